From an optimization exercise on the open Yosys and OpenROAD flow, aimed at small area and few clock cycles; shortcuts taken in it are not production practice. Where RTL was checked, it was by simulation tests only, not by an equivalence proof against the original. The runs stand in the order in which they began. Some may have run side by side, so a run need not build on the results above it, and the first need not be the original design. Not every run is shown, and edits may drop behaviour that the tests do not exercise. Only the layout flow was run in runs 2 and 3; the RTL was not checked for function there. No driver is modelled on the clock port, so clocking that relies on it looks cheaper here than on a real chip. No activity file was given, so power comes from the tool's default toggle rates.

==> design/flow/design.v <==
module SORT(
  clk,
  rst_n,
  in_valid1,
  in_valid2,
  in,
  mode,
  op,
  out_valid,
  out
);
input clk;
input rst_n;
input in_valid1;
input in_valid2;
input mode;
input [1:0] op;
input [4:0] in;
output reg out_valid;
output [4:0] out;
wire clr  = in_valid2;
wire push = in_valid1 & op[0];
wire pop  = in_valid1 & ~op[1] & ~op[0];
wire srt  = in_valid1 & op[1];
reg        qmode;             
reg  [4:0] wp;                
reg  [4:0] rp;                
reg  [4:0] s [0:9];
function [9:0] jdec;
  input [4:0] q;
  begin
    jdec[0] = ~q[4] & ~q[0];
    jdec[1] =  q[0] & ~q[1];
    jdec[2] =  q[1] & ~q[2];
    jdec[3] =  q[2] & ~q[3];
    jdec[4] =  q[3] & ~q[4];
    jdec[5] =  q[4] &  q[0];
    jdec[6] = ~q[0] &  q[1];
    jdec[7] = ~q[1] &  q[2];
    jdec[8] = ~q[2] &  q[3];
    jdec[9] = ~q[3] &  q[4];
  end
endfunction
wire [9:0] dw = jdec(wp);
wire [9:0] dr = jdec(rp);
wire       last = rp[4] & ~rp[3];    
reg  [9:0] cand;
reg  [4:0] mx;
reg  [9:0] first;
reg        seen;
integer i, b;
always @(*) begin
  cand = 10'h3ff;
  for (b = 4; b >= 0; b = b - 1) begin
    mx[b] = 1'b0;
    for (i = 0; i < 10; i = i + 1)
      mx[b] = mx[b] | (cand[i] & s[i][b]);
    for (i = 0; i < 10; i = i + 1)
      cand[i] = cand[i] & (s[i][b] | ~mx[b]);
  end
  seen = 1'b0;
  for (i = 0; i < 10; i = i + 1) begin
    first[i] = cand[i] & ~seen;
    seen = seen | cand[i];
  end
end
assign out = mx & {5{out_valid}};
always @(posedge clk or negedge rst_n) begin
  if (!rst_n)
    out_valid <= 1'b0;
  else
    out_valid <= srt | (out_valid & ~last);
end
always @(posedge clk) begin
  if (clr)
    qmode <= mode;
end
always @(posedge clk) begin
  if (clr)
    wp <= 5'd0;
  else if (push)
    wp <= {wp[3:0], ~wp[4]};
  else if (pop & ~qmode)
    wp <= {~wp[0], wp[4:1]};
end
always @(posedge clk) begin
  if (clr | srt)
    rp <= 5'd0;
  else if (out_valid | (pop & qmode))
    rp <= {rp[3:0], ~rp[4]};
end
genvar g;
generate
  for (g = 0; g < 10; g = g + 1) begin : slot
    wire we = push & dw[g];
    wire z  = clr | (out_valid & first[g]) |
              (pop & (qmode ? dr[g] : dw[(g + 1) % 10]));
    always @(posedge clk) begin
      if (we)
        s[g] <= in;
      else if (z)
        s[g] <= 5'd0;
    end
  end
endgenerate
endmodule
==> design/flow/run.sh <==
#!/bin/bash
# synth_recipe.tcl (not shown) runs the flow's synth.tcl, then flattens the netlist and writes it again
# the make line also repeats each setting of config.mk as NAME=value (left out here)
make -C /OpenROAD-flow-scripts/flow DESIGN_CONFIG=/design/flow/config.mk WORK_HOME=/design/flow/orfs CLKGATE_MAP_FILE= SYNTH_SCRIPT=/design/flow/synth_recipe.tcl finish
==> design/flow/config.mk <==
export PLATFORM = sky130hd
export DESIGN_NAME = SORT
export DESIGN_NICKNAME = SORT
export VERILOG_FILES = /design/flow/design.v
export SDC_FILE = /design/flow/constraint.sdc
export NUM_CORES = 4
export LEC_CHECK = 0
export CAP_MARGIN = 20
export CORE_MARGIN = 2
export CORE_UTILIZATION = 40
export SLEW_MARGIN = 20
==> design/flow/constraint.sdc <==
create_clock -name core_clock -period 6.0 [get_ports {clk}]
set_input_delay 1.2000 -clock core_clock [delete_from_list [all_inputs] [get_ports {clk}]]
set_output_delay 1.2000 -clock core_clock [all_outputs]
set_load 0.01 [all_outputs]
==> reports/qor.txt, run 1 <==
Synth Instances: 369
Crit Path Class: register to output port
CTS root buffer: clkbuf_8
clock skew: 0.00675 ns
post-route ant nets: 0
VDD IR max: 0.000123 V
number of antenna diodes: 0
Sink Count: 62
Max Fclk: 174 MHz
GRT Util Overall: 22.4%
startpoint types: register
leak pwr: 1.58 nW
Placed Cells incl. Taps: 506
outcome: timing/DRC/antenna clean
WL met2: 5.27 mm
Post-DP HPWL: 8.12 mm
Layout Area Growth over Synthesis: 14.0%
largest net degree at the start of global routing: 19
Wirelength per Cell: 20.6 µm
fin crit period: 5.75 ns
nets@finish: 403
crit end category: output port
via density per instance: 6.13
worst-path fanout max: 15
DRT Wirelength: 10.8 mm
Least-Margin Pin Slew: 0.998 ns
Pwr Total: 1.38 mW
Synth Net Count: 381
TritonCTS clock tree: done
Top FF cell, synth: edfxtp_1
number of flops mapped to enable cells by yosys: 51
layout cell share with drive strength beyond 1: 15.7%
Clock Latency Late Sink: 0.35 ns
Worst R2R Start: s[5][4]$_SDFFCE_PN0P_
Detailed Route Iter0 Violations: 242
number of buffers created by CTS: 9
R2R depth: 15
core footprint: 9330 µm²
yosys warns: 2
Hold Path End: rp[2]$_SDFFE_PP0P_
fillers: 883
reg2reg end: s[7][0]$_SDFFCE_PN0P_
DR vias: 3,220
most frequent cells in the layout: edfxtp_1, and2_1, nor2_1, clkdlybuf4s50_1
pwr/cell area: 313 nW/µm²
WL met1: 4.86 mm
Final GP Congestion: 0.942
asr flop ratio synth: 1.61%
Clock Tree Buf Depth: 2
hold path start: rp[2]$_SDFFE_PP0P_
DIE AREA: 10,500 µm²
Cell Area, Synth: 3870 µm²
commonest non-fill, non-tap cell in the layout: edfxtp_1
reg2reg setup slack: 0.87 ns
Slew Viols, Final: 0
uppermost routed layer: met4
average cell area after synthesis: 10.5 µm²
total grt overflow: 0
Netlist cell types: 76
Met3 Routed Length: 491 µm
Finish-stage setup viols: 0
Die X-Extent: 102 µm
number of top-level pins: 18
Seq/Total Area, Yosys: 45.4%
clk slew on worst S/H paths: 0.07 ns
Max Cap Viol: 0
count of non-filler cells in the finished layout: 525
Die Ht: 102 µm
first-pass GRT wire length: 17.4 mm
Hold WC Path Type: register to register
TritonRoute pass-1 iters: 4
Cell Rows: 35
Fin. Hold Viols: 0
Slew headroom: 32.8%
Post-route DRC: 0
Port Buffers: 17
#FFs+latches synth: 62
initial antenna violation count: 0
number of global-route vias before repair: 3,084
Data arrival, critical path: 4.55 ns
period utilisation layout: 95.9%
Critical Path RT: 4.80 ns
Hold Path Depth: 2
htree depth: 3
Initial Util: 41.5%
synthesized netlist by cell type, types with 3 or more instances:
library cell	count	area, µm²
a2111oi_0	5	43.8
a21oi_1	9	45.0
a222oi_1	4	40.0
a22oi_1	8	60.1
a31oi_1	5	31.3
and2_1	47	294
and3_1	11	68.8
and3_2	3	22.5
buf_6	4	45.0
clkbuf_1	7	26.3
dfxtp_1	10	200
edfxtp_1	51	1530
inv_1	3	11.3
nand2_1	15	56.3
nand2b_1	4	25.0
nand3_1	15	75.1
nand4_1	3	18.8
nor2_1	36	135
nor3_1	8	40.0
nor3b_1	7	52.6
nor4_1	3	18.8
o211ai_1	9	67.6
o21a_1	7	52.6
o21ai_0	15	75.1
o221a_2	4	45.0
o22a_2	6	60.1
o22ai_1	4	25.0
o31ai_1	5	37.5
kinds of logic after synthesis:
logic type,count (synthesis),share of synthesized area (%)
buffers and inverters,17,2.78
multiplexers,3,0.809
AO/OA/AOI/OAI,117,24.6
AND/OR/NAND/NOR,170,26.4
flip-flops,62,45.4
per-stage QoR:
stage	TNS (ns)	setup slack, ns	area (µm²)	util (%)	hold WS, ns
finish	0	0.248	4410	47.3	0.489
global route	-0.00661	-0.00661	4410	47.3	0.511
CTS	0	0.171	4370	46.8	0.491
detailed placement	0	0.557	4140	44.4	0.480
global placement	0	0.655	4140	44.4	0.480
floorplan	0	1.48	3870	-	0.455
cell type report:
type	instances	area (µm²)	share of cell area, %
multi-input cells	291	2020	45.8
flip-flops and latches	62	1760	39.8
repair buffers	24	235	5.33
well taps	129	161	3.66
clock buffers	12	155	3.52
clock inverters	4	70.1	1.59
inverters	3	11.3	0.255
sequential cells by signal (all words and copies together) (netlist names):
name       flops
s             50
rp             5
wp             5
out_valid      1
qmode          1
worst max-delay path, stage by stage, from the launching register on:
cell,delay (ns)
edfxtp_1,0.50
or4_4,0.58
nor2_1,0.14
o311ai_2,0.13
o31ai_4,0.35
a221o_2,0.25
a21oi_4,0.05
buf_12,0.15
o31a_1,0.30
nand4bb_4,0.27
nor2_4,0.19
o221a_2,0.30
a22oi_2,0.13
and3_1,0.20
nor2_1,0.10
clkdlybuf4s50_1,0.55
how the worst max path moves through the flow:
stage	start	to	slack, ns
after global routing	s[5][4]$_SDFFCE_PN0P_	out[0]	-0.007
after detailed placement	s[5][3]$_SDFFCE_PN0P_	out[0]	0.56
after global placement	s[5][3]$_SDFFCE_PN0P_	out[0]	0.65
after CTS	s[5][3]$_SDFFCE_PN0P_	out[0]	0.17
final	s[5][3]$_SDFFCE_PN0P_	out[0]	0.25
after floorplan	s[5][3]$_SDFFCE_PN0P_	out[0]	1.48
power breakdown:
group	leakage (nW)	internal [mW]	switching (mW)	total [mW]
registers	0.625	0.517	0.0631	0.580
logic	0.839	0.166	0.213	0.379
clock network	0.116	0.255	0.168	0.423
total	1.58	0.938	0.444	1.38
per-layer routing:
| metal | vias up | track usage (%) |
|---|---|---|
| met5 | - | 0 |
| met1 | 1587 | 30.0 |
| met2 | 103 | 37.0 |
| met3 | 20 | 4.79 |
| li1 | 1510 | - |
| met4 | 0 | 5.95 |
timing repair:
item,4_1_cts,5_1_grt
buffers inserted,0,2
endpoints found under the setup margin,0,1
endpoints found under the hold margin,0,0
hold buffers,0,0
gates resized for setup,0,2
Testbench counts, summed over its fixed seeds: cycles 5,225.
==> inputs of run 2 (changes only) <==
--- a/design/flow/design.v
+++ b/design/flow/design.v
@@ -95,12 +95,9 @@
     wire we = push & dw[g];
     wire z  = clr | (out_valid & first[g]) |
               (pop & (qmode ? dr[g] : dw[(g + 1) % 10]));
-    always @(posedge clk) begin
-      if (we)
-        s[g] <= in;
-      else if (z)
-        s[g] <= 5'd0;
-    end
+    wire keep = ~we & ~z;
+    always @(posedge clk)
+      s[g] <= (in & {5{we}}) | (s[g] & {5{keep}});
   end
 endgenerate
 endmodule
==> run 2 against run 1 <==
Clock power fell by 13%. Sequential power fell by 25%. Register-to-register slack improved by 0.10 ns. Routed wire length rose by 2.4%. Maximum frequency fell by 0.40%. Clock-buffer cell count fell by 2. Non-clock buffer count rose by 3. Setup slack got worse by 0.023 ns. Die area fell by 9.2%. Area after synthesis fell by 9.6%. Highest routed layer unchanged.
==> reports/qor.txt, run 2 <==
sequential power share: 40.8%
DRT Wirelength: 11.1 mm
combinational share of power: 24.3%
number of antenna diodes: 0
clock skew: 0.0112 ns
htree depth: 3
Synth Instances: 398
number of global-route vias before repair: 3,213
final worst setup slack: 0.225 ns
Initial Util: 40.7%
Netlist cell types: 70
Clock Latency Late Sink: 0.35 ns
pre-CTS WS: 0.474 ns
outcome: timing/DRC/antenna clean
post-route ant nets: 0
top-count cell post-synth: dfxtp_1
Hold WC Path Type: register to register
Compound-Gate Fraction of Synth Area: 40.1%
startpoint types: register
Critical Path RT: 4.80 ns
switching share of power: 32.7%
#FFs+latches synth: 62
core footprint: 8590 µm²
Sink Count: 62
clock share of power: 34.9%
period utilisation layout: 96.2%
TritonCTS clock tree: done
DR vias: 3,475
simple-gate portion of the synthesized area: 18.7%
pwr/cell area: 264 nW/µm²
Port Buffers: 17
Synth Net Count: 410
max reg flops: 50
crit path cell chain: or4_1 -> nor4_4 -> a211oi_1 -> and2_4 -> o221a_1 -> a32o_1 -> or4_4 -> a211o_1 -> nor2_2 -> o211ai_1 -> and3_1 -> nor2_1 -> clkdlybuf4s50_1
Cell Rows: 34
Pwr Total: 1.06 mW
leak pwr: 1.50 nW
count of non-filler cells in the finished layout: 532
number of top-level pins: 18
Final GP Congestion: 0.929
Top FF cell, synth: dfxtp_1
Hold Buf Count CTS: 0
Die Ht: 97.5 µm
Slew Viols, Final: 0
post-route design area: 4010 µm²
Wirelength per Cell: 20.8 µm
Data arrival, critical path: 4.57 ns
VDD IR max: 0.0000928 V
Crit path largest cell delay: 0.67 ns
register with the highest flop count: s
number of flops mapped to enable cells by yosys: 1
internal power: 0.713 mW
GRT Util Overall: 23.5%
Slew headroom: 27.1%
Clock Tree Buf Depth: 2
Post-route DRC: 0
Synth Area in XOR/XNOR: 0%
worst-path fanout max: 11
largest cells by area after synthesis: dfxtp_1, a22o_1, a32o_1
yosys warns: 2
Die X-Extent: 97.5 µm
average cell area after synthesis: 8.79 µm²
Post-synth top cells: dfxtp_1, nor2_1, nand2_1
asr flop ratio synth: 1.61%
first-pass GRT wire length: 17.5 mm
nets@finish: 431
layout cell share with drive strength beyond 1: 11.6%
CTS root buffer: clkbuf_8
CP max-delay cell: or4_1
commonest non-fill, non-tap cell in the layout: dfxtp_1
TritonRoute pass-1 iters: 5
Regs by FF count: s x50, rp x5, wp x5
largest family of logic cells by synthesized area: compound AO/OA/AOI/OAI gates
Max Cap Viol: 0
Worst Path Buf+Inv: 1
Finish-stage setup viols: 0
share of the synthesized area in the top cell type: 34.3%
initial antenna violation count: 0
Post-DP HPWL: 8.20 mm
Fin. Hold Viols: 0
via density per instance: 6.53
Detailed Route Iter0 Violations: 351
post-synth top area cell: dfxtp_1
crit end category: output port
most frequent cells in the layout: dfxtp_1, nor2_1, nand2_1, a22o_1, a32o_1
Layout Area Growth over Synthesis: 14.7%
number of buffers created by CTS: 9
Psw: 0.347 mW
DIE AREA: 9510 µm²
post-synthesis mux area share: 1.14%
fin crit period: 5.77 ns
largest net degree at the start of global routing: 18
top cell family by delay on the critical path: simple AND/OR/NAND/NOR gates
Max Fclk: 173 MHz
Post-Synth Adder-Cell Area: 0%
clk slew on worst S/H paths: 0.08 ns
Seq/Total Area, Yosys: 35.9%
Placed Cells incl. Taps: 513
Crit Path Class: register to output port
Cell Area, Placed: 3780 µm²
Least-Margin Pin Slew: 1.09 ns
total grt overflow: 0
Cell Area, Synth: 3500 µm²
==> run 2: final timing paths <==
| check | end | startpoint | cells past startpoint | slack, ns |
|---|---|---|---|---|
| worst max-delay path | out[0] | s[1][4]$_DFF_P_ | 13 | 0.23 |
| worst min-delay path | s[8][0]$_DFF_P_ | s[8][0]$_DFF_P_ | 2 | 0.51 |
| worst max register to register | s[8][4]$_DFF_P_ | s[1][4]$_DFF_P_ | 16 | 0.97 |
| worst min register to register | s[8][0]$_DFF_P_ | s[8][0]$_DFF_P_ | 2 | 0.51 |
| max in group asynchronous | out_valid$_DFF_PN0_ | rst_n | 1 | 4.92 |
| min in group asynchronous | out_valid$_DFF_PN0_ | rst_n | 1 | 0.99 |
==> run 2: cells by family (layout without fill, tap and decap cells) <==
group,count (synthesis),in the layout
flip-flops,62,62
AO/OA/AOI/OAI,168,168
buffers and inverters,35,61
multiplexers,4,4
AND/OR/NAND/NOR,129,129
==> run 2: power by group through the flow <==
stage	clock network, mW	registers, mW	logic (mW)
2_1_floorplan	0	0.437	0.179
3_3_place_gp	0	0.442	0.243
3_5_place_dp	0	0.442	0.244
4_1_cts	0.374	0.433	0.245
5_1_grt	0.393	0.434	0.278
6_report	0.370	0.433	0.258
==> run 2: area by class of cell <==
class | instances | area [µm²]
inverter | 18 | 67.6
clock buffer | 10 | 128
timing repair buffer | 27 | 245
sequential | 62 | 1260
multi-input combinational | 301 | 2120
fill | 853 | 4580
tap | 108 | 135
clock inverter | 6 | 61.3
==> run 2: routing by layer <==
metal / routed length [µm] / global-route usage [%] / up-vias / part of all wire [%]
met5: 0 / 0 / - / 0
met4: 269 / 9.51 / 0 / 2.4
met3: 736 / 3.31 / 23 / 6.7
met2: 5020 / 36.2 / 165 / 45
met1: 5040 / 33.0 / 1677 / 46
li1: - / - / 1610 / -
==> run 2: metrics by stage <==
stage | hold WS (ns) | TNS, ns | utilization, %
after floorplan | 0.465 | 0 | -
after global placement | 0.502 | 0 | 44.0
after detailed placement | 0.512 | 0 | 44.0
after CTS | 0.522 | 0 | 46.2
after global routing | 0.550 | -0.000709 | 46.7
final | 0.514 | 0 | 46.7
==> run 2: worst register-to-register path: cells and delay by family, from the launching register on <==
kind | cells | cell delay, ns
buffers and inverters | 1 | 0.17
AND/OR/NAND/NOR | 8 | 2.70
AO/OA/AOI/OAI | 7 | 1.67
flip-flops | 1 | 0.39
==> run 2: repair_timing <==
| action | 4_1_cts | 5_1_grt |
|---|---|---|
| resized for setup | 0 | 4 |
| endpoints found under the hold margin | 0 | 0 |
| setup endpoints to repair | 0 | 1 |
| setup buffers | 0 | 3 |
==> inputs of run 3 (changes only) <==
--- a/design/flow/config.mk
+++ b/design/flow/config.mk
@@ -7,5 +7,5 @@
 export LEC_CHECK = 0
 export CAP_MARGIN = 20
 export CORE_MARGIN = 2
-export CORE_UTILIZATION = 40
+export CORE_UTILIZATION = 65
 export SLEW_MARGIN = 20
==> run 3 against run 2 <==
Highest routed layer unchanged. Area after synthesis stayed put. Routed wire length up 1.1%. Clock-buffer cell count stayed put.
==> reports/qor.txt, run 3 <==
Initial Util: 68.0%
leak pwr: 1.51 nW
Synth Instances: 398
RSZ-0062 raised after global routing: false
Worst Setup EP: out[0]
Finish-stage setup viols: 0
htree depth: 3
TritonRoute pass-1 iters: 8
GRT Util Overall: 38.5%
largest net degree at the start of global routing: 18
largest cells by area after synthesis: dfxtp_1, a22o_1, a32o_1
Port Buffers: 17
setup TNS: 0 ns
post-route design area: 4000 µm²
fin util: 77.8%
worst-path fanout max: 11
Detailed Route Iter0 Violations: 531
Max Cap Viol: 0
fillers: 388
R2R depth: 16
Crit path largest cell delay: 0.61 ns
share of the synthesized area in the top cell type: 34.3%
Slew headroom: 21.0%
Clock Latency Late Sink: 0.35 ns
most frequent cells in the layout: dfxtp_1, nor2_1, nand2_1, a22o_1, a32o_1
crit path cell chain: or4_4 -> o41ai_4 -> o21ai_2 -> and2_4 -> o221a_1 -> a32o_1 -> or4_4 -> a211o_1 -> o22ai_1 -> a21oi_1 -> and3_1 -> nor2_1 -> clkdlybuf4s50_1
clk slew on worst S/H paths: 0.07 ns
average cell area after synthesis: 8.79 µm²
via density per instance: 7.57
DRT Wirelength: 11.2 mm
number of antenna diodes: 0
Worst R2R Start: s[5][4]$_DFF_P_
Synth Net Count: 410
register with the highest flop count: s
CP max-delay cell: or4_4
Crit Path Class: register to output port
Hold WC Path Type: register to register
Levels on crit path: 13
number of flops mapped to enable cells by yosys: 1
crit end category: output port
pre-CTS WS: 0.539 ns
post-synth top area cell: dfxtp_1
Data arrival, critical path: 4.63 ns
Layout Area Growth over Synthesis: 14.4%
Fin. Hold Viols: 0
total grt overflow: 0
Worst Path Buf+Inv: 1
initial antenna violation count: 0
top cell family by delay on the critical path: simple AND/OR/NAND/NOR gates
Post-DP HPWL: 8.23 mm
Wirelength per Cell: 22.7 µm
nets@finish: 430
Final GP Congestion: 1.03
Die Ht: 77.4 µm
Post-route DRC: 0
Setup crit start: s[5][4]$_DFF_P_
number of buffers created by CTS: 9
core footprint: 5140 µm²
Cell Rows: 26
CP most frequent cell: or4_4
asr flop ratio synth: 1.61%
first-pass GRT wire length: 17.9 mm
CTS root buffer: clkbuf_8
Top FF cell, synth: dfxtp_1
DR vias: 3,723
layout cell share with drive strength beyond 1: 11.8%
Max Fclk: 171 MHz
number of top-level pins: 18
Clock Tree Buf Depth: 2
reg2reg end: s[6][3]$_DFF_P_
top-count cell post-synth: dfxtp_1
#FFs+latches synth: 62
fin crit period: 5.83 ns
startpoint types: register
reg2reg setup slack: 0.94 ns
clock skew: 0.0102 ns
pwr/cell area: 278 nW/µm²
Slew Viols, Final: 0
period utilisation layout: 97.2%
yosys warns: 2
VDD IR max: 0.000174 V
max reg flops: 50
DIE AREA: 5980 µm²
number of global-route vias before repair: 3,512
Seq/Total Area, Yosys: 35.9%
post-route ant nets: 0
Netlist cell types: 70
Least-Margin Pin Slew: 1.17 ns
Die X-Extent: 77.4 µm
Sink Count: 62
final worst setup slack: 0.167 ns
Critical Path RT: 4.80 ns
outcome: timing/DRC/antenna clean
commonest non-fill, non-tap cell in the layout: dfxtp_1
Cell Area, Synth: 3500 µm²
Post-synth top cells: dfxtp_1, nor2_1, nand2_1
Cell Area, Placed: 3730 µm²
Regs by FF count: s x50, rp x5, wp x5
TritonCTS clock tree: done
==> run 3: cells by family (layout without fill, tap and decap cells) <==
| kind of cell | after synthesis | after routing | synth area share [%] |
|---|---|---|---|
| buffers and inverters | 35 | 59 | 4.15 |
| AOI/OAI and AO/OA | 168 | 168 | 40.1 |
| muxes | 4 | 4 | 1.14 |
| and+or+nand+nor | 129 | 129 | 18.7 |
| DFF | 62 | 62 | 35.9 |
==> run 3: layout make-up <==
cell class,instances,area (µm²),area share (%)
Multi-Input combinational cell,301,2130,53.2
Sequential cell,62,1260,31.4
Timing Repair Buffer,26,238,5.94
Clock buffer,10,138,3.44
Tap cell,70,87.6,2.19
Clock inverter,5,83.8,2.10
Inverter,18,67.6,1.69
==> run 3: metrics by stage <==
| step | cells | hold slack, ns | total power [mW] |
|---|---|---|---|
| after floorplan | 398 | 0.465 | 0.616 |
| after detailed placement | 475 | 0.520 | 0.686 |
| final | 492 | 0.547 | 1.11 |
| after global routing | 492 | 0.558 | 1.15 |
| after CTS | 490 | 0.541 | 1.10 |
| after global placement | 475 | 0.504 | 0.679 |
==> run 3: routing by layer <==
layer	GRT usage [%]	vias to the layer above	share of wire, %
met5	0	-	0
met1	47.5	1734	38
met3	6.16	68	9.6
met4	26.4	0	6.3
met2	61.7	305	47
li1	-	1616	-
==> run 3: how the worst min path moves through the flow <==
stage | from | end | slack, ns | cells after the start
after floorplan | s[9][0]$_DFF_P_ | s[9][0]$_DFF_P_ | 0.47 | 1
after global placement | s[8][0]$_DFF_P_ | s[8][0]$_DFF_P_ | 0.50 | 2
after detailed placement | s[8][0]$_DFF_P_ | s[8][0]$_DFF_P_ | 0.52 | 2
after CTS | s[0][1]$_DFF_P_ | s[0][1]$_DFF_P_ | 0.54 | 2
after global routing | s[5][0]$_DFF_P_ | s[5][0]$_DFF_P_ | 0.56 | 1
final | s[0][1]$_DFF_P_ | s[0][1]$_DFF_P_ | 0.55 | 2
==> run 3: report_power, final <==
part	internal [mW]	total [mW]	switching, mW	leakage (nW)
registers	0.421	0.434	0.0129	0.504
logic	0.103	0.261	0.158	0.899
clock network	0.243	0.417	0.174	0.105
==> run 3: worst reg2reg max path, delay by kind of cell, from the launching register on <==
family	cells	cell delay (ns)
buf+inv	1	0.20
simple gates	7	2.45
flops	1	0.35
compound gates	8	2.02
==> run 3: what timing repair did <==
action                     CTS  global route
gates resized for setup      0             6
hold buffers                 0             0
setup buffers                0             2
setup endpoints to repair    0             1
==> inputs of run 4 (changes only) <==
--- a/design/flow/design.v
+++ b/design/flow/design.v
@@ -84,17 +84,20 @@
     wp <= {~wp[0], wp[4:1]};
 end
 always @(posedge clk) begin
-  if (clr | srt)
+  if (clr)
+    rp <= {~mode, 4'd0};
+  else if (srt)
     rp <= 5'd0;
-  else if (out_valid | (pop & qmode))
+  else if (out_valid | (pop & qmode) | (push & ~qmode))
     rp <= {rp[3:0], ~rp[4]};
+  else if (pop)
+    rp <= {~rp[0], rp[4:1]};
 end
 genvar g;
 generate
   for (g = 0; g < 10; g = g + 1) begin : slot
     wire we = push & dw[g];
-    wire z  = clr | (out_valid & first[g]) |
-              (pop & (qmode ? dr[g] : dw[(g + 1) % 10]));
+    wire z  = clr | (out_valid & first[g]) | (pop & dr[g]);
     wire keep = ~we & ~z;
     always @(posedge clk)
       s[g] <= (in & {5{we}}) | (s[g] & {5{keep}});
==> design/flow/flow/run.sh (new file) <==
#!/bin/bash
# Layout flow: the standard flow, with two changes:
#  - synthesis maps the logic with ABC's area-oriented mapper (flow/area.abc)
#    instead of ORFS's script; registers come out exactly as in the standard
#    synthesis, since ABC only maps the logic between them;
#  - ports are buffered with sky130_fd_sc_hd__buf_1 cells.
set -euo pipefail
W=$PWD
{ head -1 synth_recipe.tcl; cat flow/abc_override.tcl; tail -n +2 synth_recipe.tcl; } > my_synth.tcl
sed -e "s#SYNTH_SCRIPT=[^ ]*#SYNTH_SCRIPT=$W/my_synth.tcl#" standard.sh > my_standard.sh
export MY_ABC_SCRIPT=$W/flow/area.abc
export BUFFER_PORTS_ARGS="-buffer_cell sky130_fd_sc_hd__buf_1"
bash my_standard.sh > flow_make.log 2>&1
==> design/flow/flow/abc_override.tcl (new file) <==
# Run ABC with the script named by MY_ABC_SCRIPT in place of ORFS's.
proc abc {args} {
  set i [lsearch -exact $args -script]
  if {$i >= 0 && [info exists ::env(MY_ABC_SCRIPT)]} {
    set args [lreplace $args [expr {$i + 1}] [expr {$i + 1}] $::env(MY_ABC_SCRIPT)]
  }
  yosys abc {*}$args
}
==> design/flow/flow/area.abc (new file) <==
strash
dch
amap
==> design/flow/standard.sh (new file) <==
#!/bin/bash
# synth_recipe.tcl (not shown) runs the flow's synth.tcl, then flattens the netlist and writes it again
# the make line also repeats each setting of config.mk as NAME=value (left out here)
make -C /OpenROAD-flow-scripts/flow DESIGN_CONFIG=/design/flow/config.mk WORK_HOME=/design/flow/orfs CLKGATE_MAP_FILE= SYNTH_SCRIPT=/design/flow/synth_recipe.tcl "${@:-finish}"
--- a/design/flow/config.mk
+++ b/design/flow/config.mk
@@ -7,5 +7,5 @@
 export LEC_CHECK = 0
 export CAP_MARGIN = 20
 export CORE_MARGIN = 2
-export CORE_UTILIZATION = 65
+export CORE_UTILIZATION = 40
 export SLEW_MARGIN = 20
removed: design/flow/run.sh
==> run 4 against run 3 <==
The layout now fails its checks (setup timing). Die area grew 31%. Sequential share of layout area is 3.4 points lower. Register-to-register slack got worse by 1.9 ns. Final cell count increased by 22%. Core utilization decreased by 11 points. Global-route usage fell by 12 points. First-iteration DRC count decreased by 64%. Combinational power grew 100%. Synthesized cell count fell by 7.0%. Cell area grew 14%. Critical endpoint unchanged. Highest routed layer unchanged.
==> reports/qor.txt, run 4 <==
Placed Cells incl. Taps: 545
CP most frequent cell: o221ai_2
clk slew on worst S/H paths: 0.08 ns
VDD IR max: 0.000217 V
count of non-filler cells in the finished layout: 599
leak pwr: 1.72 nW
number of antenna diodes: 0
yosys warns: 2
post-synth top area cell: dfxtp_1
Crit path largest cell delay: 0.48 ns
most frequent cells in the layout: buf_4, clkinv_1, dfxtp_1, o22ai_1, nor2_1
Post-route DRC: 0
pwr/cell area: 300 nW/µm²
fin crit period: 6.97 ns
Final GP Congestion: 0.849
Fail Reasons: setup timing
Crit Path Class: register to output port
number of flops mapped to enable cells by yosys: 2
DR vias: 3,403
Fin. Hold Viols: 0
max reg flops: 50
Wirelength per Cell: 18.1 µm
CTS root buffer: clkbuf_8
period utilisation layout: 116%
Cell Area, Synth: 2850 µm²
largest net degree at the start of global routing: 15
layout cell share with drive strength beyond 1: 39.0%
Pwr Total: 1.36 mW
Clock Latency Late Sink: 0.36 ns
register with the highest flop count: s
Slew headroom: 45.1%
via density per instance: 5.68
first-pass GRT wire length: 15.6 mm
total grt overflow: 0
nets@finish: 510
Sink Count: 62
Die Ht: 88.4 µm
fin util: 66.6%
average cell area after synthesis: 7.70 µm²
top-count cell post-synth: clkinv_1
Detailed Route Iter0 Violations: 192
GRT Util Overall: 26.1%
post-route ant nets: 0
Synth Instances: 370
share of the synthesized area in the top cell type: 41.5%
Clock Tree Buf Depth: 2
fillers: 529
crit end category: output port
asr flop ratio synth: 1.61%
Cell Rows: 30
Port Buffers: 17
worst-path fanout max: 8
Synth Net Count: 382
outcome: failed layout checks
Max Cap Viol: 0
Max Fclk: 143 MHz
DIE AREA: 7810 µm²
Hold WC Path Type: register to register
Layout Area Growth over Synthesis: 59.7%
Seq/Total Area, Yosys: 44.5%
Slew Viols, Final: 0
largest cells by area after synthesis: dfxtp_1, o22ai_1, clkinv_1
Data arrival, critical path: 5.77 ns
Hold Path Depth: 2
Finish-stage setup viols: 52
Top FF cell, synth: dfxtp_1
#FFs+latches synth: 62
Post-DP HPWL: 6.53 mm
number of top-level pins: 18
Post-synth top cells: clkinv_1, o22ai_1, nor2_1
R2R depth: 41
core footprint: 6830 µm²
RSZ-0062 raised after global routing: true
Regs by FF count: s x50, rp x5, wp x5
number of buffers created by CTS: 9
CP max-delay cell: a222oi_1
clock skew: 0.0128 ns
htree depth: 3
commonest non-fill, non-tap cell in the layout: buf_4
startpoint types: register
Critical Path RT: 4.80 ns
setup TNS: -32.95 ns
Die X-Extent: 88.4 µm
initial antenna violation count: 0
Initial Util: 41.7%
TritonCTS clock tree: done
final worst setup slack: -0.972 ns
Netlist cell types: 35
Least-Margin Pin Slew: 0.822 ns
TritonRoute pass-1 iters: 4
DRT Wirelength: 10.9 mm
number of global-route vias before repair: 3,148
-- run 4: cell count changes after synthesis, sizes merged, moves of 18 or more --
cell | previous run | this run
inv | 18 | 0
nand2 | 36 | 12
o22ai | 4 | 64
clkinv | 0 | 78
a32o | 26 | 0
a22o | 31 | 1
-- run 4: worst max-delay path, delay by kind of cell (launching register included) --
family          cells  cell delay, ns
buf+inv             6            0.98
simple gates        9            1.18
compound gates     16            2.89
flops               1            0.35
-- run 4: power by group --
group | switching, mW | internal (mW)
logic | 0.263 | 0.259
clock network | 0.181 | 0.218
registers | 0.0124 | 0.427
total | 0.457 | 0.905
-- run 4: final timing paths --
path                                      start             endpoint  slack [ns]
worst max-delay path            s[1][4]$_DFF_P_               out[0]       -0.97
worst min register to register  s[9][0]$_DFF_P_      s[9][0]$_DFF_P_        0.47
max in group asynchronous                 rst_n  out_valid$_DFF_PN0_        5.31
worst max register to register  s[1][4]$_DFF_P_      s[0][0]$_DFF_P_       -0.94
min in group asynchronous                 rst_n  out_valid$_DFF_PN0_        0.59
worst min-delay path            s[9][0]$_DFF_P_      s[9][0]$_DFF_P_        0.47
-- run 4: through the flow --
step / hold slack [ns] / instance area, µm² / setup WS (ns)
final: 0.472 / 4550 / -0.972
after global placement: 0.466 / 3570 / -0.739
after detailed placement: 0.474 / 3570 / -1.02
after global routing: 0.501 / 4550 / -1.21
after CTS: 0.487 / 4200 / -0.670
after floorplan: 0.446 / 2910 / 0.0168
-- run 4: logic make-up (layout without fill, tap and decap cells) --
group                  after synthesis  count (layout)  synth area share [%]
AO/OA/AOI/OAI                      127             127                  29.7
AND/OR/NAND/NOR                    103             103                  15.6
flip-flops                          62              62                  44.5
buffers and inverters               78             211                  10.3
-- run 4: final cells by class --
type	count	area (µm²)	area share, %
Multi-Input combinational cell	230	1780	39.2
Sequential cell	62	1270	28.0
Timing Repair Buffer	117	862	19.0
Inverter	78	293	6.44
Clock buffer	10	149	3.27
Tap cell	96	120	2.64
Clock inverter	6	67.6	1.49
-- run 4: metal layers --
layer  vias up  track usage, %  wire, µm
li1       1599               -         -
met1      1627            36.0      4650
met4         0            9.23       344
met2       146            39.2      5180
met3        31            7.00       681
met5         -            3.90         0
-- run 4: timing repair --
action / in CTS / in global routing
hold buffers: 0 / 0
setup endpoints to repair: 52 / 52
setup buffers: 25 / 14
resized for setup: 43 / 64
pin swaps: 22 / 40
gates cloned: 1 / 0
Testbench counts for the RTL of run 4, summed over its fixed seeds: cycles 5,225.
==> inputs of run 5 (changes only) <==
==> design/flow/flow/area.abc (replaced) <==
strash
dch
map -a
topo
stime -c
buffer -c
upsize -c
dnsize -c
==> run 5 against run 4 <==
Now clean on timing, DRC and antenna. Combinational power fell by 52%. Sequential share of layout area rose by 8.6 points. Die area grew 6.5%. First-iteration DRC count rose by 12%. Via count is 13% lower. Final cell count decreased by 12%. Sequential power about the same. Clock-buffer cell count rose by 3. Flip-flop and latch count is the same. Clock skew decreased by 0.0027 ns. Worst hold slack better by 0.017 ns. Synthesized cell count grew 7.3%. Highest routed layer unchanged.
==> reports/qor.txt, run 5 <==
TritonRoute pass-1 iters: 5
register with the highest flop count: s
Placed Cells incl. Taps: 510
number of buffers created by CTS: 9
Slew Viols, Final: 0
CTS root buffer: clkbuf_8
commonest non-fill, non-tap cell in the layout: inv_1
nets@finish: 437
GRT Util Overall: 20.6%
Regs by FF count: s x50, rp x5, wp x5
Layout Area Growth over Synthesis: 13.7%
layout cell share with drive strength beyond 1: 10.5%
average cell area after synthesis: 7.66 µm²
Hold WC Path Type: register to register
Initial Util: 41.7%
leak pwr: 1.23 nW
post-route design area: 3460 µm²
crit end category: output port
share of the synthesized area in the top cell type: 38.8%
Hold Buf Count CTS: 0
met1 Track Usage GR: 30.0%
DIE AREA: 8310 µm²
clock skew: 0.0101 ns
count of non-filler cells in the finished layout: 529
TritonCTS clock tree: done
DRT Wirelength: 8.41 mm
fillers: 787
Finish-stage setup viols: 0
Port Buffers: 17
worst-path fanout max: 10
outcome: timing/DRC/antenna clean
Slew headroom: 35.2%
Psw: 0.352 mW
final worst setup slack: 0.343 ns
Synth Net Count: 409
max reg flops: 50
fin crit period: 5.66 ns
Data arrival, critical path: 4.46 ns
GRT met3 Usage: 5.15%
Clock Latency Late Sink: 0.35 ns
pwr/cell area: 309 nW/µm²
Cell Rows: 31
Die Ht: 91.2 µm
core footprint: 7290 µm²
M2 GR Usage: 29.6%
Cell Area, Synth: 3040 µm²
Cell Area, Placed: 3220 µm²
number of global-route vias before repair: 2,636
Post-route DRC: 0
post-route ant nets: 0
startpoint types: register
Least-Margin Pin Slew: 0.964 ns
post-synth top area cell: dfxtp_1
number of antenna diodes: 0
Synth Instances: 397
setup TNS: 0 ns
top-count cell post-synth: inv_1
first-pass GRT wire length: 13.4 mm
DR vias: 2,948
clock share of power: 35.1%
Post-DP HPWL: 6.34 mm
Fin. Hold Viols: 0
pre-CTS WS: 0.812 ns
total grt overflow: 0
asr flop ratio synth: 1.61%
Seq/Total Area, Yosys: 41.6%
Die X-Extent: 91.2 µm
Top FF cell, synth: dfxtp_1
Wirelength per Cell: 15.9 µm
sequential power share: 41.4%
combinational share of power: 23.5%
clk slew on worst S/H paths: 0.07 ns
via density per instance: 5.57
htree depth: 3
VDD IR max: 0.000120 V
Critical Path RT: 4.80 ns
number of flops mapped to enable cells by yosys: 2
Clock Tree Buf Depth: 2
largest net degree at the start of global routing: 15
largest cells by area after synthesis: dfxtp_1, o22ai_1, inv_1
Sink Count: 62
Post-synth top cells: inv_1, dfxtp_1, o22ai_1
minimum hold slack: 0.489 ns
initial antenna violation count: 0
most frequent cells in the layout: inv_1, dfxtp_1, o22ai_1, nor2_1, a21oi_1
Max Fclk: 177 MHz
switching share of power: 32.9%
Max Cap Viol: 0
#FFs+latches synth: 62
Detailed Route Iter0 Violations: 215
RSZ-0062 raised after global routing: false
yosys warns: 2
Netlist cell types: 46
number of top-level pins: 18
fin util: 47.4%
Most Crowded Layer GR: met1
reg2reg setup slack: 0.67 ns
Pwr Total: 1.07 mW
Final GP Congestion: 0.906
period utilisation layout: 94.3%
Crit Path Class: register to output port
internal power: 0.716 mW
[run 5: cell types whose count changed after synthesis, moves of 5 or more]
| cell | delta |
|---|---|
| o22ai_1 | -7 |
| inv_1 | +91 |
| nand2_1 | +6 |
| nor2_1 | -23 |
| clkinv_1 | -71 |
| inv_2 | +5 |
| o21ai_1 | +14 |
| nand3_1 | -5 |
| a21oi_1 | +21 |
[run 5: area by class of cell]
cell class                 count  area, µm²  area share [%]
multi-input combinational    229       1390            40.3
inverter                     104        393            11.4
clock inverter                 3       42.5            1.23
clock buffer                  13        159            4.60
tap                           99        124            3.58
sequential                    62       1270            36.6
timing repair buffer          19       78.8            2.28
[run 5: final timing paths]
path / to / cells past startpoint / start
max reg2reg: s[9][0]$_DFF_P_ / 34 / s[6][4]$_DFF_P_
min reg2reg: s[5][1]$_DFF_P_ / 2 / s[5][1]$_DFF_P_
min: s[5][1]$_DFF_P_ / 2 / s[5][1]$_DFF_P_
max: out[0] / 26 / s[1][4]$_DFF_P_
max in group asynchronous: out_valid$_DFF_PN0_ / 1 / rst_n
min in group asynchronous: out_valid$_DFF_PN0_ / 1 / rst_n
[run 5: cell families (layout without fill, tap and decap cells)]
family | count (synthesis) | count (layout) | synth area share [%]
buffers and inverters | 107 | 139 | 13.3
and+or+nand+nor | 80 | 81 | 12.8
AOI/OAI and AO/OA | 148 | 148 | 32.3
DFF | 62 | 62 | 41.6
[run 5: per-layer routing]
layer	routed length (µm)	share of wire, %
met5	0	0
met3	479	5.7
met2	3670	44
met4	117	1.4
met1	4140	49
[run 5: worst max-delay path: stages, from the launching register on]
cell and delay, ns:
dfxtp_1 0.34, nor4_2 0.31, nand4_2 0.23, nor2_4 0.21, buf_4 0.13, nor2_1 0.03, inv_1 0.09, a221oi_2 0.07
o211ai_2 0.09, nor2_4 0.07, inv_2 0.10, a21oi_1 0.09, nand2_1 0.06, o21ai_0 0.07, a221oi_1 0.29, nand2_2 0.17
inv_4 0.11, o21ai_0 0.14, o2111ai_2 0.25, nor2_4 0.10, o21ai_1 0.20, o22ai_1 0.11, a221oi_1 0.29, nand3_2 0.19
inv_2 0.14, nor2_1 0.07, buf_1 0.15
[run 5: power by group through the flow]
| stage | registers (mW) | logic [mW] | clock network, mW |
|---|---|---|---|
| 2_1_floorplan | 0.447 | 0.185 | 0 |
| 3_3_place_gp | 0.450 | 0.236 | 0 |
| 3_5_place_dp | 0.450 | 0.238 | 0 |
| 4_1_cts | 0.441 | 0.240 | 0.378 |
| 5_1_grt | 0.443 | 0.279 | 0.396 |
| 6_report | 0.442 | 0.251 | 0.375 |
[run 5: repair_timing]
action                                  in CTS  in global routing
gates resized for setup                      0                  4
endpoints found under the setup margin       0                  1
buffers inserted                             0                  2
hold endpoints to repair                     0                  0
==> inputs of run 6 (changes only) <==
==> design/flow/flow/run.sh (replaced) <==
#!/bin/bash
# Layout flow: the standard flow (standard.sh), with these changes:
#  - synthesis maps the logic with ABC's area-recovering mapper (flow/area.abc)
#    instead of ORFS's script; ABC only maps the logic between registers, so the
#    registers come out exactly as in the standard synthesis;
#  - ports are buffered with sky130_fd_sc_hd__buf_1 cells;
#  - a small fixed clock tree (flow/clkroot.tcl, run before CTS): the clock
#    port drives one root buffer, which drives four leaf buffers, each feeding
#    a quarter of the registers; TritonCTS is then given only the clock port's
#    net, which has a single sink, so it adds nothing.
# The make output goes to flow_make.log; each ORFS step logs to orfs/logs/.
set -euo pipefail
W=$PWD
{ head -1 synth_recipe.tcl; cat flow/abc_override.tcl; tail -n +2 synth_recipe.tcl; } > my_synth.tcl
sed -e "s#SYNTH_SCRIPT=[^ ]*#SYNTH_SCRIPT=$W/my_synth.tcl#" standard.sh > my_standard.sh
export MY_ABC_SCRIPT=$W/flow/area.abc
export BUFFER_PORTS_ARGS="-buffer_cell sky130_fd_sc_hd__buf_1"
export PRE_CTS_TCL=$W/flow/clkroot.tcl
export MY_CLK_BUF=sky130_fd_sc_hd__clkbuf_8
export MY_CLK_ROOT=sky130_fd_sc_hd__clkbuf_4
export CTS_ARGS="-clk_nets clk"
bash my_standard.sh > flow_make.log 2>&1
==> design/flow/flow/clkroot.tcl (new file) <==
# Clock distribution: split the registers into four groups by position (halves
# by x, then each half by y, so the groups are of equal size) and drive each
# group from its own clock buffer (MY_CLK_BUF) placed at the group's centroid.
# The clock port drives one root buffer (MY_CLK_ROOT) that drives those four,
# so every register sees the same two buffer stages.
set block [ord::get_db_block]
set clknet [$block findNet clk]
set master [[ord::get_db] findMaster $::env(MY_CLK_BUF)]
set sinks {}
foreach it [$clknet getITerms] {
  set loc [[$it getInst] getLocation]
  lappend sinks [list $it [lindex $loc 0] [lindex $loc 1]]
}
set sinks [lsort -integer -index 1 $sinks]
set h [expr {[llength $sinks] / 2}]
set groups {}
foreach half [list [lrange $sinks 0 [expr {$h - 1}]] [lrange $sinks $h end]] {
  set half [lsort -integer -index 2 $half]
  set q [expr {[llength $half] / 2}]
  lappend groups [lrange $half 0 [expr {$q - 1}]] [lrange $half $q end]
}
set rmaster [[ord::get_db] findMaster $::env(MY_CLK_ROOT)]
set root [odb::dbInst_create $block $rmaster clkroot_r]
set rnet [odb::dbNet_create $block clknet_root_r]
$rnet setSigType CLOCK
[$root findITerm A] connect $clknet
[$root findITerm X] connect $rnet
set k 0
set rx 0; set ry 0
foreach g $groups {
  set inst [odb::dbInst_create $block $master clkroot_$k]
  set net [odb::dbNet_create $block clknet_root_$k]
  $net setSigType CLOCK
  set sx 0; set sy 0
  foreach s $g {
    set it [lindex $s 0]
    $it disconnect
    $it connect $net
    incr sx [lindex $s 1]; incr sy [lindex $s 2]
  }
  [$inst findITerm A] connect $rnet
  [$inst findITerm X] connect $net
  $inst setLocation [expr {$sx / [llength $g]}] [expr {$sy / [llength $g]}]
  $inst setPlacementStatus PLACED
  puts "clkroot_$k: drives [llength $g] clock pins"
  incr k
  set loc [$inst getLocation]
  incr rx [lindex $loc 0]; incr ry [lindex $loc 1]
}
$root setLocation [expr {$rx / $k}] [expr {$ry / $k}]
$root setPlacementStatus PLACED
--- a/design/flow/config.mk
+++ b/design/flow/config.mk
@@ -7,5 +7,5 @@
 export LEC_CHECK = 0
 export CAP_MARGIN = 20
 export CORE_MARGIN = 2
-export CORE_UTILIZATION = 40
+export CORE_UTILIZATION = 60
 export SLEW_MARGIN = 20
==> run 6 against run 5 <==
Clock power is 48% lower. Largest power group unchanged. Routed wire length fell by 8.8%. Final cell count down 8.5%. Global-route usage grew 7.3 points. Critical path depth decreased by 2. Setup slack better by 0.067 ns. Largest cell class unchanged. Sequential power about the same. Via count decreased by 3.6%. Clock skew is 0.0092 ns higher. Flip-flop and latch count unchanged.
==> reports/qor.txt, run 6 <==
outcome: timing/DRC/antenna clean
clock skew: 0.0193 ns
TritonRoute pass-1 iters: 5
Hold WC Path Type: register to register
Wirelength per Cell: 15.8 µm
Met3 Routed Length: 685 µm
switching share of power: 35.4%
first-pass GRT wire length: 12.3 mm
startpoint types: register
number of flops mapped to enable cells by yosys: 2
Least-Margin Pin Slew: 0.942 ns
WL met1: 3.70 mm
Post-CTS Setup Inserts: 0
VDD IR max: 0.000226 V
Finish-stage setup viols: 0
DRT Wirelength: 7.67 mm
largest net degree at the start of global routing: 17
Post-route DRC: 0
fillers: 457
Fin. Hold Viols: 0
Clock Latency Late Sink: 0.38 ns
Final GP Congestion: 1.00
crit end category: output port
Reg area: 1270 µm²
post-synth top area cell: dfxtp_1
via density per instance: 5.87
combinational share of power: 27.5%
number of global-route vias before repair: 2,532
Hold Buf Count CTS: 0
Max Cap Viol: 0
DIE AREA: 5650 µm²
Port Buffers: 17
average cell area after synthesis: 7.66 µm²
number of top-level pins: 18
clk slew on worst S/H paths: 0.10 ns
Cell Area, Synth: 3040 µm²
asr flop ratio synth: 1.61%
largest cells by area after synthesis: dfxtp_1, o22ai_1, inv_1
Synth Instances: 397
GRT Util Overall: 27.9%
period utilisation layout: 93.2%
commonest non-fill, non-tap cell in the layout: inv_1
clock share of power: 22.3%
Data arrival, critical path: 4.39 ns
layout cell share with drive strength beyond 1: 7.67%
nets@finish: 431
#FFs+latches synth: 62
post-route ant nets: 0
Synth Net Count: 409
Max Fclk: 179 MHz
yosys warns: 2
initial antenna violation count: 0
Layout Area Growth over Synthesis: 6.75%
multi-input logic area: 1380 µm²
setup TNS: 0 ns
core footprint: 4820 µm²
pre-CTS WS: 0.847 ns
Psw: 0.311 mW
number of antenna diodes: 0
sequential power share: 50.3%
Crit Path Class: register to output port
WL met2: 3.21 mm
Critical Path RT: 4.80 ns
Slew Viols, Final: 0
Cell Rows: 25
DR vias: 2,842
Detailed Route Iter0 Violations: 247
uppermost routed layer: met4
final worst setup slack: 0.410 ns
share of the synthesized area in the top cell type: 38.8%
leak pwr: 1.15 nW
Initial Util: 63.1%
max reg flops: 50
Top FF cell, synth: dfxtp_1
Post-synth top cells: inv_1, dfxtp_1, o22ai_1
Die X-Extent: 75.2 µm
pwr/cell area: 270 nW/µm²
top-count cell post-synth: inv_1
register with the highest flop count: s
Slew headroom: 36.7%
total grt overflow: 0
worst-path fanout max: 10
fin crit period: 5.59 ns
most frequent cells in the layout: inv_1, dfxtp_1, o22ai_1, nor2_1, a21oi_1
internal power: 0.567 mW
CTS resizes: 0
Die Ht: 75.2 µm
Post-DP HPWL: 6.01 mm
Netlist cell types: 46
Seq/Total Area, Yosys: 41.6%
Regs by FF count: s x50, rp x5, wp x5
[run 6: cell counts after synthesis]
No cell type changed its count.
[run 6: logic make-up (layout without fill, tap and decap cells)]
logic type / after synthesis / count (layout) / synth area share [%]
AOI/OAI and AO/OA: 148 / 148 / 32.3
buffers and inverters: 107 / 126 / 13.3
DFF: 62 / 62 / 41.6
and+or+nand+nor: 80 / 81 / 12.8
[run 6: worst paths after layout]
check                                     start                   to  slack [ns]  depth (start not counted)
worst max-delay path            s[1][4]$_DFF_P_               out[0]        0.41                         24
worst min-delay path            s[0][3]$_DFF_P_      s[0][3]$_DFF_P_        0.49                          2
worst max register to register  s[6][4]$_DFF_P_      s[9][4]$_DFF_P_        0.85                         33
worst min register to register  s[0][3]$_DFF_P_      s[0][3]$_DFF_P_        0.49                          2
max in group asynchronous                 rst_n  out_valid$_DFF_PN0_        5.33                          1
min in group asynchronous                 rst_n  out_valid$_DFF_PN0_        0.56                          1
[run 6: per-stage QoR]
stage	hold WS (ns)	instances	power, mW	utilization, %	instance area [µm²]
after detailed placement	0.469	478	0.684	65.9	3180
after global routing	0.506	484	0.923	67.4	3250
final	0.489	484	0.877	67.4	3250
after CTS	0.471	483	0.825	67.2	3240
after floorplan	0.441	397	0.632	-	3040
after global placement	0.464	478	0.681	65.9	3180
[run 6: layer usage]
layer / up-vias / track usage (%)
li1: 1425 / -
met1: 1314 / 44.3
met2: 97 / 40.5
met3: 6 / 5.09
met4: 0 / 3.12
met5: - / 0
[run 6: critical path: stages, from the launching register on]
cell	delay (ns)
dfxtp_1	0.34
nor4_1	0.32
nand4_2	0.21
nor2_2	0.26
nor2_1	0.06
inv_1	0.07
a22oi_1	0.07
o221ai_1	0.12
nor2_4	0.10
inv_2	0.10
a21oi_1	0.08
o2bb2ai_1	0.14
nor4_2	0.31
nand2_2	0.15
inv_4	0.11
o21ai_0	0.13
o2111ai_2	0.25
nor2_4	0.10
o21ai_1	0.19
o22ai_1	0.11
a221oi_1	0.29
nand3_2	0.19
inv_2	0.14
nor2_1	0.05
buf_1	0.15
[run 6: layout make-up]
type / count / area share, %
multi-input cells: 229 / 42.4
inverters: 104 / 12.1
repair buffers: 17 / 1.97
plain buffers: 5 / 1.93
well taps: 67 / 2.58
flip-flops and latches: 62 / 39.0
[run 6: power by group through the flow]
| stage | logic [mW] | clock network, mW | registers (mW) |
|---|---|---|---|
| final | 0.241 | 0.195 | 0.441 |
| after detailed placement | 0.234 | 0 | 0.450 |
| after global placement | 0.231 | 0 | 0.450 |
| after CTS | 0.235 | 0.140 | 0.450 |
| after global routing | 0.268 | 0.211 | 0.443 |
| after floorplan | 0.185 | 0 | 0.447 |
==> inputs of run 7 (changes only) <==
--- a/design/flow/design.v
+++ b/design/flow/design.v
@@ -47,17 +47,28 @@
 reg  [9:0] cand;
 reg  [4:0] mx;
 reg  [9:0] first;
-reg        seen;
+reg        seen, a11, a01;
 integer i, b;
 always @(*) begin
   cand = 10'h3ff;
-  for (b = 4; b >= 0; b = b - 1) begin
+  for (b = 4; b >= 2; b = b - 2) begin
     mx[b] = 1'b0;
+    a11 = 1'b0;
+    a01 = 1'b0;
+    for (i = 0; i < 10; i = i + 1) begin
+      mx[b] = mx[b] | (cand[i] & s[i][b]);
+      a11   = a11   | (cand[i] & s[i][b] & s[i][b-1]);
+      a01   = a01   | (cand[i] & s[i][b-1]);
+    end
+    mx[b-1] = mx[b] ? a11 : a01;
     for (i = 0; i < 10; i = i + 1)
-      mx[b] = mx[b] | (cand[i] & s[i][b]);
-    for (i = 0; i < 10; i = i + 1)
-      cand[i] = cand[i] & (s[i][b] | ~mx[b]);
+      cand[i] = cand[i] & (s[i][b] | ~mx[b]) & (s[i][b-1] | ~mx[b-1]);
   end
+  mx[0] = 1'b0;
+  for (i = 0; i < 10; i = i + 1)
+    mx[0] = mx[0] | (cand[i] & s[i][0]);
+  for (i = 0; i < 10; i = i + 1)
+    cand[i] = cand[i] & (s[i][0] | ~mx[0]);
   seen = 1'b0;
   for (i = 0; i < 10; i = i + 1) begin
     first[i] = cand[i] & ~seen;
--- a/design/flow/flow/run.sh
+++ b/design/flow/flow/run.sh
@@ -1,6 +1,6 @@
 #!/bin/bash
 # Layout flow: the standard flow (standard.sh), with these changes:
-#  - synthesis maps the logic with ABC's area-recovering mapper (flow/area.abc)
+#  - synthesis maps the logic with ABC's &nf mapper (flow/area.abc)
 #    instead of ORFS's script; ABC only maps the logic between registers, so the
 #    registers come out exactly as in the standard synthesis;
 #  - ports are buffered with sky130_fd_sc_hd__buf_1 cells;
==> design/flow/flow/area.abc (replaced) <==
&get -n
&st
&dch
&nf -R 1000
&put
topo
stime -c
buffer -c
upsize -c
dnsize -c
--- a/design/flow/config.mk
+++ b/design/flow/config.mk
@@ -7,5 +7,5 @@
 export LEC_CHECK = 0
 export CAP_MARGIN = 20
 export CORE_MARGIN = 2
-export CORE_UTILIZATION = 60
+export CORE_UTILIZATION = 75
 export SLEW_MARGIN = 20
==> run 7 against run 6 <==
First-iteration DRC count is 17% higher. Sequential share of layout area grew 0.99 points. Die area decreased by 20%. Area after synthesis is 0.91% lower. Core utilization is 13 points higher. Maximum frequency decreased by 2.3%. Register-to-register slack worse by 0.20 ns. Setup slack got worse by 0.13 ns. Still clean on timing, DRC and antenna. Global-route usage is 5.9 points higher. Clock skew decreased by 0.012 ns. Critical path depth fell by 6. Final cell count decreased by 20%.
==> reports/qor.txt, run 7 <==
setup TNS: 0 ns
DRT Wirelength: 7.60 mm
DR vias: 2,765
Wirelength per Cell: 19.7 µm
Post-synth top cells: dfxtp_1, a22o_1, nand2_1
commonest non-fill, non-tap cell in the layout: dfxtp_1
Post-DP HPWL: 5.65 mm
Post-CTS Setup Inserts: 0
post-route design area: 3170 µm²
Max Cap Viol: 0
Finish-stage setup viols: 0
multi-input logic area: 1650 µm²
nets@finish: 350
max reg flops: 50
yosys warns: 2
top-count cell post-synth: dfxtp_1
initial antenna violation count: 0
period utilisation layout: 95.3%
via density per instance: 7.16
Fin. Hold Viols: 0
count of non-filler cells in the finished layout: 386
Cell Rows: 23
register with the highest flop count: s
Least-Margin Pin Slew: 0.945 ns
Slew Viols, Final: 0
Hold WC Path Type: register to register
Critical Path RT: 4.80 ns
Top FF cell, synth: dfxtp_1
number of top-level pins: 18
pwr/cell area: 272 nW/µm²
Clock Latency Late Sink: 0.37 ns
RSZ-0062 raised after global routing: false
post-synth top area cell: dfxtp_1
TritonRoute pass-1 iters: 5
Reg area: 1270 µm²
Final GP Congestion: 0.885
first-pass GRT wire length: 12.0 mm
number of flops mapped to enable cells by yosys: 2
leak pwr: 1.17 nW
core footprint: 3940 µm²
largest net degree at the start of global routing: 18
worst-path fanout max: 13
VDD IR max: 0.000241 V
Slew headroom: 37.0%
Layout Area Growth over Synthesis: 5.07%
Port Buffers: 17
outcome: timing/DRC/antenna clean
number of global-route vias before repair: 2,495
Die X-Extent: 67.4 µm
average cell area after synthesis: 9.30 µm²
largest cells by area after synthesis: dfxtp_1, a22o_1, nand2_1
fillers: 261
Post-route DRC: 0
Cell Area, Placed: 3100 µm²
fin crit period: 5.72 ns
number of antenna diodes: 0
post-route ant nets: 0
DIE AREA: 4540 µm²
Netlist cell types: 50
Seq/Total Area, Yosys: 42.0%
Max Fclk: 175 MHz
most frequent cells in the layout: dfxtp_1, a22o_1, nand2_1, nor2_1, buf_1
Die Ht: 67.4 µm
Synth Instances: 324
clock skew: 0.00764 ns
#FFs+latches synth: 62
Regs by FF count: s x50, rp x5, wp x5
Placed Cells incl. Taps: 381
clk slew on worst S/H paths: 0.10 ns
startpoint types: register
Data arrival, critical path: 4.52 ns
crit end category: output port
asr flop ratio synth: 1.61%
total grt overflow: 0
Cell Area, Synth: 3010 µm²
Crit Path Class: register to output port
layout cell share with drive strength beyond 1: 11.3%
Initial Util: 76.4%
share of the synthesized area in the top cell type: 39.2%
GRT Util Overall: 33.8%
Detailed Route Iter0 Violations: 289
Synth Net Count: 336
run 7: cell types whose count changed after synthesis, sizes merged, moves of 7 or more:
cell   delta
inv      -91
o22ai    -54
a22o     +51
o21ai    -20
a21oi    -16
nand2    +14
nor2     -11
buf      +10
nor4     +10
o221a     +8
nor3b     +7
o22a      +7
run 7: worst paths after layout:
check | cells after the start | end | slack [ns] | start
max | 18 | out[0] | 0.28 | s[0][3]$_DFF_P_
min | 1 | s[9][0]$_DFF_P_ | 0.50 | s[9][0]$_DFF_P_
max reg2reg | 25 | s[8][3]$_DFF_P_ | 0.65 | s[0][3]$_DFF_P_
min reg2reg | 1 | s[9][0]$_DFF_P_ | 0.50 | s[9][0]$_DFF_P_
max in group asynchronous | 1 | out_valid$_DFF_PN0_ | 5.31 | rst_n
min in group asynchronous | 1 | out_valid$_DFF_PN0_ | 0.58 | rst_n
run 7: through the flow:
stage          hold WS (ns)  worst slack, ns  utilization (%)  power (mW)
6_report              0.500            0.281             80.3       0.860
5_1_grt               0.535         0.000175             80.3       0.899
4_1_cts               0.473            0.545             80.2       0.816
3_5_place_dp          0.469            0.580             78.6       0.674
3_3_place_gp          0.459            0.700             78.6       0.671
2_1_floorplan         0.442             1.26                -       0.630
run 7: cell type report:
type / instances / share of cell area [%]
multi-input combinational: 241 / 52.3
sequential: 62 / 40.0
timing repair buffer: 21 / 2.96
buffer: 5 / 1.98
tap: 50 / 1.98
inverter: 7 / 0.830
run 7: what timing repair did:
item	4_1_cts	5_1_grt
setup endpoints to repair	0	1
resized for setup	0	2
hold buffers	0	0
run 7: kinds of logic after synthesis:
group / Yosys count / synth area share [%]
AO/OA/AOI/OAI: 120 / 33.0
AND/OR/NAND/NOR: 120 / 21.5
flip-flops: 62 / 42.0
buffers and inverters: 21 / 3.16
multiplexers: 1 / 0.332
run 7: worst max-delay path, stage by stage (launching register included):
cell and delay (ns):
dfxtp_1 0.35, a222oi_1 0.35, nand3_1 0.13, a221o_1 0.27
a221o_1 0.27, a221oi_2 0.18, buf_4 0.21, o22ai_1 0.17
nor2_1 0.22, a221oi_1 0.08, and3_2 0.31, a41o_2 0.32
o221a_2 0.28, a22o_1 0.22, a221oi_1 0.25, o21ai_2 0.12
nor2_4 0.19, nor2_1 0.08, buf_1 0.13
run 7: report_power, final:
| part | internal (mW) | switching (mW) |
|---|---|---|
| logic | 0.0933 | 0.137 |
| registers | 0.426 | 0.0170 |
| clock network | 0.0680 | 0.119 |
| total | 0.587 | 0.273 |
run 7: layer usage:
layer | track usage (%) | vias up | share of wire [%]
met3 | 3.50 | 15 | 7.3
li1 | - | 1290 | -
met5 | 0 | - | 0
met1 | 45.0 | 1317 | 41
met2 | 59.0 | 143 | 49
met4 | 7.65 | 0 | 2.8
Testbench counts for the RTL of run 7, summed over its fixed seeds: cycles 5,225.
==> inputs of run 8 (changes only) <==
--- a/design/flow/flow/run.sh
+++ b/design/flow/flow/run.sh
@@ -7,7 +7,9 @@
 #  - a small fixed clock tree (flow/clkroot.tcl, run before CTS): the clock
 #    port drives one root buffer, which drives four leaf buffers, each feeding
 #    a quarter of the registers; TritonCTS is then given only the clock port's
-#    net, which has a single sink, so it adds nothing.
+#    net, which has a single sink, so it adds nothing. After CTS,
+#    flow/clkfix.tcl swaps a leaf buffer for sky130_fd_sc_hd__clkbuf_16 if its
+#    registers' estimated clock slew is over MY_CLK_SLEW ns.
 # The make output goes to flow_make.log; each ORFS step logs to orfs/logs/.
 set -euo pipefail
 W=$PWD
@@ -16,6 +18,8 @@
 export MY_ABC_SCRIPT=$W/flow/area.abc
 export BUFFER_PORTS_ARGS="-buffer_cell sky130_fd_sc_hd__buf_1"
 export PRE_CTS_TCL=$W/flow/clkroot.tcl
+export POST_CTS_TCL=$W/flow/clkfix.tcl
+export MY_CLK_SLEW=0.115
 export MY_CLK_BUF=sky130_fd_sc_hd__clkbuf_8
 export MY_CLK_ROOT=sky130_fd_sc_hd__clkbuf_4
 export CTS_ARGS="-clk_nets clk"
==> design/flow/flow/area.abc (replaced) <==
&get -n
&st
&dch
&nf -R 1000
&put
==> design/flow/flow/clkfix.tcl (new file) <==
# After CTS: a leaf clock buffer (from flow/clkroot.tcl) whose registers see a
# clock slew over MY_CLK_SLEW (ns, estimated from the placement) is swapped
# for sky130_fd_sc_hd__clkbuf_16, and the placement legalized again.
set block [ord::get_db_block]
set_propagated_clock [all_clocks]
estimate_parasitics -placement
set changed 0
for {set j 0} {[$block findInst clkroot_$j] ne "NULL"} {incr j} {
  set worst 0
  foreach it [[$block findNet clknet_root_$j] getITerms] {
    set i [$it getInst]
    if {[$i getName] eq "clkroot_$j"} { continue }
    set sl [get_property [get_pins "[$i getName]/[[$it getMTerm] getName]"] slew_max]
    if {$sl > $worst} { set worst $sl }
  }
  puts "clkroot_$j: worst estimated clock slew $worst"
  if {$worst > $::env(MY_CLK_SLEW)} {
    replace_cell clkroot_$j sky130_fd_sc_hd__clkbuf_16
    puts "clkroot_$j: replaced by sky130_fd_sc_hd__clkbuf_16"
    set changed 1
  }
}
if {$changed} {
  detailed_placement
  check_placement -verbose
  estimate_parasitics -placement
}
--- a/design/flow/flow/clkroot.tcl
+++ b/design/flow/flow/clkroot.tcl
@@ -2,7 +2,8 @@
 # by x, then each half by y, so the groups are of equal size) and drive each
 # group from its own clock buffer (MY_CLK_BUF) placed at the group's centroid.
 # The clock port drives one root buffer (MY_CLK_ROOT) that drives those four,
-# so every register sees the same two buffer stages.
+# so every register sees the same two buffer stages. flow/clkfix.tcl, run
+# after CTS, upsizes any leaf buffer whose clock slew is too high.
 set block [ord::get_db_block]
 set clknet [$block findNet clk]
 set master [[ord::get_db] findMaster $::env(MY_CLK_BUF)]
@@ -49,3 +50,4 @@
 }
 $root setLocation [expr {$rx / $k}] [expr {$ry / $k}]
 $root setPlacementStatus PLACED
+
--- a/design/flow/config.mk
+++ b/design/flow/config.mk
@@ -8,4 +8,5 @@
 export CAP_MARGIN = 20
 export CORE_MARGIN = 2
 export CORE_UTILIZATION = 75
+export SETUP_SLACK_MARGIN = 0.1
 export SLEW_MARGIN = 20
==> run 8 against run 7 <==
Clock skew rose by 0.0049 ns. Final cell count rose by 0.52%. Highest routed layer unchanged. Area after synthesis fell by 5.8%. First-iteration DRC count rose by 55%. Cell area fell by 1.2%. Power rose by 1.6%. Still clean on timing, DRC and antenna.
==> reports/qor.txt, run 8 <==
Data arrival, critical path: 4.59 ns
asr flop ratio synth: 1.61%
crit end category: output port
RSZ-0062 raised after global routing: false
GRT Util Overall: 39.0%
startpoint types: register
sequential power share: 50.7%
Finish-stage setup viols: 0
Slew headroom: 35.0%
Die Ht: 65.5 µm
Post-route DRC: 0
average cell area after synthesis: 9.15 µm²
number of top-level pins: 18
Max Cap Viol: 0
layout cell share with drive strength beyond 1: 6.47%
Psw: 0.290 mW
most frequent cells in the layout: dfxtp_1, a22o_1, nand2_1, nor2_1, buf_1
Least-Margin Pin Slew: 0.967 ns
total grt overflow: 0
Regs by FF count: s x50, rp x5, wp x5
max reg flops: 50
TritonRoute pass-1 iters: 6
Post-DP HPWL: 5.98 mm
DR vias: 3,008
VDD IR max: 0.000219 V
number of global-route vias before repair: 2,716
Synth Net Count: 322
combinational share of power: 26.8%
Crit Path Class: register to output port
via density per instance: 7.75
Top FF cell, synth: dfxtp_1
period utilisation layout: 96.6%
Seq/Total Area, Yosys: 44.6%
outcome: timing/DRC/antenna clean
DRT Wirelength: 8.53 mm
post-route ant nets: 0
DIE AREA: 4290 µm²
Max Fclk: 173 MHz
largest net degree at the start of global routing: 18
pwr/cell area: 280 nW/µm²
Cell Area, Placed: 3010 µm²
Die X-Extent: 65.5 µm
switching share of power: 33.2%
clock skew: 0.0125 ns
post-route design area: 3130 µm²
reg2reg setup slack: 0.33 ns
clk slew on worst S/H paths: 0.10 ns
Wirelength per Cell: 22.0 µm
Synth Instances: 310
Detailed Route Iter0 Violations: 447
number of antenna diodes: 0
Port Buffers: 17
register with the highest flop count: s
Final GP Congestion: 0.965
top-count cell post-synth: dfxtp_1
post-synth top area cell: dfxtp_1
Critical Path RT: 4.80 ns
number of flops mapped to enable cells by yosys: 2
Post-synth top cells: dfxtp_1, a22o_1, nand2_1
fillers: 229
worst-path fanout max: 8
setup TNS: 0 ns
core footprint: 3660 µm²
Hold WC Path Type: register to register
leak pwr: 1.14 nW
Clock Latency Late Sink: 0.41 ns
Pwr Total: 0.874 mW
#FFs+latches synth: 62
commonest non-fill, non-tap cell in the layout: dfxtp_1
Layout Area Growth over Synthesis: 10.2%
internal power: 0.584 mW
share of the synthesized area in the top cell type: 41.6%
yosys warns: 2
Initial Util: 77.5%
Slew Viols, Final: 0
clock share of power: 22.5%
nets@finish: 354
M2 GR Usage: 63.4%
met1 Track Usage GR: 49.3%
Fin. Hold Viols: 0
largest cells by area after synthesis: dfxtp_1, a22o_1, nand2_1
GRT met3 Usage: 5.82%
first-pass GRT wire length: 13.1 mm
Most Crowded Layer GR: met2
pre-CTS WS: 0.122 ns
Netlist cell types: 33
Cell Area, Synth: 2840 µm²
fin crit period: 5.79 ns
initial antenna violation count: 0
Cell Rows: 22
final worst setup slack: 0.207 ns
==> run 8: path summary, 6_finish.rpt <==
check / startpoint / endpoint / cells after the start
worst max-delay path: s[0][3]$_DFF_P_ / out[0] / 21
worst min-delay path: s[9][0]$_DFF_P_ / s[9][0]$_DFF_P_ / 1
worst max register to register: s[0][3]$_DFF_P_ / s[6][0]$_DFF_P_ / 26
worst min register to register: s[9][0]$_DFF_P_ / s[9][0]$_DFF_P_ / 1
max in group asynchronous: rst_n / out_valid$_DFF_PN0_ / 1
min in group asynchronous: rst_n / out_valid$_DFF_PN0_ / 1
==> run 8: final cells by class <==
| class | count | area, µm² | area share [%] |
|---|---|---|---|
| Multi-Input combinational cell | 242 | 1600 | 51.0 |
| Tap cell | 48 | 60.1 | 1.92 |
| Timing Repair Buffer | 24 | 116 | 3.72 |
| Buffer | 5 | 62.6 | 2.00 |
| Sequential cell | 62 | 1270 | 40.5 |
| Inverter | 7 | 26.3 | 0.840 |
==> run 8: logic make-up (layout without fill, tap and decap cells) <==
group	Yosys count	count (layout)	share of synthesized area [%]
flops	62	62	44.6
buf+inv	7	36	0.926
simple gates	120	121	19.9
mux	1	1	0.353
compound gates	120	120	34.2
==> run 8: per-stage QoR <==
step,hold slack (ns),cells,utilization [%]
floorplan,0.442,310,-
global placement,0.466,380,82.1
detailed placement,0.470,380,82.1
global route,0.529,388,85.4
finish,0.515,388,85.4
==> run 8: power groups by stage <==
stage	Clock (mW)	Sequential (mW)	Combinational, mW
floorplan	0	0.447	0.151
global placement	0	0.451	0.203
detailed placement	0	0.452	0.209
global route	0.206	0.445	0.253
finish	0.197	0.443	0.234
==> run 8: metal layers <==
| layer | vias to the layer above | part of all wire, % |
|---|---|---|
| met5 | - | 0 |
| met4 | 0 | 6.3 |
| met3 | 59 | 10 |
| met2 | 262 | 46 |
| met1 | 1376 | 37 |
| li1 | 1311 | - |
==> run 8: worst max-delay path, cell delays in order (launching register included) <==
cell and delay, ns:
dfxtp_1 0.36, a222oi_1 0.37, nand3_1 0.15, a221o_1 0.28, a221o_1 0.27, a221oi_2 0.22
buf_4 0.21, o22ai_1 0.10, clkinv_1 0.08, and2_0 0.20, a221o_1 0.13, a221oi_1 0.04
o21ai_0 0.09, a221oi_1 0.07, a41o_2 0.32, o221a_1 0.27, a22o_1 0.24, a221oi_1 0.22
o21ai_1 0.15, nor2_2 0.23, nor2_1 0.08, buf_1 0.13
==> inputs of run 9 (changes only) <==
--- a/design/flow/design.v
+++ b/design/flow/design.v
@@ -109,9 +109,8 @@
   for (g = 0; g < 10; g = g + 1) begin : slot
     wire we = push & dw[g];
     wire z  = clr | (out_valid & first[g]) | (pop & dr[g]);
-    wire keep = ~we & ~z;
     always @(posedge clk)
-      s[g] <= (in & {5{we}}) | (s[g] & {5{keep}});
+      s[g] <= (in & {5{we}}) | (s[g] & {5{~z}});
   end
 endgenerate
 endmodule
==> run 9 against run 8 <==
Setup slack better by 0.091 ns. First-iteration DRC count is 16% lower. Clock power is 4% lower. Final cell count is 3.9% lower. Sequential power hardly changed. Critical path depth is 3 lower. Core utilization is 1.8 points lower. Clock skew is 0.0023 ns higher. Critical path type unchanged. Global-route usage is 2.7 points lower. Maximum frequency is 1.6% higher. Largest cell class unchanged. Cell area is 2.8% lower. Worst hold slack better by 0.011 ns.
==> reports/qor.txt, run 9 <==
Detailed Route Iter0 Violations: 377
Synth Instances: 298
count of non-filler cells in the finished layout: 373
fillers: 239
initial antenna violation count: 0
Max Cap Viol: 0
post-synth top area cell: dfxtp_1
share of the synthesized area in the top cell type: 42.2%
GRT Util Overall: 36.3%
RSZ-0062 raised after global routing: false
Hold WC Path Type: register to register
DIE AREA: 4240 µm²
minimum hold slack: 0.526 ns
Clock Latency Late Sink: 0.38 ns
DRT Wirelength: 7.72 mm
Fin. Hold Viols: 0
average cell area after synthesis: 9.40 µm²
Die Ht: 65.1 µm
number of global-route vias before repair: 2,526
Port Buffers: 17
first-pass GRT wire length: 12.3 mm
max reg flops: 50
VDD IR max: 0.000211 V
DR vias: 2,843
yosys warns: 2
Slew headroom: 36.1%
Initial Util: 77.1%
Synth Net Count: 310
Regs by FF count: s x50, rp x5, wp x5
Die X-Extent: 65.1 µm
nets@finish: 339
Cell Area, Synth: 2800 µm²
clock skew: 0.0148 ns
register with the highest flop count: s
core footprint: 3630 µm²
clk slew on worst S/H paths: 0.09 ns
Cell Rows: 22
#FFs+latches synth: 62
Final GP Congestion: 0.965
outcome: timing/DRC/antenna clean
largest net degree at the start of global routing: 17
leak pwr: 1.11 nW
most frequent cells in the layout: dfxtp_1, a22o_1, nand2_1, nor2_1, nand3_1
number of antenna diodes: 0
via density per instance: 7.62
Layout Area Growth over Synthesis: 8.58%
startpoint types: register
Netlist cell types: 33
Post-DP HPWL: 5.64 mm
Seq/Total Area, Yosys: 45.2%
asr flop ratio synth: 1.61%
Max Fclk: 175 MHz
Crit Path Class: register to output port
Top FF cell, synth: dfxtp_1
Slew Viols, Final: 0
pwr/cell area: 285 nW/µm²
total grt overflow: 0
post-route design area: 3040 µm²
Post-route DRC: 0
Data arrival, critical path: 4.50 ns
Wirelength per Cell: 20.7 µm
post-route ant nets: 0
setup TNS: 0 ns
Post-synth top cells: dfxtp_1, a22o_1, nand2_1
Least-Margin Pin Slew: 0.953 ns
worst-path fanout max: 13
commonest non-fill, non-tap cell in the layout: dfxtp_1
number of top-level pins: 18
Cell Area, Placed: 2960 µm²
crit end category: output port
Critical Path RT: 4.80 ns
number of flops mapped to enable cells by yosys: 2
layout cell share with drive strength beyond 1: 4.31%
largest cells by area after synthesis: dfxtp_1, a22o_1, nand2_1
TritonRoute pass-1 iters: 6
fin crit period: 5.70 ns
Finish-stage setup viols: 0
top-count cell post-synth: dfxtp_1
Placed Cells incl. Taps: 368
period utilisation layout: 95.0%
[run 9: changes by cell type in the layout (fill, tap and decap cells not counted), sizes merged, moves of 5 or more]
cell   delta
nor2      -7
nand2     -6
nand3     +7
nor4      -6
a22oi     +5
[run 9: layout make-up]
| class | instances | area [µm²] | share of cell area, % |
|---|---|---|---|
| plain buffers | 5 | 62.6 | 2.06 |
| inverters | 4 | 15.0 | 0.494 |
| multi-input cells | 232 | 1540 | 50.5 |
| flip-flops and latches | 62 | 1270 | 41.6 |
| well taps | 48 | 60.1 | 1.98 |
| repair buffers | 22 | 101 | 3.33 |
[run 9: through the flow]
step	util [%]	setup slack (ns)	power [mW]
detailed placement	81.5	0.419	0.673
global route	83.7	0.0593	0.902
finish	83.7	0.298	0.868
global placement	81.5	0.661	0.666
floorplan	-	0.164	0.608
[run 9: path summary, 6_finish.rpt]
kind	slack [ns]	start	to	depth (start not counted)
setup / recovery	0.30	s[0][3]$_DFF_P_	out[0]	18
hold / removal	0.53	s[5][2]$_DFF_P_	s[5][2]$_DFF_P_	1
setup reg to reg	0.51	s[0][3]$_DFF_P_	s[5][4]$_DFF_P_	22
hold reg to reg	0.53	s[5][2]$_DFF_P_	s[5][2]$_DFF_P_	1
max in group asynchronous	5.35	rst_n	out_valid$_DFF_PN0_	1
min in group asynchronous	0.56	rst_n	out_valid$_DFF_PN0_	1
[run 9: critical path, cell delays in order, from the launching register on]
cell and delay [ns]:
dfxtp_1 0.37, a222oi_1 0.36, nand3_1 0.15, a221o_1 0.27, a221o_1 0.29, a221oi_2 0.25
buf_4 0.20, o22a_1 0.22, a222oi_1 0.11, a21boi_0 0.13, and3_2 0.27, nand4_1 0.09
o21ai_0 0.08, buf_4 0.19, o221a_1 0.26, a222oi_1 0.37, and3_4 0.31, nor2_1 0.06
buf_1 0.13
[run 9: power by group]
group | switching (mW) | internal (mW)
Sequential | 0.0187 | 0.427
Clock | 0.121 | 0.0680
Combinational | 0.142 | 0.0914
Total | 0.282 | 0.586
[run 9: cell families (layout without fill, tap and decap cells)]
group	count (synthesis)	in the layout	share of synthesized area (%)
and+or+nand+nor	108	108	18.2
buffers and inverters	4	31	0.536
AOI/OAI and AO/OA	124	124	36.0
DFF	62	62	45.2
[run 9: layer usage]
layer / up-vias / wire (µm) / track usage, %
li1: 1267 / - / -
met1: 1310 / 3030 / 48.5
met2: 224 / 3630 / 60.4
met3: 42 / 731 / 4.45
met4: 0 / 328 / 14.1
met5: - / 0 / 0
Testbench counts for the RTL of run 9, summed over its fixed seeds: cycles 5,225.
==> inputs of run 10 (changes only) <==
--- a/design/flow/config.mk
+++ b/design/flow/config.mk
@@ -8,5 +8,6 @@
 export CAP_MARGIN = 20
 export CORE_MARGIN = 2
 export CORE_UTILIZATION = 75
+export GPL_ROUTABILITY_DRIVEN = 0
 export SETUP_SLACK_MARGIN = 0.1
 export SLEW_MARGIN = 20
==> run 10 against run 9 <==
Core utilization is 0.41 points higher. Clock skew is 0.0014 ns higher. Sequential share of layout area is 0.20 points lower. Register-to-register slack worse by 0.10 ns. Highest routed layer unchanged. Largest cell class unchanged. Still clean on timing, DRC and antenna. Area after synthesis stayed put. Via count is 1.7% higher. Critical path type unchanged. Global-route usage is 1.6 points higher. Sequential power hardly changed. Die area stayed put. Cell area is 0.49% higher. Flip-flop and latch count stayed put.
==> reports/qor.txt, run 10 <==
number of top-level pins: 18
Cell Rows: 22
Seq/Total Area, Yosys: 45.2%
commonest non-fill, non-tap cell in the layout: dfxtp_1
Placed Cells incl. Taps: 367
Max Fclk: 173 MHz
DR vias: 2,891
yosys warns: 2
count of non-filler cells in the finished layout: 375
initial antenna violation count: 0
fillers: 225
Layout Area Growth over Synthesis: 9.12%
layout cell share with drive strength beyond 1: 4.89%
Synth Instances: 298
core footprint: 3630 µm²
average cell area after synthesis: 9.40 µm²
RSZ-0062 raised after global routing: false
crit end category: output port
Post-route DRC: 0
Critical Path RT: 4.80 ns
number of antenna diodes: 0
nets@finish: 341
Post-DP HPWL: 5.91 mm
DIE AREA: 4240 µm²
register with the highest flop count: s
Data arrival, critical path: 4.56 ns
most frequent cells in the layout: dfxtp_1, a22o_1, nand2_1, nor2_1, nand3_1
TritonRoute pass-1 iters: 8
Slew headroom: 32.7%
max reg flops: 50
Detailed Route Iter0 Violations: 444
post-synth top area cell: dfxtp_1
largest net degree at the start of global routing: 17
top-count cell post-synth: dfxtp_1
clock skew: 0.0162 ns
Crit Path Class: register to output port
first-pass GRT wire length: 12.6 mm
setup TNS: 0 ns
pwr/cell area: 287 nW/µm²
Slew Viols, Final: 0
VDD IR max: 0.000256 V
Post-synth top cells: dfxtp_1, a22o_1, nand2_1
asr flop ratio synth: 1.61%
number of flops mapped to enable cells by yosys: 2
worst-path fanout max: 13
share of the synthesized area in the top cell type: 42.2%
DRT Wirelength: 8.27 mm
M2 GR Usage: 63.7%
Hold WC Path Type: register to register
outcome: timing/DRC/antenna clean
period utilisation layout: 96.1%
Initial Util: 77.1%
Die Ht: 65.1 µm
Top FF cell, synth: dfxtp_1
Regs by FF count: s x50, rp x5, wp x5
Port Buffers: 17
#FFs+latches synth: 62
Die X-Extent: 65.1 µm
via density per instance: 7.71
leak pwr: 1.12 nW
largest cells by area after synthesis: dfxtp_1, a22o_1, nand2_1
GRT Util Overall: 37.9%
Fin. Hold Viols: 0
post-route ant nets: 0
met1 Track Usage GR: 48.9%
total grt overflow: 0
Least-Margin Pin Slew: 1.00 ns
Cell Area, Synth: 2800 µm²
fin crit period: 5.76 ns
Wirelength per Cell: 22.1 µm
Netlist cell types: 33
clk slew on worst S/H paths: 0.10 ns
number of global-route vias before repair: 2,564
Clock Latency Late Sink: 0.38 ns
Finish-stage setup viols: 0
Max Cap Viol: 0
Synth Net Count: 310
GRT met3 Usage: 5.65%
Most Crowded Layer GR: met2
startpoint types: register
==> run 10: cells by family after synthesis <==
family	Yosys count	synth area share (%)
and+or+nand+nor	108	18.2
DFF	62	45.2
buffers and inverters	4	0.536
AOI/OAI and AO/OA	124	36.0
==> run 10: metal layers <==
layer | vias up | part of all wire (%)
li1 | 1272 | -
met1 | 1319 | 37
met2 | 246 | 47
met3 | 54 | 10
met4 | 0 | 5.8
met5 | - | 0
==> run 10: layout make-up <==
class	count	area [µm²]	share of cell area, %
repair buffers	24	114	3.73
flip-flops and latches	62	1270	41.4
plain buffers	5	62.6	2.05
inverters	4	15.0	0.491
multi-input cells	232	1540	50.3
well taps	48	60.1	1.97
==> run 10: final timing paths <==
path	start	to	slack, ns	cells past startpoint
hold reg to reg	rp[1]$_SDFFE_PP0P_	rp[0]$_SDFFE_PP0P_	0.53	2
min in group asynchronous	rst_n	out_valid$_DFF_PN0_	0.56	1
hold / removal	rp[1]$_SDFFE_PP0P_	rp[0]$_SDFFE_PP0P_	0.53	2
setup / recovery	s[0][3]$_DFF_P_	out[0]	0.24	18
setup reg to reg	s[0][3]$_DFF_P_	s[9][3]$_DFF_P_	0.41	26
max in group asynchronous	rst_n	out_valid$_DFF_PN0_	5.34	1
==> run 10: stage by stage <==
step	total power, mW	worst slack, ns	utilization (%)	hold WS, ns	cell area [µm²]
floorplan	0.608	0.164	-	0.450	2800
global placement	0.666	0.635	81.3	0.477	2950
detailed placement	0.672	0.397	81.3	0.497	2950
global route	0.908	0.0776	84.1	0.535	3060
finish	0.877	0.236	84.1	0.534	3060
==> run 10: critical path, stage by stage, from the launching register on <==
cell and delay [ns]:
dfxtp_1 0.36, a222oi_1 0.35, nand3_1 0.17, a221o_1 0.29
a221o_1 0.29, a221oi_2 0.27, buf_4 0.20, o22a_1 0.24
a222oi_1 0.11, a21boi_0 0.15, and3_2 0.27, nand4_1 0.09
o21ai_0 0.10, buf_4 0.19, o221a_1 0.26, a222oi_1 0.36
and3_4 0.30, nor2_1 0.05, buf_1 0.13
==> run 10: where the power goes <==
| group | internal [mW] | leakage [nW] | switching (mW) |
|---|---|---|---|
| Sequential | 0.427 | 0.510 | 0.0193 |
| Combinational | 0.0940 | 0.577 | 0.146 |
| Clock | 0.0682 | 0.0334 | 0.123 |
==> inputs of run 11 (changes only) <==
--- a/design/flow/flow/run.sh
+++ b/design/flow/flow/run.sh
@@ -9,7 +9,8 @@
 #    a quarter of the registers; TritonCTS is then given only the clock port's
 #    net, which has a single sink, so it adds nothing. After CTS,
 #    flow/clkfix.tcl swaps a leaf buffer for sky130_fd_sc_hd__clkbuf_16 if its
-#    registers' estimated clock slew is over MY_CLK_SLEW ns.
+#    registers' estimated clock slew is over MY_CLK_SLEW ns, and then removes
+#    the root buffer so that the clock port drives the four leaf buffers.
 # The make output goes to flow_make.log; each ORFS step logs to orfs/logs/.
 set -euo pipefail
 W=$PWD
@@ -20,6 +21,7 @@
 export PRE_CTS_TCL=$W/flow/clkroot.tcl
 export POST_CTS_TCL=$W/flow/clkfix.tcl
 export MY_CLK_SLEW=0.115
+export MY_CLK_NOROOT=1
 export MY_CLK_BUF=sky130_fd_sc_hd__clkbuf_8
 export MY_CLK_ROOT=sky130_fd_sc_hd__clkbuf_4
 export CTS_ARGS="-clk_nets clk"
--- a/design/flow/flow/clkfix.tcl
+++ b/design/flow/flow/clkfix.tcl
@@ -25,3 +25,23 @@
   check_placement -verbose
   estimate_parasitics -placement
 }
+
+# The root buffer is only there so that TritonCTS, given the clock port's net,
+# finds a single sink and adds nothing; with MY_CLK_NOROOT=1 it is removed now
+# and the clock port drives the leaf buffers directly.
+if {[info exists ::env(MY_CLK_NOROOT)] && $::env(MY_CLK_NOROOT)} {
+  set clknet [$block findNet clk]
+  set rnet [$block findNet clknet_root_r]
+  set root [$block findInst clkroot_r]
+  foreach it [$rnet getITerms] {
+    if {[[$it getInst] getName] eq "clkroot_r"} { continue }
+    $it disconnect
+    $it connect $clknet
+  }
+  odb::dbInst_destroy $root
+  odb::dbNet_destroy $rnet
+  puts "clkroot_r: removed; the clock port drives the leaf buffers"
+  detailed_placement
+  check_placement -verbose
+  estimate_parasitics -placement
+}
--- a/design/flow/config.mk
+++ b/design/flow/config.mk
@@ -8,6 +8,5 @@
 export CAP_MARGIN = 20
 export CORE_MARGIN = 2
 export CORE_UTILIZATION = 75
-export GPL_ROUTABILITY_DRIVEN = 0
 export SETUP_SLACK_MARGIN = 0.1
 export SLEW_MARGIN = 20
==> run 11 against run 10 <==
Area after synthesis stayed put. Core utilization is 0.59 points lower. Highest routed layer unchanged. Setup slack better by 0.18 ns. Synthesized cell count stayed put. Global-route usage is 1.7 points lower. Still clean on timing, DRC and antenna. Sequential power hardly changed. Maximum frequency is 3.3% higher. Register-to-register slack better by 0.08 ns. Worst hold slack worse by 0.013 ns. Cell area is 0.70% lower. Die area stayed put. Critical path depth stayed put.
==> reports/qor.txt, run 11 <==
outcome: timing/DRC/antenna clean
worst-path fanout max: 13
sequential power share: 52.9%
number of antenna diodes: 0
VDD IR max: 0.000214 V
Cell Rows: 22
post-synth top area cell: dfxtp_1
Finish-stage setup viols: 0
most frequent cells in the layout: dfxtp_1, a22o_1, nand2_1, nor2_1, nand3_1
post-synthesis mux area share: 0%
GRT Util Overall: 36.2%
CP max-delay cell: and3_1
Synth Net Count: 310
Final GP Congestion: 0.965
via density per instance: 7.55
initial antenna violation count: 0
Critical Path RT: 4.80 ns
RSZ-0062 raised after global routing: false
Worst R2R Start: s[0][3]$_DFF_P_
DR vias: 2,809
Pwr Total: 0.843 mW
top-count cell post-synth: dfxtp_1
#FFs+latches synth: 62
number of top-level pins: 18
Cell Area, Placed: 2960 µm²
clk slew on worst S/H paths: 0.10 ns
Slew Viols, Final: 0
DRT Wirelength: 7.67 mm
CP most frequent cell: a222oi_1
number of flops mapped to enable cells by yosys: 2
combinational share of power: 27.6%
internal power: 0.579 mW
Cell Area, Synth: 2800 µm²
nets@finish: 338
Synth Area in XOR/XNOR: 0%
Slew headroom: 38.3%
setup TNS: 0 ns
Initial Util: 77.1%
largest net degree at the start of global routing: 17
Wirelength per Cell: 20.6 µm
clock share of power: 19.5%
yosys warns: 2
Synth Instances: 298
fin util: 83.5%
minimum hold slack: 0.521 ns
period utilisation layout: 93.0%
asr flop ratio synth: 1.61%
Data arrival, critical path: 4.38 ns
core footprint: 3630 µm²
Max Fclk: 179 MHz
post-route ant nets: 0
Post-DP HPWL: 5.64 mm
largest cells by area after synthesis: dfxtp_1, a22o_1, nand2_1
Regs by FF count: s x50, rp x5, wp x5
Post-synth top cells: dfxtp_1, a22o_1, nand2_1
Crit path largest cell delay: 0.40 ns
simple-gate portion of the synthesized area: 18.2%
number of global-route vias before repair: 2,523
commonest non-fill, non-tap cell in the layout: dfxtp_1
Netlist cell types: 33
Worst Setup EP: out[0]
total grt overflow: 0
Crit Path Class: register to output port
post-route design area: 3030 µm²
crit path cell chain: a222oi_1 -> nand3_1 -> a221o_1 -> a221o_1 -> a221oi_2 -> buf_4 -> o22a_1 -> a222oi_1 -> a21boi_0 -> and3_2 -> nand4_1 -> o21ai_0 -> buf_4 -> o221a_1 -> a222oi_1 -> and3_1 -> nor2_1 -> buf_1
clock skew: 0.0126 ns
Seq/Total Area, Yosys: 45.2%
Layout Area Growth over Synthesis: 8.36%
register with the highest flop count: s
reg2reg setup slack: 0.49 ns
layout cell share with drive strength beyond 1: 4.01%
crit end category: output port
Clock Latency Late Sink: 0.16 ns
Compound-Gate Fraction of Synth Area: 36.0%
R2R depth: 23
Setup crit start: s[0][3]$_DFF_P_
Port Buffers: 17
fin crit period: 5.58 ns
Least-Margin Pin Slew: 0.920 ns
Fin. Hold Viols: 0
Max Cap Viol: 0
Psw: 0.264 mW
largest family of logic cells by synthesized area: compound AO/OA/AOI/OAI gates
share of the synthesized area in the top cell type: 42.2%
average cell area after synthesis: 9.40 µm²
leak pwr: 1.10 nW
Die Ht: 65.1 µm
reg2reg end: s[7][4]$_DFF_P_
Hold WC Path Type: register to register
Die X-Extent: 65.1 µm
max reg flops: 50
switching share of power: 31.3%
startpoint types: register
TritonRoute pass-1 iters: 8
Post-Synth Adder-Cell Area: 0%
Post-route DRC: 0
first-pass GRT wire length: 12.2 mm
pwr/cell area: 278 nW/µm²
DIE AREA: 4240 µm²
Top FF cell, synth: dfxtp_1
Detailed Route Iter0 Violations: 364
[run 11: worst min path at each step]
stage	start	endpoint	slack, ns	cells after the start
2_1_floorplan	s[9][0]$_DFF_P_	s[9][0]$_DFF_P_	0.45	1
3_3_place_gp	s[9][0]$_DFF_P_	s[9][0]$_DFF_P_	0.49	1
6_report	s[9][0]$_DFF_P_	s[9][0]$_DFF_P_	0.52	1
5_1_grt	s[5][2]$_DFF_P_	s[5][2]$_DFF_P_	0.54	1
3_5_place_dp	s[9][0]$_DFF_P_	s[9][0]$_DFF_P_	0.48	1
[run 11: layer usage]
layer  vias to the layer above  part of all wire (%)  track usage (%)
li1                       1264                     -                -
met1                      1310                    39             49.0
met2                       205                    48             60.7
met3                        30                   9.5             3.25
met4                         0                   3.4             13.0
met5                         -                     0                0
[run 11: worst max-delay path: cells and delay by family (launching register included)]
kind	cells	cell delay (ns)
AOI/OAI and AO/OA	10	2.31
buffers and inverters	3	0.54
DFF	1	0.36
and+or+nand+nor	5	1.01
[run 11: cell families (layout without fill, tap and decap cells)]
logic type	count (synthesis)	after routing
flip-flops	62	62
buffers and inverters	4	30
AO/OA/AOI/OAI	124	124
AND/OR/NAND/NOR	108	108
[run 11: area by class of cell]
class                      count  area [µm²]
inverter                       4        15.0
tap                           48        60.1
timing repair buffer          22         101
fill                         238         599
multi-input combinational    232        1540
buffer                         4        55.1
sequential                    62        1270
[run 11: per-stage QoR]
stage / cells / setup WS, ns
2_1_floorplan: 298 / 0.164
3_3_place_gp: 368 / 0.661
3_5_place_dp: 368 / 0.419
5_1_grt: 372 / 0.125
6_report: 372 / 0.419
[run 11: power groups by stage]
stage	clock network [mW]	logic [mW]	registers [mW]
floorplan	0	0.159	0.449
global placement	0	0.213	0.453
detailed placement	0	0.219	0.454
global route	0.177	0.250	0.447
finish	0.164	0.233	0.446

[separate check: timing with driven ports]
In the flow no input, the clock included, has a driving cell. The finished layouts below were timed again as built, in two steps. Step 1: set_driving_cell puts a clkbuf_16 on clk and a buf_2 on each other input, an assumption about the parent block. Step 2 adds t to the input delays and takes it off the output delays; t is the mean of the earliest and latest rising clock arrival at the registers after step 1. Input paths then give back, and output paths get back, about the clock's delay inside the block. Three values: ideal ports, drivers, drivers and shift; two values: the first two.
| run | shift t [ns] | setup WS [ns] | worst slew at a driven data input, ns |
|---|---|---|---|
| run 1 | 0.374 | 0.248 / 0.218 / 0.592 | 0.03 |
| run 2 | 0.378 | 0.225 / 0.193 / 0.570 | 0.03 |
| run 3 | 0.376 | 0.167 / 0.136 / 0.512 | 0.04 |
| run 4 | 0.381 | -0.972 / -1.003 / -0.940 | 0.04 |
| run 5 | 0.380 | 0.343 / 0.313 / 0.668 | 0.03 |
| run 6 | 0.400 | 0.410 / 0.384 / 0.784 | 0.03 |
| run 7 | 0.395 | 0.281 / 0.255 / 0.650 | 0.03 |
| run 8 | 0.425 | 0.207 / 0.181 / 0.331 | 0.03 |
| run 9 | 0.399 | 0.298 / 0.273 / 0.505 | 0.03 |
| run 10 | 0.394 | 0.236 / 0.209 / 0.409 | 0.03 |
| run 11 | 0.211 | 0.419 / 0.360 / 0.486 | 0.03 |
